Background: an optimization exercise with open tools, aiming at small area. Do not read the settings as production practice.
In this exercise RTL edits were held to simulation tests only and were not proved equivalent to the original.
Runs are listed by start time; runs that overlapped did not see each other's results, and the first one shown may already differ from the original design.
Not every run is shown, and edits may drop behaviour that the tests do not exercise.
Power and IR drop assume default switching activity. The flow treats the clock pin as an ideal source, which a real chip does not have.

## flow/design.v

```verilog
module cic_filter #(
    parameter INPUT_WIDTH  = 5,            
    parameter R            = 16,            
    parameter N            = 15,           
    parameter M            = 1,            
    parameter INTERNAL_WIDTH = INPUT_WIDTH + N * $clog2(R*M) 
)(
    input  wire                          clk,
    input  wire                          rst_n,
    input  wire                          in_valid,
    input  wire signed [INPUT_WIDTH-1:0] in_data,
    output reg                           out_valid,
    output reg  signed [INTERNAL_WIDTH-1:0] out_data
);
    reg signed [INTERNAL_WIDTH-1:0] integrator [0:N-1];
    reg signed [INTERNAL_WIDTH-1:0] comb [0:N-1];
    reg signed [INTERNAL_WIDTH-1:0] comb_delay [0:N-1];
    reg [$clog2(R)-1:0] decim_counter;
    reg signed [INTERNAL_WIDTH-1:0] decimated_sample;
    reg decimated_valid;
    wire signed [INTERNAL_WIDTH-1:0] in_data_ext;
    assign in_data_ext = {{(INTERNAL_WIDTH-INPUT_WIDTH){in_data[INPUT_WIDTH-1]}}, in_data};
    integer i;
    always @(posedge clk or negedge rst_n) begin
        if (!rst_n) begin
            for (i = 0; i < N; i = i + 1) begin
                integrator[i] <= 0;
            end
            decim_counter <= 0;
            decimated_sample <= 0;
            decimated_valid <= 0;
        end else if (in_valid) begin
            integrator[0] <= integrator[0] + in_data_ext;
            for (i = 1; i < N; i = i + 1) begin
                integrator[i] <= integrator[i] + integrator[i-1];
            end
            if (decim_counter == R - 1) begin
                decim_counter <= 0;
                decimated_sample <= integrator[N-1];
                decimated_valid <= 1;
            end else begin
                decim_counter <= decim_counter + 1;
                decimated_valid <= 0;
            end
        end else begin
            decimated_valid <= 0;
        end
    end
    always @(posedge clk or negedge rst_n) begin
        if (!rst_n) begin
            for (i = 0; i < N; i = i + 1) begin
                comb[i] <= 0;
                comb_delay[i] <= 0;
            end
            out_valid <= 0;
            out_data <= 0;
        end else if (decimated_valid) begin
            comb[0] <= decimated_sample - comb_delay[0];
            comb_delay[0] <= decimated_sample;
            for (i = 1; i < N; i = i + 1) begin
                comb[i] <= comb[i-1] - comb_delay[i];
                comb_delay[i] <= comb[i-1];
            end
            out_data <= comb[N-1];
            out_valid <= 1;
        end else begin
            out_valid <= 0;
        end
    end
endmodule
```

## flow/run.sh

```bash
#!/bin/bash
# synth_recipe.tcl (not shown) runs the flow's synth.tcl, then flattens the netlist and writes it again
# the make line also repeats each setting of config.mk as NAME=value (left out here)
make -C /OpenROAD-flow-scripts/flow DESIGN_CONFIG=/design/flow/config.mk WORK_HOME=/design/flow/orfs CLKGATE_MAP_FILE= SYNTH_SCRIPT=/design/flow/synth_recipe.tcl finish
```

## flow/config.mk

```make
export PLATFORM = sky130hd
export DESIGN_NAME = cic_filter
export DESIGN_NICKNAME = cic_filter
export VERILOG_FILES = /design/flow/design.v
export SDC_FILE = /design/flow/constraint.sdc
export NUM_CORES = 4
export LEC_CHECK = 0
export CAP_MARGIN = 20
export CORE_MARGIN = 2
export CORE_UTILIZATION = 45
export SLEW_MARGIN = 20
```

## flow/constraint.sdc

```tcl
create_clock -name core_clock -period 15.0 [get_ports {clk}]
set_input_delay 3.0000 -clock core_clock [delete_from_list [all_inputs] [get_ports {clk}]]
set_output_delay 3.0000 -clock core_clock [all_outputs]
set_load 0.01 [all_outputs]
```

==> flow_metrics.env, run 1 <==
export IMPL_area_delta_synth_final_pct=8.378
export IMPL_ys_top_cells_by_area="dfrtp_1 35%, ha_1 11%, mux2_2 8.6%"
export IMPL_ys_flop_type="dfrtp_1"
export IMPL_ios=74
export IMPL_die_y_um=702.4
export IMPL_cts_buffers=368
export IMPL_routabilityCongestion=0.8685
export IMPL_utilization=0.4895
export IMPL_critical_path_max_fanout=5
export IMPL_postCtsHoldBufs=0
export IMPL_fin_crit_sh=0.4702
export IMPL_worst_endpoint_arrival_ns=7.90
export IMPL_r2r_start="comb[0][0]"
export IMPL_core_um2=485900
export IMPL_worstPathRequired_ns=15.84
export IMPL_tightestPinTransition_ns=1.106
export IMPL_hold_path_startpoint="integrator[14][64]"
export IMPL_synth_nets=26356
export IMPL_synth_distinct_cells=103
export IMPL_firstDrtPassIters=6
export IMPL_ys_seq_area_frac=0.3490
export IMPL_cts_root_buf="clkbuf_16"
export IMPL_crit_top_cell="a31oi_1"
export IMPL_slew_violations=0
export IMPL_post_cts_buffers=0
export IMPL_dr_total_vias=171641
export IMPL_drc=0
export IMPL_holdCritPathClass="reg2reg"
export IMPL_rr_endpoint="comb[1][58]"
export IMPL_start_util=0.4517
export IMPL_synth_edf_count=0
export IMPL_post_place_cells=29930
export IMPL_hold_violations=0
export IMPL_ys_warn_count=4
export IMPL_cts_resized=0
export IMPL_fin_crit_ns=7.053
export IMPL_drv_cap=0
export IMPL_critPathLaunchType="input port"
export IMPL_crit_type="in2reg"
export IMPL_drt_wirelength_per_cell_um=17.51
export IMPL_crit_chain="clkdlybuf4s50_1 -> ha_1 -> fa_1 -> a21oi_1 -> o21bai_1 -> a211oi_2 -> o21ai_2 -> a31oi_1 -> o31ai_2 -> a31oi_1 -> o41a_1 -> nor2_1 -> o311ai_2 -> o31a_1 -> xnor2_1 -> mux2_2"
export IMPL_crit_slowest_cell="clkdlybuf4s50_1"
export IMPL_grt_max_degree=258
export IMPL_yosysTopAreaCell="dfrtp_1"
export IMPL_die_w_um=702.4
export IMPL_grt_pass1_wl_mm=882.9
export IMPL_ant_nets=0
export IMPL_rsz0062_at_grt="false"
export IMPL_path_buf_inv=1
export IMPL_grt_ovfl_total=0
export IMPL_insertion_delay_ns=0.97
export IMPL_hpwl_mm=401.6
export IMPL_die_area_um2=493300
export IMPL_cts_sinks=3061
export IMPL_cts_max_level=5
export IMPL_synth_area_um2=219500
export IMPL_numPortBuffers=73
export IMPL_netlist_area_leader_share=0.3490
export IMPL_nets=25810
export IMPL_setup_violations=0
export IMPL_max_freq_mhz=141.8
export IMPL_avgSynthCellArea_um2=8.996
export IMPL_critPathCaptureType="flip-flop"
export IMPL_grt_pass1_vias=166616
export IMPL_status="timing/DRC/antenna clean"
export IMPL_vias_per_cell=5.608
export IMPL_cts_clk_slew_worst_paths_ns=0.06
export IMPL_drt_initial_drc_count=10778
export IMPL_wl_mm=535.9
export IMPL_drive_gt1_frac=0.1064
export IMPL_grt_antenna_before_repair=4
export IMPL_num_rows=256
export IMPL_cpLargestDelayFamily="compound AO/OA/AOI/OAI gates"
export IMPL_reg2reg_depth=16
export IMPL_setup_worst_path_end="integrator[0][56]"
export IMPL_synthArstFlopShare=1.000
export IMPL_cp_startpoint="in_data[0]"
export IMPL_tns_ns=0
export IMPL_stdcell_count=30605
export IMPL_clk_path_buf_depth=4
export IMPL_critPathMaxStageDelay_ns=0.61
export IMPL_ys_ff_latch=3061
export IMPL_r2r_setup_slack_ns=9.72
export IMPL_path_depth=16
export IMPL_fillers=46071
export IMPL_syn_inst=24397
export IMPL_maxSlewHeadroom=0.2439
export IMPL_cts_tree="done"
export IMPL_finClkSkew_ns=0.04487
export IMPL_grt_use_total=0.2121
==> worst register-to-register path: stages (launching register included) <==
cell and delay, ns:
dfrtp_1 0.35, inv_1 0.05, ha_1 0.21, fa_1 0.39, nand2b_1 0.16, a21boi_0 0.24, o21ai_0 0.23, a211oi_1 0.45
o211ai_1 0.19, a21oi_1 0.39, a21boi_0 0.35, a2111oi_0 1.03, o2111a_1 0.38, a41oi_1 0.23, nor3_1 0.26, mux2i_1 0.21
nand2_1 0.06
==> through the flow <==
step / instance area [um2] / hold slack, ns / setup slack [ns]
after floorplan: 219500 / 0.3519 / 8.714
after global placement: 225100 / 0.4748 / 6.894
after detailed placement: 225100 / 0.4712 / 7.021
after CTS: 237800 / 0.4835 / 8.051
after global routing: 237900 / 0.5010 / 7.765
final: 237900 / 0.4810 / 7.947
==> layout make-up <==
class,count,area (um2),area share
multi-input cells,18806,133400,0.5607
repair buffers,165,1679,0.007059
diodes,4,10.01,0.00004208
flip-flops and latches,3061,76600,0.3220
well taps,6450,8070,0.03393
inverters,1449,5449,0.02291
clock buffers,515,10700,0.04500
clock inverters,155,1973,0.008295
==> cells by family (layout without fill, tap and decap cells) <==
family                     Yosys count  count (layout)  synth area share
adders and majority gates         1951            1951            0.1123
and+or+nand+nor                   5792            5792            0.1223
xor gates and xnor gates          1781            1781           0.07107
other                                0               4                 0
DFF                               3061            3061            0.3490
AOI/OAI and AO/OA                 7570            7570            0.2144
buffers and inverters             2530            2284           0.04329
muxes                             1712            1712           0.08767
==> routing by layer <==
layer / track usage / vias up / wire [um]
met4: 0.04959 / 2 / 12790
met1: 0.2885 / 82189 / 251700
met3: 0.01961 / 718 / 16380
li1: - / 86235 / -
met5: 0 / - / 13
met2: 0.3644 / 2497 / 255000
==> layout by cell type, fill, tap and decap left out, types with 47 or more instances in the layout <==
cell             count
nand2_1           2521
or2_2               49
a21boi_0            72
a221oi_1            62
o31ai_1            141
clkbuf_16          378
a211oi_1           122
nand4_1            433
mux2_2            1682
nor4_1              47
o21a_1             185
inv_1             1446
o21ai_0           2047
a31oi_1            232
clkbuf_1            64
o211ai_1            83
a31o_2              48
o21bai_1           356
and4_1              50
nor2_1            1062
clkinv_2            69
xor2_1             669
buf_4               72
nand2b_1           252
and3_1             203
clkbuf_8            73
a21oi_1           2233
xnor2_1           1112
a41oi_1             52
nor3_1             250
a21o_1            1398
clkdlybuf4s50_1     70
nor2b_1            265
dfrtp_1           3060
and2_1             104
or3_1               65
ha_1              1921
nand3_1            363
==> Yosys cell counts (40+ instances only) <==
master,count
o31a_1,40
o31ai_1,141
o211ai_1,83
nor2_1,1062
nand2b_1,252
xor2_1,669
a21oi_1,2233
or2_2,49
xnor2_1,1112
mux2_2,1682
ha_1,1921
o21bai_1,356
a221oi_1,62
or3_1,65
nor3_1,250
a41oi_1,52
a21boi_0,72
dfrtp_1,3061
nand4_1,433
inv_1,1448
and4_1,50
o21ai_0,2047
nand2_1,2521
a211oi_1,122
a31o_2,48
nand3_1,363
a221o_1,40
nor2b_1,265
a21o_1,1398
o21a_1,185
a31oi_1,232
clkbuf_1,1039
and2_1,104
and3_1,203
nor4_1,47
==> how the worst min path moves through the flow <==
stage                     slack [ns]  cells after the start            endpoint
after floorplan                 0.35                      0           out_valid
after CTS                       0.48                      1    comb_delay[9][0]
after detailed placement        0.47                      1  integrator[14][64]
final                           0.48                      1  integrator[14][64]
after global routing            0.50                      1    comb_delay[9][0]
after global placement          0.47                      1  integrator[14][64]
==> state kept, by name, summed over array words and instances, names as in the netlist <==
register,count
decim_counter,4
out_data,65
comb_delay,975
decimated_sample,65
integrator,975
decimated_valid,1
out_valid,1
comb,975
Power of run 1 is left out: the tool's default activity adds up to more than one toggle a clock period on the data nets, which glitch-free logic cannot reach.
==> inputs of run 2 (changes only) <==
==> flow/design.v (replaced) <==
module cic_filter #(
    parameter INPUT_WIDTH  = 5,
    parameter R            = 16,
    parameter N            = 15,
    parameter M            = 1,
    parameter INTERNAL_WIDTH = INPUT_WIDTH + N * $clog2(R*M)
)(
    input  wire                          clk,
    input  wire                          rst_n,
    input  wire                          in_valid,
    input  wire signed [INPUT_WIDTH-1:0] in_data,
    output reg                           out_valid,
    output wire signed [INTERNAL_WIDTH-1:0] out_data
);
    localparam W  = INTERNAL_WIDTH;    
    localparam NS = 3;                 
    localparam L  = N;                 
    localparam S0 = 22, S1 = 22, S2 = W - S0 - S1;
    function integer LO(input integer s);
        LO = (s == 0) ? 0 : (s == 1) ? S0 : S0 + S1;
    endfunction
    function integer SW(input integer s);
        SW = (s == 0) ? S0 : (s == 1) ? S1 : S2;
    endfunction
    genvar s, k;
    reg [NS-1:1] gd;          
    wire [NS-1:0] g = {gd, in_valid};
    reg [NS-1:1] gsign;       
    reg [3:0]    cnt;         
    wire ev0 = in_valid & (cnt == R-1);    
    reg [NS-1:1] ev;          
    always @(posedge clk or negedge rst_n) begin
        if (!rst_n) begin
            gd <= 0;
            gsign <= 0;
            ev <= 0;
            cnt <= 0;
        end else begin
            gd <= g[NS-2:0];
            gsign <= {gsign[NS-2:1], in_valid & in_data[INPUT_WIDTH-1]};
            ev <= {ev[NS-2:1], ev0};
            if (in_valid) cnt <= cnt + 1'b1;
        end
    end
    reg  [N*W-1:0]  integ;
    reg  [N*NS-1:0] icarry;    
    generate
        for (s = 0; s < NS; s = s + 1) begin : iseg
            for (k = 0; k < N; k = k + 1) begin : istage
                wire [SW(s)-1:0] addend;
                wire             cin;
                if (k == 0) begin : first
                    if (s == 0)
                        assign addend = {{(SW(0)-INPUT_WIDTH){in_data[INPUT_WIDTH-1]}}, in_data} & {SW(0){in_valid}};
                    else
                        assign addend = {SW(s){gsign[s]}};
                end else begin : rest
                    assign addend = integ[(k-1)*W+LO(s) +: SW(s)] & {SW(s){g[s]}};
                end
                if (s == 0) begin : c0
                    assign cin = 1'b0;
                end else begin : cn
                    assign cin = icarry[k*NS+s];
                end
                wire [SW(s):0] sum = {1'b0, integ[k*W+LO(s) +: SW(s)]} + {1'b0, addend} + cin;
                always @(posedge clk or negedge rst_n) begin
                    if (!rst_n) begin
                        integ[k*W+LO(s) +: SW(s)] <= 0;
                    end else begin
                        integ[k*W+LO(s) +: SW(s)] <= sum[SW(s)-1:0];
                    end
                end
                if (s < NS-1) begin : cout
                    always @(posedge clk or negedge rst_n) begin
                        if (!rst_n) icarry[k*NS+s+1] <= 1'b0;
                        else        icarry[k*NS+s+1] <= sum[SW(s)];
                    end
                end
            end
        end
    endgenerate
    reg [W-1:0] dlat;
    generate
        for (s = 0; s < NS; s = s + 1) begin : dseg
            wire le;
            if (s == 0) begin : l0
                assign le = ev0;
            end else begin : ln
                assign le = ev[s];
            end
            always @(posedge clk) begin
                if (le) dlat[LO(s) +: SW(s)] <= integ[(N-1)*W+LO(s) +: SW(s)];
            end
        end
    endgenerate
    reg [3:0] ph;         
    reg       dpend;      
    reg       busy;       
    reg       pdone;      
    reg [3:0] ocnt;       
    wire step0  = (ph == 0) & dpend;
    wire proc0  = (ph == 0) ? dpend : busy;
    wire last0  = (ph == L-1) & busy;
    wire pmask0 = ~pdone;
    always @(posedge clk or negedge rst_n) begin
        if (!rst_n) begin
            ph <= 0;
            dpend <= 0;
            busy <= 0;
            pdone <= 0;
            ocnt <= 0;
        end else begin
            ph <= (ph == L-1) ? 4'd0 : ph + 1'b1;
            if (ev0) dpend <= 1'b1;
            else if (ph == 0) dpend <= 1'b0;
            if (ph == 0) busy <= dpend;
            else if (ph == L-1) busy <= 1'b0;
            if (last0) pdone <= 1'b1;
            if (step0 && ocnt != L) ocnt <= ocnt + 1'b1;
        end
    end
    reg [NS-1:1] step_d, proc_d, last_d, pmask_d;
    always @(posedge clk or negedge rst_n) begin
        if (!rst_n) begin
            step_d <= 0; proc_d <= 0; last_d <= 0; pmask_d <= {(NS-1){1'b1}};
        end else begin
            step_d  <= {step_d[NS-2:1],  step0};
            proc_d  <= {proc_d[NS-2:1],  proc0};
            last_d  <= {last_d[NS-2:1],  last0};
            pmask_d <= {pmask_d[NS-2:1], pmask0};
        end
    end
    reg  [L*W-1:0] rp;    
    reg  [L*W-1:0] rq;    
    reg  [W-1:0] acc;           
    reg  [NS-1:1] ccarry;       
    wire [W-1:0] p_in, q_in;
    generate
        for (s = 0; s < NS; s = s + 1) begin : cseg
            wire st, pr, la, pm, cin;
            if (s == 0) begin : c0
                assign st = step0; assign pr = proc0; assign la = last0; assign pm = pmask0;
                assign cin = 1'b1;
            end else begin : cn
                assign st = step_d[s]; assign pr = proc_d[s]; assign la = last_d[s]; assign pm = pmask_d[s];
                assign cin = ccarry[s];
            end
            wire [SW(s)-1:0] src  = st ? dlat[LO(s) +: SW(s)] : acc[LO(s) +: SW(s)];
            wire [SW(s)-1:0] pnot = ~rp[LO(s) +: SW(s)] | {SW(s){pm}};
            wire [SW(s):0]   dif  = {1'b0, src} + {1'b0, pnot} + cin;
            assign p_in[LO(s) +: SW(s)] = pr ? src : rp[LO(s) +: SW(s)];
            assign q_in[LO(s) +: SW(s)] = la ? dif[SW(s)-1:0] :
                                          pr ? rq[W+LO(s) +: SW(s)] : rq[LO(s) +: SW(s)];
            always @(posedge clk) begin
                acc[LO(s) +: SW(s)] <= dif[SW(s)-1:0];
            end
            if (s < NS-1) begin : cout
                always @(posedge clk) ccarry[s+1] <= dif[SW(s)];
            end
        end
    endgenerate
    always @(posedge clk) begin
        rp <= {p_in, rp[L*W-1:W]};
        rq <= {q_in, rq[L*W-1:W]};
    end
    reg [S0-1:0] o0a, o0b;
    reg [S1-1:0] o1a;
    reg [NS-2:0] vpipe;    
    reg [NS-2:0] rpipe;    
    always @(posedge clk) begin
        o0a <= rq[S0-1:0];
        o0b <= o0a;
        o1a <= rq[S0 +: S1];
    end
    always @(posedge clk or negedge rst_n) begin
        if (!rst_n) begin
            vpipe <= 0; rpipe <= 0; out_valid <= 1'b0;
        end else begin
            vpipe <= {vpipe[NS-3:0], step0};
            rpipe <= {rpipe[NS-3:0], step0 & (ocnt == L)};
            out_valid <= vpipe[NS-3];
        end
    end
    wire real_r = rpipe[NS-2];
    assign out_data = {rq[S0+S1 +: S2], o1a, o0b} & {W{real_r}};
endmodule
==> run 2 against run 1 <==
Still clean on timing, DRC and antenna. Non-clock buffer count down 65. Count of clock-buffer cells in the layout down 21. Utilization up 2.1 points. Critical path type unchanged.
==> flow_metrics.env, run 2 <==
export IMPL_status="timing/DRC/antenna clean"
export IMPL_hold_violations=0
export IMPL_fin_crit_sh=0.4389
export IMPL_clk_path_buf_depth=4
export IMPL_holdCritPathClass="reg2reg"
export IMPL_slew_violations=0
export IMPL_vias_per_cell=4.919
export IMPL_rsz0062_at_grt="false"
export IMPL_synthTopCellsByCount="2,083 x dfxtp_1, 1,034 x dfrtp_1, 995 x and2_1"
export IMPL_routabilityCongestion=0.8422
export IMPL_crit_type="in2reg"
export IMPL_ys_top_cells_by_area="dfxtp_1 34%, dfrtp_1 21%, ha_1 10%"
export IMPL_final_common_cell="dfxtp_1"
export IMPL_start_util=0.4534
export IMPL_ys_warn_count=1
export IMPL_core_um2=271200
export IMPL_cts_clk_slew_worst_paths_ns=0.06
export IMPL_cts_root_buf="clkbuf_16"
export IMPL_max_freq_mhz=151.9
export IMPL_synthArstFlopShare=0.3254
export IMPL_drt_initial_drc_count=2640
export IMPL_grt_antenna_before_repair=1
export IMPL_area_delta_synth_final_pct=12.60
export IMPL_critPathCaptureType="flip-flop"
export IMPL_grt_pass1_wl_mm=343.4
export IMPL_grt_use_total=0.1435
export IMPL_maxSlewHeadroom=0.3482
export IMPL_postCtsHoldBufs=0
export IMPL_hpwl_mm=137.0
export IMPL_yosysTopAreaCell="dfxtp_1"
export IMPL_cts_sinks=3184
export IMPL_die_y_um=526.8
export IMPL_critical_path_max_fanout=129
export IMPL_die_area_um2=277500
export IMPL_num_rows=191
export IMPL_grt_ovfl_total=0
export IMPL_tightestPinTransition_ns=0.9777
export IMPL_synth_edf_count=65
export IMPL_synth_most_common_cell="dfxtp_1"
export IMPL_nets=11965
export IMPL_fillers=23105
export IMPL_grt_pass1_vias=75135
export IMPL_cts_resized=0
export IMPL_ant_nets=0
export IMPL_synth_distinct_cells=91
export IMPL_wl_mm=200.3
export IMPL_fin_crit_ns=6.583
export IMPL_die_w_um=526.8
export IMPL_ios=74
export IMPL_grt_max_degree=274
export IMPL_finClkSkew_ns=0.06625
export IMPL_cts_max_level=5
export IMPL_synth_nets=11698
export IMPL_firstDrtPassIters=5
export IMPL_worstPathRequired_ns=15.73
export IMPL_worst_endpoint_arrival_ns=7.31
export IMPL_netlist_area_leader_share=0.3391
export IMPL_cts_tree="done"
export IMPL_numPortBuffers=73
export IMPL_drv_cap=0
export IMPL_setup_violations=0
export IMPL_tns_ns=0
export IMPL_syn_inst=10618
export IMPL_seq_area_um2=69590
export IMPL_final_cell_mix="2,083 x dfxtp_1, 1,028 x dfrtp_1, 995 x and2_1, 992 x ha_1, 653 x a21oi_1"
export IMPL_ys_seq_area_frac=0.5657
export IMPL_multiInputGateArea_um2=51730
export IMPL_cts_buffers=324
export IMPL_ys_ff_latch=3184
export IMPL_critPathLaunchType="input port"
export IMPL_dr_total_vias=72349
export IMPL_drive_gt1_frac=0.06278
export IMPL_insertion_delay_ns=0.88
export IMPL_r2r_setup_slack_ns=9.89
export IMPL_post_cts_buffers=0
export IMPL_reg_top3="integ (975), rp (975), rq (975)"
export IMPL_ys_flop_type="dfxtp_1"
export IMPL_drc=0
export IMPL_drt_wirelength_per_cell_um=13.62
export IMPL_synth_area_um2=123000
export IMPL_avgSynthCellArea_um2=11.58
[run 2: cell count changes after synthesis, sizes merged, moves of 929 or more]
cell | previous run | this run
dfrtp | 3061 | 1034
a21oi | 2238 | 655
nand2 | 2521 | 471
inv | 1448 | 283
o21ai | 2087 | 352
dfxtp | 0 | 2083
a21o | 1398 | 332
ha | 1921 | 992
mux2 | 1682 | 105
[run 2: critical path, stage by stage]
cell,delay [ns]
buf_6,0.51
buf_4,0.64
and2_1,0.23
ha_1,0.26
a21o_1,0.19
a21oi_1,0.21
o21bai_1,0.12
a2111oi_0,0.59
o31ai_1,0.25
a21boi_1,0.27
o21ai_0,0.16
a2111oi_0,0.47
or3_1,0.21
o21ai_0,0.10
[run 2: final timing paths]
| kind | start | to | depth (start not counted) |
|---|---|---|---|
| max | in_valid | icarry[40] | 14 |
| min | rp[778] | rp[713] | 0 |
| max reg2reg | gd[1] | integ[822] | 16 |
| min reg2reg | rp[778] | rp[713] | 0 |
| max in group asynchronous | rst_n | proc_d[1] | 4 |
| min in group asynchronous | rst_n | integ[63] | 1 |
[run 2: area by class of cell]
class                   instances  share of cell area
flip-flops and latches       3184              0.5025
well taps                    3570             0.03225
multi-input cells            6990              0.3735
inverters                     285            0.007761
clock inverters                82            0.007083
diodes                          2          0.00003614
clock buffers                 494             0.06930
repair buffers                100            0.007526
[run 2: per-layer routing]
layer	track usage	routed length [um]	vias to the layer above
li1	-	-	37348
met3	0.02408	6405	364
met5	0	0	-
met2	0.2489	94370	747
met4	0.04166	4850	0
met1	0.1830	94670	33890
[run 2: cell families after synthesis]
family / share of synthesized area
compound gates: 0.1111
xor+xnor: 0.06274
fa+ha+maj: 0.1139
buf+inv: 0.01368
flops: 0.5657
mux: 0.01385
simple gates: 0.1189
[run 2: per-stage QoR]
| step | cell area (um2) | util | instances | setup slack (ns) | hold slack (ns) |
|---|---|---|---|---|---|
| 2_1_floorplan | 123000 | - | 10618 | 8.659 | 0.3096 |
| 3_3_place_gp | 127800 | 0.4713 | 14127 | 7.542 | 0.3095 |
| 3_5_place_dp | 127800 | 0.4713 | 14127 | 7.514 | 0.3121 |
| 4_1_cts | 138400 | 0.5103 | 14703 | 8.407 | 0.2728 |
| 5_1_grt | 138500 | 0.5106 | 14706 | 7.803 | 0.2845 |
| 6_report | 138500 | 0.5106 | 14707 | 8.417 | 0.2686 |
Power of run 2 is not shown: the default activity estimate is doubtful for this run.
==> inputs of run 3 (changes only) <==
--- a/flow/design.v
+++ b/flow/design.v
@@ -62,7 +62,8 @@
                 end else begin : cn
                     assign cin = icarry[k*NS+s];
                 end
-                wire [SW(s):0] sum = {1'b0, integ[k*W+LO(s) +: SW(s)]} + {1'b0, addend} + cin;
+                wire [SW(s):0] sum;
+                cic_rca #(.WIDTH(SW(s))) add (.a(integ[k*W+LO(s) +: SW(s)]), .b(addend), .ci(cin), .s(sum));
                 always @(posedge clk or negedge rst_n) begin
                     if (!rst_n) begin
                         integ[k*W+LO(s) +: SW(s)] <= 0;
@@ -147,7 +148,8 @@
             end
             wire [SW(s)-1:0] src  = st ? dlat[LO(s) +: SW(s)] : acc[LO(s) +: SW(s)];
             wire [SW(s)-1:0] pnot = ~rp[LO(s) +: SW(s)] | {SW(s){pm}};
-            wire [SW(s):0]   dif  = {1'b0, src} + {1'b0, pnot} + cin;
+            wire [SW(s):0]   dif;
+            cic_rca #(.WIDTH(SW(s))) sub (.a(src), .b(pnot), .ci(cin), .s(dif));
             assign p_in[LO(s) +: SW(s)] = pr ? src : rp[LO(s) +: SW(s)];
             assign q_in[LO(s) +: SW(s)] = la ? dif[SW(s)-1:0] :
                                           pr ? rq[W+LO(s) +: SW(s)] : rq[LO(s) +: SW(s)];
@@ -184,3 +186,22 @@
     wire real_r = rpipe[NS-2];
     assign out_data = {rq[S0+S1 +: S2], o1a, o0b} & {W{real_r}};
 endmodule
+module cic_rca #(
+    parameter WIDTH = 8
+)(
+    input  wire [WIDTH-1:0] a,
+    input  wire [WIDTH-1:0] b,
+    input  wire             ci,
+    output wire [WIDTH:0]   s
+);
+    wire [WIDTH:0] c;
+    assign c[0] = ci;
+    genvar i;
+    generate
+        for (i = 0; i < WIDTH; i = i + 1) begin : fa
+            assign s[i]   = a[i] ^ b[i] ^ c[i];
+            assign c[i+1] = (a[i] & b[i]) | (a[i] & c[i]) | (b[i] & c[i]);
+        end
+    endgenerate
+    assign s[WIDTH] = c[WIDTH];
+endmodule
==> run 3 against run 2 <==
Still clean on timing, DRC and antenna. Die area decreased by 17%. Clock skew increased by 0.011 ns. Sequential share of layout area increased by 9.4 points. Worst hold slack about the same. Count of clock-buffer cells in the layout decreased by 21. Utilization increased by 0.83 points. Synthesized area decreased by 17%. Non-clock buffer count increased by 4. Fmax decreased by 50%. Critical path type is now reg2reg. Largest cell class unchanged.
==> flow_metrics.env, run 3 <==
export IMPL_status="timing/DRC/antenna clean"
export IMPL_synthArstFlopShare=0.3254
export IMPL_fin_crit_ns=13.16
export IMPL_setup_ws_ns=1.840
export IMPL_ys_seq_area_frac=0.6830
export IMPL_crit_slowest_cell="dfrtp_2"
export IMPL_ir_drop_mv=0.1006
export IMPL_crit_top_cell="fa_1"
export IMPL_p_clk_frac=0.299
export IMPL_netlist_area_leader_share=0.4093
export IMPL_hpwl_mm=83.41
export IMPL_slew_violations=0
export IMPL_critical_path_max_fanout=70
export IMPL_cts_sinks=3184
export IMPL_hold_violations=0
export IMPL_cts_root_buf="clkbuf_16"
export IMPL_routabilityCongestion=0.7438
export IMPL_yosysTopAreaCell="dfxtp_1"
export IMPL_drc=0
export IMPL_ant_nets=0
export IMPL_fin_crit_sh=0.8773
export IMPL_drt_initial_drc_count=2027
export IMPL_synth_area_um2=101900
export IMPL_worst_endpoint_arrival_ns=13.94
export IMPL_num_rows=174
export IMPL_power_leakage_uw=0.05027
export IMPL_drt_wirelength_per_cell_um=13.52
export IMPL_grt_antenna_before_repair=8
export IMPL_ys_ff_latch=3184
export IMPL_final_cell_mix="2,083 x dfxtp_1, 1,028 x dfrtp_1, 1,008 x fa_1, 915 x and2_1, 367 x inv_1"
export IMPL_post_cts_buffers=0
export IMPL_avgSynthCellArea_um2=16.14
export IMPL_vias_per_cell=4.329
export IMPL_holdCritPathClass="reg2reg"
export IMPL_maxSlewHeadroom=0.2905
export IMPL_die_y_um=479.8
export IMPL_cts_resized=0
export IMPL_setup_violations=0
export IMPL_die_w_um=479.8
export IMPL_pre_cts_ws_ns=1.580
export IMPL_cts_tree="done"
export IMPL_clk_path_buf_depth=4
export IMPL_tightestPinTransition_ns=1.061
export IMPL_critPathLaunchType="flip-flop"
export IMPL_swShare=0.2794
export IMPL_tns_ns=0
export IMPL_ys_flop_type="dfxtp_1"
export IMPL_area_delta_synth_final_pct=14.54
export IMPL_worstPathRequired_ns=15.78
export IMPL_drv_cap=0
export IMPL_insertion_delay_ns=0.91
export IMPL_synthTopCellsByCount="2,083 x dfxtp_1, 1,034 x dfrtp_1, 1,008 x fa_1"
export IMPL_synth_nets=7344
export IMPL_postCtsHoldBufs=0
export IMPL_final_common_cell="dfxtp_1"
export IMPL_grt_pass1_wl_mm=235.0
export IMPL_ys_top_cells_by_area="dfxtp_1 41%, dfrtp_1 25%, fa_1 20%"
export IMPL_crit_type="reg2reg"
export IMPL_die_area_um2=230200
export IMPL_p_int_uw=18960
export IMPL_nets=7598
export IMPL_p_per_area_nw_per_um2=225.5
export IMPL_max_freq_mhz=75.99
export IMPL_ios=74
export IMPL_grt_pass1_vias=45925
export IMPL_grt_use_total=0.1246
export IMPL_synth_edf_count=65
export IMPL_critPathCaptureType="flip-flop"
export IMPL_cts_max_level=5
export IMPL_synth_most_common_cell="dfxtp_1"
export IMPL_start_util=0.4530
export IMPL_combPwrFrac=0.204
export IMPL_syn_inst=6310
export IMPL_firstDrtPassIters=5
export IMPL_core_um2=224900
export IMPL_p_sw_uw=7350
export IMPL_finClkSkew_ns=0.07763
export IMPL_grt_max_degree=310
export IMPL_rsz0062_at_grt="false"
export IMPL_critPathMaxStageDelay_ns=0.66
export IMPL_fillers=18277
export IMPL_wl_mm=132.3
export IMPL_reg_top3="integ (975), rp (975), rq (975)"
export IMPL_dr_total_vias=42376
export IMPL_drive_gt1_frac=0.08052
export IMPL_power_frac_seq=0.497
export IMPL_numPortBuffers=73
export IMPL_grt_ovfl_total=0
export IMPL_cts_buffers=324
export IMPL_ys_warn_count=1
export IMPL_synth_distinct_cells=43
export IMPL_cts_clk_slew_worst_paths_ns=0.06
## run 3: per-layer routing
layer  share of wire  track usage  vias to the layer above
met5        0.000053            0                        -
li1                -            -                    20009
met3           0.041      0.02653                      288
met4           0.027      0.04291                        2
met1            0.50       0.1917                    21532
met2            0.43       0.1747                      545
## run 3: kinds of logic after synthesis
| family | Yosys count | synth area share |
|---|---|---|
| flip-flops | 3184 | 0.6830 |
| buffers and inverters | 546 | 0.02057 |
| AND/OR/NAND/NOR | 1198 | 0.06957 |
| adder cells (fa/ha/maj) | 1026 | 0.2003 |
| multiplexers | 78 | 0.007799 |
| AO/OA/AOI/OAI | 242 | 0.01566 |
| XOR/XNOR | 36 | 0.003095 |
## run 3: power groups by stage
stage | logic [uW] | registers (uW) | clock network (uW)
4_1_cts | 5630 | 13200 | 8140
5_1_grt | 6660 | 13600 | 8510
6_report | 5360 | 13100 | 7870
3_5_place_dp | 5570 | 13300 | 0
3_3_place_gp | 5110 | 13200 | 0
2_1_floorplan | 4330 | 12800 | 0
## run 3: worst max-delay path: cells and delay by family (launching register included)
kind | cells | cell delay [ns]
fa+ha+maj | 21 | 9.80
simple gates | 4 | 1.42
flops | 1 | 0.66
buf+inv | 3 | 0.93
compound gates | 2 | 0.25
## run 3: cell type report
cell class              count  area (um2)  area share
clock buffers             473        9642     0.08263
inverters                 370        1389     0.01190
flip-flops and latches   3184       69590      0.5964
well taps                2992        3744     0.03208
clock inverters            82        1007    0.008632
multi-input cells        2580       30200      0.2588
repair buffers            104        1105    0.009468
diodes                      4       10.01  0.00008578
## run 3: final timing paths
check | cells after the start | start | end | slack, ns
max in group asynchronous | 4 | rst_n | integ[19] | 10.58
min in group asynchronous | 1 | rst_n | integ[847] | 2.11
worst min-delay path | 0 | rp[393] | rp[328] | 0.27
worst min register to register | 0 | rp[393] | rp[328] | 0.27
worst max-delay path | 30 | ph[1] | rq[931] | 1.84
worst max register to register | 30 | ph[1] | rq[931] | 1.84
## run 3: through the flow
step | area (um2) | util | hold WS (ns) | total power [uW] | cells
finish | 116700 | 0.5189 | 0.2685 | 26310 | 9789
global route | 116700 | 0.5188 | 0.2860 | 28730 | 9786
CTS | 116600 | 0.5183 | 0.2808 | 26970 | 9781
detailed placement | 105900 | 0.4710 | 0.3121 | 18920 | 9226
global placement | 105900 | 0.4710 | 0.3096 | 18330 | 9226
floorplan | 101900 | - | 0.3096 | 17160 | 6310
==> inputs of run 4 (changes only) <==
--- a/flow/config.mk
+++ b/flow/config.mk
@@ -7,5 +7,7 @@
 export LEC_CHECK = 0
 export CAP_MARGIN = 20
 export CORE_MARGIN = 2
-export CORE_UTILIZATION = 45
+export CORE_UTILIZATION = 60
+export CTS_BUF_LIST = sky130_fd_sc_hd__clkbuf_8
+export CTS_CLUSTER_SIZE = 32
 export SLEW_MARGIN = 20
==> run 4 against run 3 <==
Non-clock buffer count grew 1. Combinational power up 1%. Power shrank 3.4%. Largest power group unchanged. Synthesized cell count stayed put. Still clean on timing, DRC and antenna.
==> flow_metrics.env, run 4 <==
export IMPL_cts_clk_slew_worst_paths_ns=0.06
export IMPL_final_cell_mix="2,083 x dfxtp_1, 1,029 x dfrtp_1, 1,008 x fa_1, 915 x and2_1, 627 x clkbuf_8"
export IMPL_ios=74
export IMPL_drc=0
export IMPL_maxSlewHeadroom=0.2931
export IMPL_cpLargestDelayFamily="adder cells"
export IMPL_slew_violations=0
export IMPL_avgSynthCellArea_um2=16.14
export IMPL_grt_use_total=0.1646
export IMPL_cts_resized=0
export IMPL_setup_violations=0
export IMPL_die_y_um=416.1
export IMPL_synthArstFlopShare=0.3254
export IMPL_power_leakage_uw=0.05061
export IMPL_cts_root_buf="clkbuf_8"
export IMPL_synth_top_family_by_area="adder cells"
export IMPL_path_buf_inv=3
export IMPL_insertion_delay_ns=1.06
export IMPL_synth_xor_area_share=0.003095
export IMPL_crit_type="reg2reg"
export IMPL_syn_inst=6310
export IMPL_ant_nets=0
export IMPL_grt_antenna_before_repair=5
export IMPL_synth_compound_area_share=0.01566
export IMPL_hpwl_mm=80.28
export IMPL_synth_distinct_cells=43
export IMPL_drt_initial_drc_count=2057
export IMPL_postCtsHoldBufs=0
export IMPL_tns_ns=0
export IMPL_ys_seq_area_frac=0.6830
export IMPL_synth_area_um2=101900
export IMPL_drt_wirelength_per_cell_um=14.04
export IMPL_synthTopCellsByCount="2,083 x dfxtp_1, 1,034 x dfrtp_1, 1,008 x fa_1"
export IMPL_yosys_area_share_adder=0.2003
export IMPL_crit_slowest_cell="dfrtp_1"
export IMPL_grt_pass1_vias=46119
export IMPL_critical_path_max_fanout=24
export IMPL_finClkSkew_ns=0.08666
export IMPL_muxShareOfSynthArea=0.007799
export IMPL_ys_flop_type="dfxtp_1"
export IMPL_crit_top_cell="fa_1"
export IMPL_area_delta_synth_final_pct=12.68
export IMPL_utilization=0.6788
export IMPL_worstPathRequired_ns=15.94
export IMPL_status="timing/DRC/antenna clean"
export IMPL_synth_most_common_cell="dfxtp_1"
export IMPL_critPathCaptureType="flip-flop"
export IMPL_fillers=11738
export IMPL_wl_mm=130.7
export IMPL_vias_per_cell=4.605
export IMPL_num_rows=151
export IMPL_ys_top_cells_by_area="dfxtp_1 41%, dfrtp_1 25%, fa_1 20%"
export IMPL_cts_buffers=481
export IMPL_stdcell_count=9308
export IMPL_critPathMaxStageDelay_ns=0.53
export IMPL_numPortBuffers=73
export IMPL_start_util=0.6025
export IMPL_rsz0062_at_grt="false"
export IMPL_yosys_area_share_simple=0.06957
export IMPL_grt_pass1_wl_mm=231.4
export IMPL_tightestPinTransition_ns=1.060
export IMPL_synth_edf_count=65
export IMPL_fin_crit_sh=0.8066
export IMPL_holdCritPathClass="reg2reg"
export IMPL_cts_tree="done"
export IMPL_firstDrtPassIters=5
export IMPL_yosysTopAreaCell="dfxtp_1"
export IMPL_final_common_cell="dfxtp_1"
export IMPL_ir_drop_mv=0.1309
export IMPL_p_per_area_nw_per_um2=221.4
export IMPL_routabilityCongestion=0.7323
export IMPL_die_w_um=416.1
export IMPL_fin_crit_ns=12.10
export IMPL_grt_ovfl_total=0
export IMPL_drv_cap=0
export IMPL_die_area_um2=173100
export IMPL_critPathLaunchType="flip-flop"
export IMPL_drive_gt1_frac=0.1068
export IMPL_reg_top3="integ (975), rp (975), rq (975)"
export IMPL_core_um2=169100
export IMPL_max_freq_mhz=82.65
export IMPL_hold_violations=0
export IMPL_nets=7756
export IMPL_post_cts_buffers=0
export IMPL_ys_warn_count=1
export IMPL_clk_path_buf_depth=4
export IMPL_worst_endpoint_arrival_ns=13.04
export IMPL_netlist_area_leader_share=0.4093
export IMPL_grt_max_degree=186
export IMPL_cts_max_level=5
export IMPL_ys_ff_latch=3184
export IMPL_dr_total_vias=42859
export IMPL_cts_sinks=3184
export IMPL_post_place_cells=8455
export IMPL_synth_nets=7344
-- run 4: layer usage --
metal / track usage / vias to the layer above / part of all wire / wire length (um)
met4: 0.06453 / 0 / 0.029 / 3759
met1: 0.2654 / 21560 / 0.52 / 67390
li1: - / 20372 / - / -
met5: 0 / - / 0 / 0
met2: 0.2182 / 595 / 0.42 / 54520
met3: 0.03568 / 332 / 0.039 / 5068
-- run 4: cells by family (layout without fill, tap and decap cells) --
kind of cell | after synthesis | after routing
xor gates and xnor gates | 36 | 36
adders and majority gates | 1026 | 1026
DFF | 3184 | 3184
other | 0 | 4
muxes | 78 | 78
buffers and inverters | 546 | 1322
AOI/OAI and AO/OA | 242 | 242
and+or+nand+nor | 1198 | 1198
-- run 4: area by class of cell --
cell class | instances | area, um2 | area share
well taps | 2218 | 2775 | 0.02418
clock buffers | 626 | 8616 | 0.07506
multi-input cells | 2580 | 30200 | 0.2631
inverters | 370 | 1389 | 0.01210
repair buffers | 105 | 1075 | 0.009364
diodes | 4 | 10.01 | 0.00008720
flip-flops and latches | 3184 | 69590 | 0.6063
clock inverters | 221 | 1130 | 0.009843
-- run 4: where the power goes --
part | total, uW | switching [uW] | internal, uW
logic | 5440 | 2840 | 2600
registers | 13100 | 1480 | 11600
clock network | 6900 | 3070 | 3830
total | 25400 | 7380 | 18000
-- run 4: per-stage QoR --
stage	power, uW	worst slack (ns)	instance area [um2]	hold slack, ns
final	25410	2.900	114800	0.2472
after global routing	27770	2.449	114800	0.2477
after CTS	26020	2.844	114700	0.2305
after detailed placement	18970	1.969	105000	0.3121
after global placement	18420	2.072	105000	0.3095
after floorplan	17160	2.386	101900	0.3096
-- run 4: path summary, 6_finish.rpt --
check	startpoint	to	slack (ns)	cells past startpoint
hold reg to reg	rp[791]	rp[726]	0.25	0
max in group asynchronous	rst_n	proc_d[2]	10.18	4
setup reg to reg	ph[0]	rq[931]	2.90	31
min in group asynchronous	rst_n	integ[5]	2.02	1
setup / recovery	ph[0]	rq[931]	2.90	31
hold / removal	rp[791]	rp[726]	0.25	0
-- run 4: worst register-to-register path: cells and delay by family, from the launching register on --
kind,cells,cell delay [ns]
flops,1,0.53
simple gates,4,0.81
buf+inv,3,0.42
compound gates,2,0.19
fa+ha+maj,22,10.02
==> inputs of run 5 (changes only) <==
--- a/flow/design.v
+++ b/flow/design.v
@@ -23,23 +23,28 @@
         SW = (s == 0) ? S0 : (s == 1) ? S1 : S2;
     endfunction
     genvar s, k;
-    reg [NS-1:1] gd;          
-    wire [NS-1:0] g = {gd, in_valid};
-    reg [NS-1:1] gsign;       
-    reg [3:0]    cnt;         
-    wire ev0 = in_valid & (cnt == R-1);    
-    reg [NS-1:1] ev;          
-    always @(posedge clk or negedge rst_n) begin
-        if (!rst_n) begin
-            gd <= 0;
+    reg  [INPUT_WIDTH-1:0] xr;       
+    reg  [NS-1:0] g;                 
+    reg  [NS-1:0] gn;                
+    reg  [NS-1:1] gsign;             
+    reg  [3:0]    cnt;               
+    wire ev0 = g[0] & (cnt == R-1);  
+    reg  [NS-1:1] ev;                
+    always @(posedge clk or negedge rst_n) begin
+        if (!rst_n) begin
+            xr <= 0;
+            g <= 0;
+            gn <= {NS{1'b1}};
             gsign <= 0;
             ev <= 0;
             cnt <= 0;
         end else begin
-            gd <= g[NS-2:0];
-            gsign <= {gsign[NS-2:1], in_valid & in_data[INPUT_WIDTH-1]};
+            xr <= in_valid ? in_data : {INPUT_WIDTH{1'b0}};
+            g <= {g[NS-2:0], in_valid};
+            gn <= {gn[NS-2:0], ~in_valid};
+            gsign <= {gsign[NS-2:1], xr[INPUT_WIDTH-1]};
             ev <= {ev[NS-2:1], ev0};
-            if (in_valid) cnt <= cnt + 1'b1;
+            if (g[0]) cnt <= cnt + 1'b1;
         end
     end
     reg  [N*W-1:0]  integ;
@@ -51,14 +56,14 @@
                 wire             cin;
                 if (k == 0) begin : first
                     if (s == 0)
-                        assign addend = {{(SW(0)-INPUT_WIDTH){in_data[INPUT_WIDTH-1]}}, in_data} & {SW(0){in_valid}};
+                        assign addend = {{(SW(0)-INPUT_WIDTH){xr[INPUT_WIDTH-1]}}, xr};
                     else
                         assign addend = {SW(s){gsign[s]}};
                 end else begin : rest
-                    assign addend = integ[(k-1)*W+LO(s) +: SW(s)] & {SW(s){g[s]}};
+                    assign addend = ~(integ[(k-1)*W+LO(s) +: SW(s)] | {SW(s){gn[s]}});
                 end
                 if (s == 0) begin : c0
-                    assign cin = 1'b0;
+                    assign cin = (k == 0) ? 1'b0 : g[0];
                 end else begin : cn
                     assign cin = icarry[k*NS+s];
                 end
@@ -135,7 +140,9 @@
     reg  [L*W-1:0] rq;    
     reg  [W-1:0] acc;           
     reg  [NS-1:1] ccarry;       
-    wire [W-1:0] p_in, q_in;
+    wire [W-1:0] p_in;          
+    wire [W-1:0] q_in;          
+    wire [W-1:0] q_new;         
     generate
         for (s = 0; s < NS; s = s + 1) begin : cseg
             wire st, pr, la, pm, cin;
@@ -151,8 +158,14 @@
             wire [SW(s):0]   dif;
             cic_rca #(.WIDTH(SW(s))) sub (.a(src), .b(pnot), .ci(cin), .s(dif));
             assign p_in[LO(s) +: SW(s)] = pr ? src : rp[LO(s) +: SW(s)];
-            assign q_in[LO(s) +: SW(s)] = la ? dif[SW(s)-1:0] :
-                                          pr ? rq[W+LO(s) +: SW(s)] : rq[LO(s) +: SW(s)];
+            wire [SW(s)-1:0] qshift = proc0 ? rq[W+LO(s) +: SW(s)] : rq[LO(s) +: SW(s)];
+            if (s == 0) begin : q0
+                assign q_in[LO(s) +: SW(s)]  = la ? dif[SW(s)-1:0] : qshift;
+                assign q_new[LO(s) +: SW(s)] = {SW(s){1'b0}};
+            end else begin : qn
+                assign q_in[LO(s) +: SW(s)]  = qshift;
+                assign q_new[LO(s) +: SW(s)] = la ? dif[SW(s)-1:0] : rq[(L-s)*W+LO(s) +: SW(s)];
+            end
             always @(posedge clk) begin
                 acc[LO(s) +: SW(s)] <= dif[SW(s)-1:0];
             end
@@ -163,28 +176,32 @@
     endgenerate
     always @(posedge clk) begin
         rp <= {p_in, rp[L*W-1:W]};
-        rq <= {q_in, rq[L*W-1:W]};
-    end
-    reg [S0-1:0] o0a, o0b;
-    reg [S1-1:0] o1a;
-    reg [NS-2:0] vpipe;    
-    reg [NS-2:0] rpipe;    
-    always @(posedge clk) begin
-        o0a <= rq[S0-1:0];
-        o0b <= o0a;
-        o1a <= rq[S0 +: S1];
-    end
-    always @(posedge clk or negedge rst_n) begin
-        if (!rst_n) begin
-            vpipe <= 0; rpipe <= 0; out_valid <= 1'b0;
-        end else begin
-            vpipe <= {vpipe[NS-3:0], step0};
-            rpipe <= {rpipe[NS-3:0], step0 & (ocnt == L)};
-            out_valid <= vpipe[NS-3];
-        end
-    end
-    wire real_r = rpipe[NS-2];
-    assign out_data = {rq[S0+S1 +: S2], o1a, o0b} & {W{real_r}};
+    end
+    generate
+        for (k = 0; k < L; k = k + 1) begin : qpos
+            for (s = 0; s < NS; s = s + 1) begin : qseg
+                always @(posedge clk) begin
+                    if (k == L-1)
+                        rq[k*W+LO(s) +: SW(s)] <= q_in[LO(s) +: SW(s)];
+                    else if (s > 0 && k == L-1-s)
+                        rq[k*W+LO(s) +: SW(s)] <= q_new[LO(s) +: SW(s)];
+                    else
+                        rq[k*W+LO(s) +: SW(s)] <= rq[(k+1)*W+LO(s) +: SW(s)];
+                end
+            end
+        end
+    endgenerate
+    wire step0_next = (ph == L-1) & (dpend | ev0);
+    reg  real_r;     
+    always @(posedge clk or negedge rst_n) begin
+        if (!rst_n) begin
+            out_valid <= 1'b0; real_r <= 1'b0;
+        end else begin
+            out_valid <= step0_next;
+            real_r <= step0_next & (ocnt == L);
+        end
+    end
+    assign out_data = rq[W-1:0] & {W{real_r}};
 endmodule
 module cic_rca #(
     parameter WIDTH = 8
==> flow/flow/run.sh (new file) <==
#!/bin/bash
# The standard layout, with clock tree synthesis set to larger sink clusters
# and no dummy loads. Each tool's output is in the ORFS logs under orfs/logs.
export CTS_ARGS="-sink_clustering_enable -repair_clock_nets -dont_use_dummy_load -buf_list sky130_fd_sc_hd__clkbuf_16 -sink_clustering_size 30 -sink_clustering_max_diameter 100"
bash standard.sh > standard.log 2>&1
==> flow/standard.sh (new file) <==
#!/bin/bash
# synth_recipe.tcl (not shown) runs the flow's synth.tcl, then flattens the netlist and writes it again
# the make line also repeats each setting of config.mk as NAME=value (left out here)
make -C /OpenROAD-flow-scripts/flow DESIGN_CONFIG=/design/flow/config.mk WORK_HOME=/design/flow/orfs CLKGATE_MAP_FILE= SYNTH_SCRIPT=/design/flow/synth_recipe.tcl "${@:-finish}"
--- a/flow/config.mk
+++ b/flow/config.mk
@@ -8,6 +8,5 @@
 export CAP_MARGIN = 20
 export CORE_MARGIN = 2
 export CORE_UTILIZATION = 60
-export CTS_BUF_LIST = sky130_fd_sc_hd__clkbuf_8
-export CTS_CLUSTER_SIZE = 32
+export CTS_BUF_LIST = sky130_fd_sc_hd__clkbuf_16
 export SLEW_MARGIN = 20
removed: flow/run.sh
==> run 5 against run 4 <==
Combinational power is essentially flat. Critical path depth is 3 lower. Cell count down 9.0%. Via count shrank 7.4%. Synthesized area down 2.9%. Fmax fell by 0.72%. Global-route usage shrank 0.72 points. Non-clock buffer count up 6. Sequential power hardly changed. Count of clock-buffer cells in the layout down 512. Sequential share of layout area grew 4.6 points. Sequential cell count fell by 59. Critical path type unchanged.
==> flow_metrics.env, run 5 <==
export IMPL_status="timing/DRC/antenna clean"
export IMPL_crit_slowest_cell="dfrtp_1"
export IMPL_die_y_um=410.0
export IMPL_critical_path_max_fanout=48
export IMPL_grt_pass1_vias=41673
export IMPL_maxSlewHeadroom=0.2717
export IMPL_slew_violations=0
export IMPL_cts_sinks=3125
export IMPL_holdCritPathClass="reg2reg"
export IMPL_cts_resized=0
export IMPL_ys_seq_area_frac=0.6921
export IMPL_crit_type="reg2reg"
export IMPL_ys_warn_count=1
export IMPL_drc=0
export IMPL_firstDrtPassIters=5
export IMPL_worst_endpoint_arrival_ns=12.79
export IMPL_fin_crit_ns=12.19
export IMPL_nets=7326
export IMPL_postCtsHoldBufs=0
export IMPL_fillers=11675
export IMPL_synth_most_common_cell="dfxtp_1"
export IMPL_synthArstFlopShare=0.3338
export IMPL_drt_initial_drc_count=2218
export IMPL_start_util=0.6061
export IMPL_area_delta_synth_final_pct=6.077
export IMPL_critPathLaunchType="flip-flop"
export IMPL_grt_ovfl_total=0
export IMPL_grt_antenna_before_repair=3
export IMPL_p_total_uw=22180
export IMPL_cts_root_buf="clkbuf_16"
export IMPL_die_w_um=410.0
export IMPL_numPortBuffers=73
export IMPL_worstPathRequired_ns=15.61
export IMPL_hold_violations=0
export IMPL_routabilityCongestion=0.7738
export IMPL_die_area_um2=168100
export IMPL_synth_distinct_cells=46
export IMPL_wl_mm=121.5
export IMPL_ys_ff_latch=3125
export IMPL_synthTopCellsByCount="2,017 x dfxtp_1, 1,038 x dfrtp_1, 1,022 x fa_1"
export IMPL_ant_nets=0
export IMPL_clk_path_buf_depth=3
export IMPL_ir_drop_mv=0.1326
export IMPL_final_common_cell="dfxtp_1"
export IMPL_cts_tree="done"
export IMPL_synth_edf_count=65
export IMPL_yosysTopAreaCell="dfxtp_1"
export IMPL_tns_ns=0
export IMPL_final_cell_mix="2,017 x dfxtp_1, 1,038 x dfrtp_1, 1,022 x fa_1, 920 x nor2_1, 367 x inv_1"
export IMPL_grt_use_total=0.1574
export IMPL_fin_crit_sh=0.8125
export IMPL_stdcell_count=8466
export IMPL_vias_per_cell=4.686
export IMPL_rsz0062_at_grt="false"
export IMPL_setup_ws_ns=2.813
export IMPL_drv_cap=0
export IMPL_critPathMaxStageDelay_ns=0.54
export IMPL_post_cts_buffers=0
export IMPL_synth_nets=7279
export IMPL_pre_cts_ws_ns=2.784
export IMPL_power_leakage_uw=0.04511
export IMPL_dr_total_vias=39670
export IMPL_post_place_cells=8349
export IMPL_finClkSkew_ns=0.09618
export IMPL_netlist_area_leader_share=0.4083
export IMPL_drive_gt1_frac=0.04547
export IMPL_cts_buffers=114
export IMPL_hpwl_mm=80.87
export IMPL_synth_area_um2=98890
export IMPL_grt_max_degree=240
export IMPL_num_rows=148
export IMPL_core_um2=163100
export IMPL_ys_top_cells_by_area="dfxtp_1 41%, dfrtp_1 26%, fa_1 21%"
export IMPL_cts_clk_slew_worst_paths_ns=0.11
export IMPL_insertion_delay_ns=0.78
export IMPL_crit_top_cell="fa_1"
export IMPL_avgSynthCellArea_um2=15.83
export IMPL_ios=74
export IMPL_ys_flop_type="dfxtp_1"
export IMPL_critPathCaptureType="flip-flop"
export IMPL_max_freq_mhz=82.06
export IMPL_setup_violations=0
export IMPL_reg_top3="integ (975), rp (975), rq (975)"
export IMPL_cts_max_level=3
export IMPL_tightestPinTransition_ns=1.092
export IMPL_drt_wirelength_per_cell_um=14.35
export IMPL_syn_inst=6245
export IMPL_grt_pass1_wl_mm=214.3
export IMPL_p_per_area_nw_per_um2=211.4
==> run 5: metrics by stage <==
stage                     hold slack, ns  instance area (um2)  utilization
after floorplan                   0.3096                98890            -
after global placement            0.3095               102000       0.6251
after detailed placement          0.3121               102000       0.6251
after CTS                         0.2721               104800       0.6426
after global routing              0.2813               104900       0.6430
final                             0.2711               104900       0.6430
==> run 5: cells by family after synthesis <==
| family | count (synthesis) | share of synthesized area |
|---|---|---|
| buffers and inverters | 549 | 0.02113 |
| flip-flops | 3125 | 0.6921 |
| AND/OR/NAND/NOR | 1190 | 0.05167 |
| AO/OA/AOI/OAI | 222 | 0.01383 |
| multiplexers | 98 | 0.01065 |
| XOR/XNOR | 35 | 0.003239 |
| adder cells (fa/ha/maj) | 1026 | 0.2074 |
==> run 5: routing by layer <==
| layer | GRT usage | wire length (um) | vias to the layer above |
|---|---|---|---|
| met5 | 0 | 0 | - |
| met4 | 0.03385 | 2147 | 0 |
| met3 | 0.01992 | 3743 | 135 |
| met2 | 0.2190 | 51130 | 327 |
| met1 | 0.2667 | 64450 | 20104 |
| li1 | - | - | 19104 |
==> run 5: worst max-delay path: cells and delay by family (launching register included) <==
family / cells / cell delay, ns
adders and majority gates: 22 / 9.98
DFF: 1 / 0.54
buffers and inverters: 2 / 0.58
AOI/OAI and AO/OA: 1 / 0.32
and+or+nand+nor: 3 / 0.66
==> run 5: worst paths after layout <==
| check | from | end | slack, ns | cells past startpoint |
|---|---|---|---|---|
| max in group asynchronous | rst_n | integ[692] | 9.65 | 4 |
| min in group asynchronous | rst_n | xr[3] | 2.21 | 1 |
| min reg2reg | rq[327] | rq[262] | 0.27 | 0 |
| max reg2reg | ph[1] | rq[931] | 2.81 | 28 |
| min | rq[327] | rq[262] | 0.27 | 0 |
| max | ph[1] | rq[931] | 2.81 | 28 |
==> run 5: final cells by class <==
class | instances | area, um2 | share of cell area
sequential | 3125 | 68450 | 0.6525
multi-input combinational | 2571 | 28370 | 0.2704
clock buffer | 114 | 2853 | 0.02720
tap | 2175 | 2721 | 0.02594
inverter | 369 | 1385 | 0.01320
timing repair buffer | 111 | 1119 | 0.01066
antenna | 1 | 2.502 | 0.00002386
==> run 5: power by group <==
group          switching, uW  internal (uW)
logic                   2960           2510
registers               1550          11500
clock network           2260           1370
total                   6770          15400
==> inputs of run 6 (changes only) <==
==> flow/flow/run.sh (replaced) <==
#!/bin/bash
# The standard layout, with clock tree synthesis set to larger sink clusters
# and no dummy loads. Each tool's output is in the ORFS logs under orfs/logs.
export CTS_ARGS="-sink_clustering_enable -repair_clock_nets -dont_use_dummy_load -buf_list sky130_fd_sc_hd__clkbuf_8 -sink_clustering_size 16 -sink_clustering_max_diameter 80"
bash standard.sh > standard.log 2>&1
--- a/flow/config.mk
+++ b/flow/config.mk
@@ -8,5 +8,5 @@
 export CAP_MARGIN = 20
 export CORE_MARGIN = 2
 export CORE_UTILIZATION = 60
-export CTS_BUF_LIST = sky130_fd_sc_hd__clkbuf_16
+export CTS_BUF_LIST = sky130_fd_sc_hd__clkbuf_8
 export SLEW_MARGIN = 20
==> run 6 against run 5 <==
Still clean. Count of clock-buffer cells in the layout grew 100. Fmax hardly changed. Synthesized area did not move. Sequential share of layout area decreased by 0.057 points. Wire length rose by 1.7%. Combinational power about the same. Register-to-register slack barely moved. Power is 0.11% lower. First-iteration DRC count fell by 6.2%. Critical endpoint unchanged.
==> flow_metrics.env, run 6 <==
export IMPL_status="timing/DRC/antenna clean"
export IMPL_cts_sinks=3125
export IMPL_ant_nets=0
export IMPL_hold_violations=0
export IMPL_p_total_uw=22150
export IMPL_ys_warn_count=1
export IMPL_cts_tree="done"
export IMPL_path_buf_inv=2
export IMPL_fin_crit_sh=0.8126
export IMPL_synth_distinct_cells=46
export IMPL_maxSlewHeadroom=0.1854
export IMPL_synth_nets=7279
export IMPL_reg2reg_depth=28
export IMPL_tns_ns=0
export IMPL_cts_clk_slew_worst_paths_ns=0.09
export IMPL_crit_type="reg2reg"
export IMPL_start_util=0.6061
export IMPL_area_delta_synth_final_pct=6.170
export IMPL_die_w_um=410.0
export IMPL_synth_edf_count=65
export IMPL_drt_wirelength_per_cell_um=14.42
export IMPL_ir_drop_mv=0.1119
export IMPL_drv_cap=0
export IMPL_hpwl_mm=80.87
export IMPL_worstPathRequired_ns=15.85
export IMPL_critPathLaunchType="flip-flop"
export IMPL_hold_path_startpoint="rp[546]"
export IMPL_r2r_setup_slack_ns=2.81
export IMPL_final_cell_mix="2,017 x dfxtp_1, 1,038 x dfrtp_1, 1,022 x fa_1, 920 x nor2_1, 367 x inv_1"
export IMPL_cts_root_buf="clkbuf_8"
export IMPL_critPathMaxStageDelay_ns=0.52
export IMPL_p_clk_frac=0.162
export IMPL_ys_ff_latch=3125
export IMPL_rr_endpoint="rq[931]"
export IMPL_drive_gt1_frac=0.06041
export IMPL_ys_flop_type="dfxtp_1"
export IMPL_drc=0
export IMPL_num_rows=148
export IMPL_rsz0062_at_grt="false"
export IMPL_power_frac_seq=0.591
export IMPL_cpLargestDelayFamily="adder cells"
export IMPL_netlist_area_leader_share=0.4083
export IMPL_drt_initial_drc_count=2080
export IMPL_worst_endpoint_arrival_ns=13.04
export IMPL_holdPathEnd="rp[481]"
export IMPL_critPathCaptureType="flip-flop"
export IMPL_firstDrtPassIters=5
export IMPL_grt_ovfl_total=0
export IMPL_final_common_cell="dfxtp_1"
export IMPL_p_sw_uw=6828
export IMPL_synth_top_family_by_area="adder cells"
export IMPL_numPortBuffers=73
export IMPL_grt_max_degree=240
export IMPL_postCtsHoldBufs=0
export IMPL_min_delay_path_depth=0
export IMPL_ys_top_cells_by_area="dfxtp_1 41%, dfrtp_1 26%, fa_1 21%"
export IMPL_avgSynthCellArea_um2=15.83
export IMPL_vias_per_cell=4.694
export IMPL_synth_compound_area_share=0.01383
export IMPL_fillers=11728
export IMPL_tightestPinTransition_ns=1.222
export IMPL_nets=7426
export IMPL_yosys_area_share_simple=0.05167
export IMPL_max_freq_mhz=82.04
export IMPL_slew_violations=0
export IMPL_critical_path_max_fanout=48
export IMPL_synth_most_common_cell="dfxtp_1"
export IMPL_crit_slowest_cell="dfrtp_1"
export IMPL_power_leakage_uw=0.04525
export IMPL_holdCritPathClass="reg2reg"
export IMPL_grt_pass1_wl_mm=217.1
export IMPL_combPwrFrac=0.247
export IMPL_p_per_area_nw_per_um2=211.0
export IMPL_grt_antenna_before_repair=4
export IMPL_core_um2=163100
export IMPL_post_cts_buffers=0
export IMPL_grt_pass1_vias=42595
export IMPL_insertion_delay_ns=0.96
export IMPL_yosys_area_share_adder=0.2074
export IMPL_grt_use_total=0.1610
export IMPL_yosysTopAreaCell="dfxtp_1"
export IMPL_synth_xor_area_share=0.003239
export IMPL_synthArstFlopShare=0.3338
export IMPL_synthTopCellsByCount="2,017 x dfxtp_1, 1,038 x dfrtp_1, 1,022 x fa_1"
export IMPL_clk_path_buf_depth=3
export IMPL_die_y_um=410.0
export IMPL_reg_top3="integ (975), rp (975), rq (975)"
export IMPL_r2r_start="ph[0]"
export IMPL_setup_violations=0
export IMPL_routabilityCongestion=0.7738
export IMPL_crit_top_cell="fa_1"
export IMPL_cts_buffers=214
export IMPL_finClkSkew_ns=0.07058
export IMPL_wl_mm=123.5
export IMPL_dr_total_vias=40208
export IMPL_swShare=0.3082
export IMPL_cts_resized=0
export IMPL_ios=74
export IMPL_die_area_um2=168100
export IMPL_synth_area_um2=98890
export IMPL_cts_max_level=4
export IMPL_syn_inst=6245
export IMPL_fin_crit_ns=12.19
export IMPL_ys_seq_area_frac=0.6921
export IMPL_muxShareOfSynthArea=0.01065
export IMPL_p_int_uw=15330
run 6: how the worst max path moves through the flow:
stage | start | endpoint | cells past startpoint
finish | ph[0] | rq[931] | 28
detailed placement | ph[0] | rq[931] | 28
global route | ph[0] | rq[931] | 28
CTS | ph[0] | rq[931] | 28
floorplan | ph[0] | rq[931] | 30
global placement | ph[0] | rq[931] | 28
run 6: cells by family after synthesis:
kind of cell,after synthesis
flops,3125
mux,98
xor+xnor,35
compound gates,222
fa+ha+maj,1026
simple gates,1190
buf+inv,549
run 6: worst reg2reg max path: cells and delay by family, from the launching register on:
kind	cells	cell delay [ns]
and+or+nand+nor	3	0.68
adders and majority gates	22	10.01
AOI/OAI and AO/OA	1	0.32
DFF	1	0.52
buffers and inverters	2	0.57
run 6: final cells by class:
cell class	instances	area, um2	share of cell area
sequential	3125	68450	0.6520
antenna	1	2.502	0.00002383
inverter	369	1385	0.01319
timing repair buffer	111	1119	0.01065
clock buffer	214	2945	0.02805
tap	2175	2721	0.02592
multi-input combinational	2571	28370	0.2702
run 6: stage by stage:
step	cells	worst slack (ns)	hold slack, ns	instance area [um2]	utilization
3_5_place_dp	8349	2.784	0.3121	102000	0.6251
5_1_grt	8566	2.312	0.2753	105000	0.6435
4_1_cts	8563	2.752	0.2805	104900	0.6432
3_3_place_gp	8348	2.794	0.3095	102000	0.6251
2_1_floorplan	6245	3.323	0.3096	98890	-
6_report	8566	2.811	0.2826	105000	0.6435
run 6: power by group through the flow:
stage	sequential, uW	combinational (uW)	clock (uW)
3_5_place_dp	13400	5680	0
3_3_place_gp	13300	5190	0
2_1_floorplan	12900	4330	0
6_report	13100	5470	3600
5_1_grt	13600	6740	4100
4_1_cts	13200	5710	3780
run 6: routing by layer:
| metal | vias up | share of wire | global-route usage |
|---|---|---|---|
| li1 | 19273 | - | - |
| met1 | 20287 | 0.53 | 0.2665 |
| met2 | 446 | 0.42 | 0.2192 |
| met3 | 202 | 0.037 | 0.02931 |
| met4 | 0 | 0.021 | 0.04520 |
| met5 | - | 0 | 0 |
==> inputs of run 7 (changes only) <==
==> flow/flow/run.sh (replaced) <==
#!/bin/bash
# The standard layout (standard.sh), with two changes:
#  - clock tree synthesis uses larger sink clusters and adds no dummy loads;
#  - the port buffers are the smallest buffer cell.
# Each tool's full output is in the ORFS logs under orfs/logs; make's own
# output is in standard.log.
export CTS_ARGS="-sink_clustering_enable -repair_clock_nets -dont_use_dummy_load -buf_list sky130_fd_sc_hd__clkbuf_16 -sink_clustering_size 30 -sink_clustering_max_diameter 100"
export BUFFER_PORTS_ARGS="-buffer_cell sky130_fd_sc_hd__buf_1"
bash standard.sh > standard.log 2>&1
--- a/flow/config.mk
+++ b/flow/config.mk
@@ -8,5 +8,5 @@
 export CAP_MARGIN = 20
 export CORE_MARGIN = 2
 export CORE_UTILIZATION = 60
-export CTS_BUF_LIST = sky130_fd_sc_hd__clkbuf_8
+export CTS_BUF_LIST = sky130_fd_sc_hd__clkbuf_16
 export SLEW_MARGIN = 20
==> run 7 against run 6 <==
Synthesized area did not move. Clock power barely moved. Synthesized cell count did not move. Setup slack improved by 0.067 ns. Still clean. Final area fell by 0.52%. Power barely moved. Register-to-register slack improved by 0.07 ns. Global-route usage fell by 0.23 points. Sequential cell count did not move.
==> flow_metrics.env, run 7 <==
export IMPL_area_delta_synth_final_pct=5.614
export IMPL_post_place_cells=8349
export IMPL_ys_seq_area_frac=0.6921
export IMPL_ys_flop_type="dfxtp_1"
export IMPL_cts_max_level=3
export IMPL_synthTopCellsByCount="2,017 x dfxtp_1, 1,038 x dfrtp_1, 1,022 x fa_1"
export IMPL_ir_drop_mv=0.1475
export IMPL_insertion_delay_ns=0.79
export IMPL_synth_area_um2=98890
export IMPL_crit_slowest_cell="dfrtp_1"
export IMPL_avgSynthCellArea_um2=15.83
export IMPL_p_sw_uw=6766
export IMPL_final_area_um2=104400
export IMPL_fillers=11827
export IMPL_cts_root_buf="clkbuf_16"
export IMPL_critPathLaunchType="flip-flop"
export IMPL_die_y_um=410.0
export IMPL_core_um2=163100
export IMPL_p_clk_frac=0.164
export IMPL_die_area_um2=168100
export IMPL_netlist_area_leader_share=0.4083
export IMPL_numPortBuffers=73
export IMPL_crit_top_cell="fa_1"
export IMPL_reg_top3="integ (975), rp (975), rq (975)"
export IMPL_drv_cap=0
export IMPL_synth_edf_count=65
export IMPL_synth_distinct_cells=46
export IMPL_final_common_cell="dfxtp_1"
export IMPL_nets=7325
export IMPL_ios=74
export IMPL_grt_pass1_wl_mm=216.1
export IMPL_fin_crit_sh=0.8082
export IMPL_postCtsHoldBufs=0
export IMPL_syn_inst=6245
export IMPL_critPathCaptureType="flip-flop"
export IMPL_swShare=0.3051
export IMPL_ys_top_cells_by_area="dfxtp_1 41%, dfrtp_1 26%, fa_1 21%"
export IMPL_power_leakage_uw=0.04494
export IMPL_slew_violations=0
export IMPL_num_rows=148
export IMPL_firstDrtPassIters=7
export IMPL_maxSlewHeadroom=0.2651
export IMPL_cts_buffers=114
export IMPL_multiInputGateArea_um2=28370
export IMPL_ys_ff_latch=3125
export IMPL_holdCritPathClass="reg2reg"
export IMPL_yosysTopAreaCell="dfxtp_1"
export IMPL_status="timing/DRC/antenna clean"
export IMPL_worst_endpoint_arrival_ns=12.76
export IMPL_critPathMaxStageDelay_ns=0.53
export IMPL_power_frac_seq=0.590
export IMPL_hold_ws_ns=0.2789
export IMPL_synth_nets=7279
export IMPL_crit_type="reg2reg"
export IMPL_drc=0
export IMPL_max_freq_mhz=82.49
export IMPL_cts_tree="done"
export IMPL_cts_sinks=3125
export IMPL_grt_use_total=0.1587
export IMPL_fin_crit_ns=12.12
export IMPL_die_w_um=410.0
export IMPL_tns_ns=0
export IMPL_grt_pass1_vias=41999
export IMPL_synthArstFlopShare=0.3338
export IMPL_dr_total_vias=39733
export IMPL_post_cts_buffers=0
export IMPL_hpwl_mm=80.87
export IMPL_cts_clk_slew_worst_paths_ns=0.11
export IMPL_seq_area_um2=68450
export IMPL_p_per_area_nw_per_um2=212.3
export IMPL_tightestPinTransition_ns=1.102
export IMPL_ys_warn_count=1
export IMPL_final_cell_mix="2,017 x dfxtp_1, 1,038 x dfrtp_1, 1,022 x fa_1, 920 x nor2_1, 367 x inv_1"
export IMPL_synth_most_common_cell="dfxtp_1"
export IMPL_routabilityCongestion=0.7694
export IMPL_combPwrFrac=0.246
export IMPL_drt_wirelength_per_cell_um=14.41
export IMPL_hold_violations=0
export IMPL_worstPathRequired_ns=15.64
export IMPL_clk_path_buf_depth=3
export IMPL_p_int_uw=15410
export IMPL_grt_ovfl_total=0
export IMPL_drt_initial_drc_count=2386
export IMPL_finClkSkew_ns=0.06586
export IMPL_stdcell_count=8466
export IMPL_critical_path_max_fanout=48
export IMPL_drive_gt1_frac=0.04532
export IMPL_cts_resized=0
export IMPL_vias_per_cell=4.693
export IMPL_ant_nets=0
export IMPL_rsz0062_at_grt="false"
export IMPL_post_dp_cell_area_um2=101600
export IMPL_setup_violations=0
export IMPL_wl_mm=122.0
export IMPL_start_util=0.6061
export IMPL_grt_antenna_before_repair=1
export IMPL_grt_max_degree=222
run 7: cell counts after synthesis:
Identical to the previous run, type by type.
run 7: path summary, 6_finish.rpt:
path,start,to,slack (ns),depth (start not counted)
max,ph[0],rq[931],2.88,28
min,rp[664],rp[599],0.28,0
max reg2reg,ph[0],rq[931],2.88,28
min reg2reg,rp[664],rp[599],0.28,0
max in group asynchronous,rst_n,integ[903],9.98,4
min in group asynchronous,rst_n,xr[3],2.30,1
run 7: logic make-up (layout without fill, tap and decap cells):
family / Yosys count / after routing / synth area share
AOI/OAI and AO/OA: 222 / 222 / 0.01383
xor gates and xnor gates: 35 / 35 / 0.003239
adders and majority gates: 1026 / 1026 / 0.2074
buffers and inverters: 549 / 593 / 0.02113
DFF: 3125 / 3125 / 0.6921
muxes: 98 / 98 / 0.01065
other: 0 / 2 / 0
and+or+nand+nor: 1190 / 1190 / 0.05167
run 7: layout make-up:
type,count,area share
timing repair buffer,110,0.006302
antenna,2,0.00004792
tap,2175,0.02606
multi-input combinational,2571,0.2716
sequential,3125,0.6554
clock buffer,114,0.02731
inverter,369,0.01326
run 7: layer usage:
metal | global-route usage | vias up | share of wire | wire, um
li1 | - | 19108 | - | -
met1 | 0.2684 | 20129 | 0.53 | 65070
met2 | 0.2211 | 340 | 0.42 | 50930
met3 | 0.02146 | 156 | 0.028 | 3416
met4 | 0.03290 | 0 | 0.021 | 2564
met5 | 0 | - | 0 | 0
run 7: stage by stage:
step                      total power [uW]  setup slack, ns    util
after global routing                 24470            2.371  0.6401
final                                22180            2.878  0.6402
after global placement               18460            2.893  0.6224
after floorplan                      17230            3.323       -
after CTS                            22710            2.804  0.6400
after detailed placement             19060            2.835  0.6225
run 7: power by group through the flow:
stage               registers, uW  clock network [uW]  logic [uW]
floorplan                   12900                   0        4330
CTS                         13200                3790        5710
detailed placement          13400                   0        5680
global route                13600                4090        6790
finish                      13100                3630        5460
global placement            13300                   0        5180
run 7: critical path: cells and delay by family, from the launching register on:
| kind | cells | cell delay, ns |
|---|---|---|
| buffers and inverters | 2 | 0.55 |
| AOI/OAI and AO/OA | 1 | 0.32 |
| and+or+nand+nor | 3 | 0.67 |
| adders and majority gates | 22 | 9.92 |
| DFF | 1 | 0.53 |
==> inputs of run 8 (changes only) <==
--- a/flow/design.v
+++ b/flow/design.v
@@ -102,38 +102,35 @@
     reg [3:0] ph;         
     reg       dpend;      
     reg       busy;       
-    reg       pdone;      
-    reg [3:0] ocnt;       
+    reg       started;    
     wire step0  = (ph == 0) & dpend;
     wire proc0  = (ph == 0) ? dpend : busy;
     wire last0  = (ph == L-1) & busy;
-    wire pmask0 = ~pdone;
+    wire pre0   = ~started;
     always @(posedge clk or negedge rst_n) begin
         if (!rst_n) begin
             ph <= 0;
             dpend <= 0;
             busy <= 0;
-            pdone <= 0;
-            ocnt <= 0;
+            started <= 0;
         end else begin
             ph <= (ph == L-1) ? 4'd0 : ph + 1'b1;
             if (ev0) dpend <= 1'b1;
             else if (ph == 0) dpend <= 1'b0;
             if (ph == 0) busy <= dpend;
             else if (ph == L-1) busy <= 1'b0;
-            if (last0) pdone <= 1'b1;
-            if (step0 && ocnt != L) ocnt <= ocnt + 1'b1;
-        end
-    end
-    reg [NS-1:1] step_d, proc_d, last_d, pmask_d;
+            if (step0) started <= 1'b1;
+        end
+    end
+    reg [NS-1:1] step_d, proc_d, last_d, pre_d;
     always @(posedge clk or negedge rst_n) begin
         if (!rst_n) begin
-            step_d <= 0; proc_d <= 0; last_d <= 0; pmask_d <= {(NS-1){1'b1}};
+            step_d <= 0; proc_d <= 0; last_d <= 0; pre_d <= {(NS-1){1'b1}};
         end else begin
             step_d  <= {step_d[NS-2:1],  step0};
             proc_d  <= {proc_d[NS-2:1],  proc0};
             last_d  <= {last_d[NS-2:1],  last0};
-            pmask_d <= {pmask_d[NS-2:1], pmask0};
+            pre_d   <= {pre_d[NS-2:1],   pre0};
         end
     end
     reg  [L*W-1:0] rp;    
@@ -145,20 +142,21 @@
     wire [W-1:0] q_new;         
     generate
         for (s = 0; s < NS; s = s + 1) begin : cseg
-            wire st, pr, la, pm, cin;
+            wire st, pr, la, pz, cin;
             if (s == 0) begin : c0
-                assign st = step0; assign pr = proc0; assign la = last0; assign pm = pmask0;
+                assign st = step0; assign pr = proc0; assign la = last0; assign pz = pre0;
                 assign cin = 1'b1;
             end else begin : cn
-                assign st = step_d[s]; assign pr = proc_d[s]; assign la = last_d[s]; assign pm = pmask_d[s];
+                assign st = step_d[s]; assign pr = proc_d[s]; assign la = last_d[s]; assign pz = pre_d[s];
                 assign cin = ccarry[s];
             end
             wire [SW(s)-1:0] src  = st ? dlat[LO(s) +: SW(s)] : acc[LO(s) +: SW(s)];
-            wire [SW(s)-1:0] pnot = ~rp[LO(s) +: SW(s)] | {SW(s){pm}};
+            wire [SW(s)-1:0] pnot = ~rp[LO(s) +: SW(s)];
             wire [SW(s):0]   dif;
             cic_rca #(.WIDTH(SW(s))) sub (.a(src), .b(pnot), .ci(cin), .s(dif));
-            assign p_in[LO(s) +: SW(s)] = pr ? src : rp[LO(s) +: SW(s)];
-            wire [SW(s)-1:0] qshift = proc0 ? rq[W+LO(s) +: SW(s)] : rq[LO(s) +: SW(s)];
+            assign p_in[LO(s) +: SW(s)] = pr ? src : pz ? {SW(s){1'b0}} : rp[LO(s) +: SW(s)];
+            wire [SW(s)-1:0] qshift = proc0 ? rq[W+LO(s) +: SW(s)] :
+                                      pre0  ? {SW(s){1'b0}} : rq[LO(s) +: SW(s)];
             if (s == 0) begin : q0
                 assign q_in[LO(s) +: SW(s)]  = la ? dif[SW(s)-1:0] : qshift;
                 assign q_new[LO(s) +: SW(s)] = {SW(s){1'b0}};
@@ -192,16 +190,11 @@
         end
     endgenerate
     wire step0_next = (ph == L-1) & (dpend | ev0);
-    reg  real_r;     
-    always @(posedge clk or negedge rst_n) begin
-        if (!rst_n) begin
-            out_valid <= 1'b0; real_r <= 1'b0;
-        end else begin
-            out_valid <= step0_next;
-            real_r <= step0_next & (ocnt == L);
-        end
-    end
-    assign out_data = rq[W-1:0] & {W{real_r}};
+    always @(posedge clk or negedge rst_n) begin
+        if (!rst_n) out_valid <= 1'b0;
+        else        out_valid <= step0_next;
+    end
+    assign out_data = rq[W-1:0];
 endmodule
 module cic_rca #(
     parameter WIDTH = 8
==> run 8 against run 7 <==
Cell count fell by 1.2%. Synthesized cell count fell by 0.83%. Clock skew fell by 0.013 ns. Register-to-register slack improved by 0.71 ns. Global-route usage rose by 0.14 points. Power fell by 0.25%. Setup slack improved by 0.71 ns.
==> flow_metrics.env, run 8 <==
export IMPL_status="timing/DRC/antenna clean"
export IMPL_maxSlewHeadroom=0.2888
export IMPL_cts_tree="done"
export IMPL_cts_root_buf="clkbuf_16"
export IMPL_core_um2=162400
export IMPL_yosysTopAreaCell="dfxtp_1"
export IMPL_drc=0
export IMPL_synth_distinct_cells=37
export IMPL_p_sw_uw=6842
export IMPL_synthArstFlopShare=0.3327
export IMPL_finClkSkew_ns=0.05299
export IMPL_dr_total_vias=38846
export IMPL_worst_endpoint_arrival_ns=12.07
export IMPL_crit_slowest_cell="dfstp_4"
export IMPL_cts_buffers=113
export IMPL_p_int_uw=15280
export IMPL_power_frac_seq=0.587
export IMPL_synth_most_common_cell="dfxtp_1"
export IMPL_grt_max_degree=186
export IMPL_drive_gt1_frac=0.03893
export IMPL_p_clk_frac=0.164
export IMPL_start_util=0.6035
export IMPL_die_w_um=408.2
export IMPL_setup_ws_ns=3.590
export IMPL_max_freq_mhz=87.64
export IMPL_ys_ff_latch=3120
export IMPL_netlist_area_leader_share=0.4120
export IMPL_combPwrFrac=0.249
export IMPL_crit_top_cell="fa_1"
export IMPL_synth_nets=7226
export IMPL_insertion_delay_ns=0.75
export IMPL_grt_pass1_vias=41226
export IMPL_grt_use_total=0.1601
export IMPL_tightestPinTransition_ns=1.067
export IMPL_vias_per_cell=4.643
export IMPL_postCtsHoldBufs=0
export IMPL_path_buf_inv=5
export IMPL_pre_cts_ws_ns=3.480
export IMPL_final_common_cell="dfxtp_1"
export IMPL_swShare=0.3093
export IMPL_drt_wirelength_per_cell_um=14.56
export IMPL_final_cell_mix="2,017 x dfxtp_1, 1,031 x dfrtp_1, 1,021 x fa_1, 880 x nor2_1, 374 x inv_1"
export IMPL_critical_path_max_fanout=99
export IMPL_crit_type="reg2reg"
export IMPL_grt_antenna_before_repair=0
export IMPL_ys_seq_area_frac=0.6970
export IMPL_fin_crit_sh=0.7606
export IMPL_drt_initial_drc_count=2092
export IMPL_cts_sinks=3120
export IMPL_clk_path_buf_depth=3
export IMPL_ys_warn_count=1
export IMPL_area_delta_synth_final_pct=5.230
export IMPL_fin_crit_ns=11.41
export IMPL_synth_area_um2=98010
export IMPL_wl_mm=121.8
export IMPL_r2r_setup_slack_ns=3.59
export IMPL_tns_ns=0
export IMPL_num_rows=148
export IMPL_ir_drop_mv=0.1240
export IMPL_critPathMaxStageDelay_ns=0.98
export IMPL_ant_nets=0
export IMPL_holdCritPathClass="reg2reg"
export IMPL_numPortBuffers=73
export IMPL_slew_violations=0
export IMPL_ys_top_cells_by_area="dfxtp_1 41%, dfrtp_1 26%, fa_1 21%"
export IMPL_routabilityCongestion=0.7139
export IMPL_fillers=11890
export IMPL_grt_ovfl_total=0
export IMPL_p_per_area_nw_per_um2=214.5
export IMPL_reg_top3="integ (975), rp (975), rq (975)"
export IMPL_worstPathRequired_ns=15.66
export IMPL_ys_flop_type="dfxtp_1"
export IMPL_cts_resized=0
export IMPL_rsz0062_at_grt="false"
export IMPL_critPathCaptureType="flip-flop"
export IMPL_die_area_um2=166600
export IMPL_syn_inst=6193
export IMPL_drv_cap=0
export IMPL_synth_edf_count=65
export IMPL_firstDrtPassIters=5
export IMPL_n_antenna_cell=0
export IMPL_synthTopCellsByCount="2,017 x dfxtp_1, 1,033 x dfrtp_1, 1,021 x fa_1"
export IMPL_avgSynthCellArea_um2=15.83
export IMPL_hpwl_mm=80.52
export IMPL_cts_max_level=3
export IMPL_hold_violations=0
export IMPL_cts_clk_slew_worst_paths_ns=0.11
export IMPL_post_cts_buffers=0
export IMPL_critPathLaunchType="flip-flop"
export IMPL_power_leakage_uw=0.04459
export IMPL_setup_violations=0
export IMPL_cpLargestDelayFamily="adder cells"
export IMPL_grt_pass1_wl_mm=215.9
export IMPL_die_y_um=408.2
export IMPL_ios=74
export IMPL_nets=7226
-- run 8: changes by cell type in the layout (fill, tap and decap cells not counted), sizes merged, moves of 6 or more --
cell	before	now
nand2	11	140
and2	112	5
nand3	24	84
mux2	58	11
nor2b	41	0
nor2	920	883
a31oi	27	2
a211oi	22	0
mux2i	40	62
o221ai	21	0
inv	368	374
-- run 8: kinds of logic (layout without fill, tap and decap cells) --
family | count (synthesis) | after routing | synth area share
xor gates and xnor gates | 36 | 36 | 0.003217
DFF | 3120 | 3120 | 0.6970
muxes | 73 | 73 | 0.007596
and+or+nand+nor | 1190 | 1190 | 0.04895
AOI/OAI and AO/OA | 153 | 153 | 0.008604
adders and majority gates | 1025 | 1025 | 0.2091
buffers and inverters | 596 | 594 | 0.02557
-- run 8: final timing paths --
path / endpoint / startpoint / cells past startpoint
worst max-delay path: integ[476] / gn[0] / 28
worst min-delay path: rp[223] / rp[288] / 0
worst max register to register: integ[476] / gn[0] / 28
worst min register to register: rp[223] / rp[288] / 0
max in group asynchronous: integ[764] / rst_n / 4
min in group asynchronous: xr[2] / rst_n / 1
-- run 8: layer usage --
layer,global-route usage,share of wire,vias up
li1,-,-,18666
met1,0.2697,0.53,19836
met2,0.2253,0.43,221
met3,0.01888,0.026,123
met4,0.03531,0.018,0
met5,0,0,-
-- run 8: per-stage QoR --
| stage | utilization | instance area (um2) | total power [uW] | cells | hold slack, ns |
|---|---|---|---|---|---|
| final | 0.6351 | 103100 | 22120 | 8366 | 0.2841 |
| after global placement | 0.6173 | 100300 | 18460 | 8251 | 0.3095 |
| after CTS | 0.6349 | 103100 | 22660 | 8365 | 0.2963 |
| after detailed placement | 0.6175 | 100300 | 19030 | 8252 | 0.3121 |
| after global routing | 0.6351 | 103100 | 24400 | 8366 | 0.3003 |
| after floorplan | - | 98010 | 17090 | 6193 | 0.3096 |
-- run 8: final cells by class --
class                   instances  area, um2  share of cell area
flip-flops and latches       3120      68330              0.6625
multi-input cells            2477      27210              0.2638
clock buffers                 113       2828             0.02742
well taps                    2175       2721             0.02639
inverters                     375       1409             0.01366
repair buffers                106      640.6            0.006211
-- run 8: power by group through the flow --
| stage | Sequential, uW | Combinational, uW | Clock (uW) |
|---|---|---|---|
| 3_3_place_gp | 13200 | 5260 | 0 |
| 3_5_place_dp | 13300 | 5740 | 0 |
| 5_1_grt | 13500 | 6840 | 4080 |
| 6_report | 13000 | 5510 | 3620 |
| 4_1_cts | 13100 | 5770 | 3780 |
| 2_1_floorplan | 12800 | 4290 | 0 |
==> inputs of run 9 (changes only) <==
--- a/flow/config.mk
+++ b/flow/config.mk
@@ -7,6 +7,7 @@
 export LEC_CHECK = 0
 export CAP_MARGIN = 20
 export CORE_MARGIN = 2
-export CORE_UTILIZATION = 60
+export CORE_UTILIZATION = 70
 export CTS_BUF_LIST = sky130_fd_sc_hd__clkbuf_16
+export PLACE_DENSITY = 0.72
 export SLEW_MARGIN = 20
==> run 9 against run 8 <==
Final area is 0.42% lower. Synthesized cell count unchanged. Still clean on timing, DRC and antenna. Sequential cell count stayed put.
==> flow_metrics.env, run 9 <==
export IMPL_holdPathEnd="rp[861]"
export IMPL_critPathCaptureType="flip-flop"
export IMPL_p_int_uw=15330
export IMPL_ios=74
export IMPL_syn_inst=6193
export IMPL_dr_total_vias=39213
export IMPL_cpLargestDelayFamily="adder cells"
export IMPL_nets=7223
export IMPL_finClkSkew_ns=0.06461
export IMPL_maxSlewHeadroom=0.2951
export IMPL_stdcell_count=8067
export IMPL_power_leakage_uw=0.04456
export IMPL_post_dp_cell_area_um2=99860
export IMPL_ant_nets=0
export IMPL_max_freq_mhz=88.16
export IMPL_netlist_area_leader_share=0.4120
export IMPL_synth_area_um2=98010
export IMPL_setup_violations=0
export IMPL_die_y_um=378.2
export IMPL_routabilityCongestion=0.7377
export IMPL_p_clk_frac=0.162
export IMPL_ys_ff_latch=3120
export IMPL_cts_clk_slew_worst_paths_ns=0.11
export IMPL_reg_top3="integ (975), rp (975), rq (975)"
export IMPL_num_rows=137
export IMPL_cts_resized=0
export IMPL_status="timing/DRC/antenna clean"
export IMPL_critPathLaunchType="flip-flop"
export IMPL_critical_path_max_fanout=119
export IMPL_grt_ovfl_total=0
export IMPL_seq_area_um2=68330
export IMPL_synth_nets=7226
export IMPL_grt_antenna_before_repair=0
export IMPL_hold_ws_ns=0.2783
export IMPL_synthArstFlopShare=0.3327
export IMPL_crit_slowest_cell="dfstp_4"
export IMPL_core_um2=139200
export IMPL_slew_violations=0
export IMPL_drive_gt1_frac=0.03846
export IMPL_grt_max_degree=189
export IMPL_cts_sinks=3120
export IMPL_cts_tree="done"
export IMPL_synth_edf_count=65
export IMPL_drv_cap=0
export IMPL_ir_drop_mv=0.1215
export IMPL_worst_endpoint_arrival_ns=12.01
export IMPL_fin_crit_sh=0.7562
export IMPL_ys_flop_type="dfxtp_1"
export IMPL_r2r_setup_slack_ns=3.66
export IMPL_yosysTopAreaCell="dfxtp_1"
export IMPL_die_area_um2=143000
export IMPL_die_w_um=378.2
export IMPL_vias_per_cell=4.861
export IMPL_insertion_delay_ns=0.77
export IMPL_avgSynthCellArea_um2=15.83
export IMPL_reg2reg_depth=26
export IMPL_numPortBuffers=73
export IMPL_combPwrFrac=0.253
export IMPL_post_place_cells=7951
export IMPL_wl_mm=123.6
export IMPL_crit_top_cell="fa_1"
export IMPL_tightestPinTransition_ns=1.057
export IMPL_synth_most_common_cell="dfxtp_1"
export IMPL_grt_pass1_vias=42006
export IMPL_drt_wirelength_per_cell_um=15.32
export IMPL_postCtsHoldBufs=0
export IMPL_tns_ns=0
export IMPL_firstDrtPassIters=5
export IMPL_cts_root_buf="clkbuf_16"
export IMPL_area_delta_synth_final_pct=4.784
export IMPL_ys_warn_count=1
export IMPL_fin_crit_ns=11.34
export IMPL_worstPathRequired_ns=15.67
export IMPL_swShare=0.3114
export IMPL_rsz0062_at_grt="false"
export IMPL_holdCritPathClass="reg2reg"
export IMPL_power_frac_seq=0.586
export IMPL_final_area_um2=102700
export IMPL_hpwl_mm=83.33
export IMPL_fillers=8502
export IMPL_grt_use_total=0.1907
export IMPL_cts_buffers=113
export IMPL_drc=0
export IMPL_p_sw_uw=6934
export IMPL_critPathMaxStageDelay_ns=1.31
export IMPL_final_common_cell="dfxtp_1"
export IMPL_p_per_area_nw_per_um2=216.8
export IMPL_synth_distinct_cells=37
export IMPL_synthTopCellsByCount="2,017 x dfxtp_1, 1,033 x dfrtp_1, 1,021 x fa_1"
export IMPL_hold_violations=0
export IMPL_crit_type="reg2reg"
export IMPL_rr_endpoint="integ[151]"
export IMPL_hold_path_startpoint="rp[926]"
export IMPL_final_cell_mix="2,017 x dfxtp_1, 1,031 x dfrtp_1, 1,021 x fa_1, 880 x nor2_1, 374 x inv_1"
export IMPL_drt_initial_drc_count=2243
export IMPL_path_buf_inv=4
export IMPL_r2r_start="gn[0]"
export IMPL_min_delay_path_depth=0
export IMPL_cts_max_level=3
export IMPL_ys_seq_area_frac=0.6970
export IMPL_post_cts_buffers=0
export IMPL_grt_pass1_wl_mm=217.1
export IMPL_multiInputGateArea_um2=27210
export IMPL_start_util=0.7041
export IMPL_clk_path_buf_depth=3
export IMPL_ys_top_cells_by_area="dfxtp_1 41%, dfrtp_1 26%, fa_1 21%"
## run 9: changes by cell type in the layout (fill, tap and decap cells not counted), sizes merged
cell | before | now
buf | 105 | 102
diode | 0 | 3
## run 9: cell families (layout without fill, tap and decap cells)
logic type | count (synthesis) | after routing | share of synthesized area
DFF | 3120 | 3120 | 0.6970
and+or+nand+nor | 1190 | 1190 | 0.04895
adders and majority gates | 1025 | 1025 | 0.2091
buffers and inverters | 596 | 591 | 0.02557
AOI/OAI and AO/OA | 153 | 153 | 0.008604
muxes | 73 | 73 | 0.007596
xor gates and xnor gates | 36 | 36 | 0.003217
other | 0 | 3 | 0
## run 9: metrics by stage
| step | util | total power (uW) | setup slack, ns |
|---|---|---|---|
| finish | 0.7378 | 22270 | 3.657 |
| global placement | 0.7174 | 18370 | 3.681 |
| global route | 0.7378 | 24430 | 3.044 |
| floorplan | - | 17090 | 4.438 |
| CTS | 0.7377 | 22740 | 3.483 |
| detailed placement | 0.7174 | 19150 | 3.523 |
## run 9: routing by layer
metal | track usage | vias up | wire length (um)
met5 | 0 | - | 0
met4 | 0.04074 | 0 | 2188
met3 | 0.02185 | 122 | 3207
met2 | 0.2784 | 271 | 55300
met1 | 0.3167 | 20137 | 62900
li1 | - | 18683 | -
## run 9: cell type report
type / count / area share
timing repair buffer: 103 / 0.005544
clock buffer: 113 / 0.02753
sequential: 3120 / 0.6653
multi-input combinational: 2477 / 0.2650
antenna: 3 / 0.00007310
tap: 1876 / 0.02286
inverter: 375 / 0.01372
## run 9: power groups by stage
stage / registers (uW) / clock network [uW] / logic, uW
after floorplan: 12800 / 0 / 4290
after global placement: 13200 / 0 / 5190
after detailed placement: 13300 / 0 / 5830
after CTS: 13100 / 3720 / 5870
after global routing: 13500 / 4000 / 6920
final: 13000 / 3600 / 5630
## run 9: how the worst max path moves through the flow
stage          startpoint          to  slack [ns]  depth (start not counted)
2_1_floorplan       gn[1]  integ[173]        4.44                         30
6_report            gn[0]  integ[151]        3.66                         26
3_5_place_dp        gn[0]  integ[151]        3.52                         26
5_1_grt             gn[1]  integ[628]        3.04                         28
3_3_place_gp        gn[0]  integ[151]        3.68                         26
4_1_cts             gn[1]  integ[628]        3.48                         28
## run 9: worst register-to-register path: stages, from the launching register on
cell and delay (ns):
dfstp_4 1.31, buf_4 0.80, or2_2 0.32, fa_1 0.16
inv_1 0.05, fa_1 0.42, fa_1 0.43, fa_1 0.42
fa_1 0.42, fa_1 0.43, fa_1 0.42, fa_1 0.43
fa_1 0.44, fa_1 0.44, fa_1 0.43, fa_1 0.43
fa_1 0.42, fa_1 0.43, fa_1 0.45, fa_1 0.43
fa_1 0.43, fa_1 0.42, fa_1 0.42, fa_1 0.39
inv_1 0.08, fa_1 0.41, inv_1 0.06
==> inputs of run 10 (changes only) <==
==> flow/flow/run.sh (replaced) <==
#!/bin/bash
# The standard layout (standard.sh), with two changes:
#  - clock tree synthesis uses larger sink clusters and adds no dummy loads;
#  - the port buffers are the smallest buffer cell.
# Each tool's full output is in the ORFS logs under orfs/logs; make's own
# output is in standard.log.
export CTS_ARGS="-sink_clustering_enable -repair_clock_nets -dont_use_dummy_load -buf_list sky130_fd_sc_hd__clkbuf_16 -sink_clustering_size 30 -sink_clustering_max_diameter 80"
export BUFFER_PORTS_ARGS="-buffer_cell sky130_fd_sc_hd__buf_1"
bash standard.sh > standard.log 2>&1
--- a/flow/config.mk
+++ b/flow/config.mk
@@ -7,7 +7,7 @@
 export LEC_CHECK = 0
 export CAP_MARGIN = 20
 export CORE_MARGIN = 2
-export CORE_UTILIZATION = 70
+export CORE_UTILIZATION = 75
 export CTS_BUF_LIST = sky130_fd_sc_hd__clkbuf_16
-export PLACE_DENSITY = 0.72
+export PLACE_DENSITY = 0.8
 export SLEW_MARGIN = 20
==> run 10 against run 9 <==
Sequential cell count stayed put. Count of clock-buffer cells in the layout is 7 higher. Combinational power is 4.1% higher. Register-to-register slack worse by 0.29 ns.
==> flow_metrics.env, run 10 <==
export IMPL_cts_buffers=120
export IMPL_reg_top3="integ (975), rp (975), rq (975)"
export IMPL_synth_xor_area_share=0.003217
export IMPL_crit_type="reg2reg"
export IMPL_setup_violations=0
export IMPL_drt_initial_drc_count=2459
export IMPL_max_freq_mhz=85.98
export IMPL_die_y_um=365.5
export IMPL_rsz0062_at_grt="false"
export IMPL_wl_mm=140.5
export IMPL_post_place_cells=7818
export IMPL_insertion_delay_ns=0.81
export IMPL_cts_root_buf="clkbuf_16"
export IMPL_cts_tree="done"
export IMPL_synthTopCellsByCount="2,017 x dfxtp_1, 1,033 x dfrtp_1, 1,021 x fa_1"
export IMPL_hpwl_mm=90.02
export IMPL_start_util=0.7559
export IMPL_vias_per_cell=5.101
export IMPL_r2r_start="gn[1]"
export IMPL_worstPathRequired_ns=15.67
export IMPL_synth_nets=7226
export IMPL_clk_path_buf_depth=3
export IMPL_synth_area_um2=98010
export IMPL_yosysTopAreaCell="dfxtp_1"
export IMPL_critPathCaptureType="flip-flop"
export IMPL_drt_wirelength_per_cell_um=17.70
export IMPL_fin_crit_sh=0.7753
export IMPL_synth_edf_count=65
export IMPL_tightestPinTransition_ns=1.090
export IMPL_ys_warn_count=1
export IMPL_core_um2=129600
export IMPL_final_cell_mix="2,017 x dfxtp_1, 1,031 x dfrtp_1, 1,021 x fa_1, 882 x nor2_1, 374 x inv_1"
export IMPL_synth_compound_area_share=0.008605
export IMPL_critPathMaxStageDelay_ns=1.12
export IMPL_critical_path_max_fanout=85
export IMPL_grt_max_degree=200
export IMPL_grt_pass1_wl_mm=239.0
export IMPL_die_area_um2=133600
export IMPL_cts_max_level=3
export IMPL_critPathLaunchType="flip-flop"
export IMPL_crit_top_cell="fa_1"
export IMPL_num_rows=132
export IMPL_r2r_setup_slack_ns=3.37
export IMPL_p_per_area_nw_per_um2=221.1
export IMPL_crit_slowest_cell="dfstp_4"
export IMPL_fin_crit_ns=11.63
export IMPL_hold_path_startpoint="rp[334]"
export IMPL_tns_ns=0
export IMPL_yosys_area_share_adder=0.2091
export IMPL_grt_ovfl_total=0
export IMPL_drv_cap=0
export IMPL_ant_nets=0
export IMPL_n_antenna_cell=0
export IMPL_drc=0
export IMPL_synth_top_family_by_area="adder cells"
export IMPL_slew_violations=0
export IMPL_syn_inst=6193
export IMPL_yosys_area_share_simple=0.04895
export IMPL_cts_clk_slew_worst_paths_ns=0.11
export IMPL_ys_top_cells_by_area="dfxtp_1 41%, dfrtp_1 26%, fa_1 21%"
export IMPL_maxSlewHeadroom=0.2731
export IMPL_power_leakage_uw=0.04468
export IMPL_grt_antenna_before_repair=3
export IMPL_avgSynthCellArea_um2=15.83
export IMPL_postCtsHoldBufs=0
export IMPL_routabilityCongestion=0.7397
export IMPL_ir_drop_mv=0.1388
export IMPL_firstDrtPassIters=5
export IMPL_grt_use_total=0.2303
export IMPL_stdcell_count=7940
export IMPL_holdCritPathClass="reg2reg"
export IMPL_drive_gt1_frac=0.03969
export IMPL_path_buf_inv=5
export IMPL_muxShareOfSynthArea=0.007596
export IMPL_die_w_um=365.5
export IMPL_grt_pass1_vias=45200
export IMPL_synth_most_common_cell="dfxtp_1"
export IMPL_ys_ff_latch=3120
export IMPL_synthArstFlopShare=0.3327
export IMPL_finClkSkew_ns=0.1140
export IMPL_synth_distinct_cells=37
export IMPL_ios=74
export IMPL_cts_sinks=3120
export IMPL_cpLargestDelayFamily="adder cells"
export IMPL_numPortBuffers=73
export IMPL_dr_total_vias=40505
export IMPL_hold_violations=0
export IMPL_ys_seq_area_frac=0.6970
export IMPL_nets=7233
export IMPL_final_common_cell="dfxtp_1"
export IMPL_worst_endpoint_arrival_ns=12.30
export IMPL_status="timing/DRC/antenna clean"
export IMPL_cts_resized=0
export IMPL_netlist_area_leader_share=0.4120
export IMPL_cp_startpoint="gn[1]"
export IMPL_ys_flop_type="dfxtp_1"
export IMPL_post_cts_buffers=0
export IMPL_area_delta_synth_final_pct=4.843
[run 10: power breakdown]
group / internal [uW] / leakage (uW) / total [uW] / switching [uW]
combinational: 2620 / 0.0139 / 5860 / 3250
sequential: 11400 / 0.0293 / 13100 / 1680
clock: 1430 / 0.00148 / 3730 / 2290
total: 15500 / 0.0447 / 22700 / 7220
[run 10: kinds of logic after synthesis]
| family | Yosys count |
|---|---|
| buf+inv | 596 |
| xor+xnor | 36 |
| compound gates | 153 |
| mux | 73 |
| simple gates | 1190 |
| fa+ha+maj | 1025 |
| flops | 3120 |
[run 10: path summary, 6_finish.rpt]
kind / cells after the start / to
worst max-delay path: 28 / integ[953]
worst min-delay path: 0 / rp[269]
worst max register to register: 28 / integ[953]
worst min register to register: 0 / rp[269]
max in group asynchronous: 4 / integ[464]
min in group asynchronous: 1 / started
[run 10: metrics by stage]
stage | hold slack, ns | utilization | worst slack (ns) | total power [uW] | area [um2]
floorplan | 0.3096 | - | 4.438 | 17090 | 98010
detailed placement | 0.3121 | 0.7689 | 3.427 | 19300 | 99680
global route | 0.2703 | 0.7926 | 2.805 | 24720 | 102800
finish | 0.2630 | 0.7926 | 3.370 | 22720 | 102800
CTS | 0.2576 | 0.7920 | 3.223 | 23120 | 102700
global placement | 0.3095 | 0.7688 | 3.674 | 18280 | 99680
[run 10: cell type report]
cell class                 instances  area [um2]
clock buffer                     120        3003
sequential                      3120       68330
fill                            6812       26900
tap                             1742        2180
timing repair buffer             106       626.9
multi-input combinational       2477       27210
inverter                         375        1409
[run 10: worst reg2reg max path: cells and delay by family, from the launching register on]
family / cells / cell delay, ns
simple gates: 1 / 0.19
buf+inv: 5 / 1.00
flops: 1 / 1.12
fa+ha+maj: 22 / 9.28
[run 10: layer usage]
metal,wire (um),part of all wire,track usage
met1,63980,0.46,0.3491
met2,69590,0.50,0.3693
met5,9,0.000064,0
met4,3192,0.023,0.05132
met3,3770,0.027,0.02981
==> inputs of run 11 (changes only) <==
==> flow/flow/run.sh (replaced) <==
#!/bin/bash
# The standard layout (standard.sh), with two changes:
#  - clock tree synthesis uses larger sink clusters and adds no dummy loads;
#  - the port buffers are the smallest buffer cell.
# Each tool's full output is in the ORFS logs under orfs/logs; make's own
# output is in standard.log.
export CTS_ARGS="-sink_clustering_enable -repair_clock_nets -dont_use_dummy_load -buf_list sky130_fd_sc_hd__clkbuf_8 -sink_clustering_size 20 -sink_clustering_max_diameter 60"
export BUFFER_PORTS_ARGS="-buffer_cell sky130_fd_sc_hd__buf_1"
bash standard.sh > standard.log 2>&1
--- a/flow/config.mk
+++ b/flow/config.mk
@@ -7,7 +7,7 @@
 export LEC_CHECK = 0
 export CAP_MARGIN = 20
 export CORE_MARGIN = 2
-export CORE_UTILIZATION = 75
-export CTS_BUF_LIST = sky130_fd_sc_hd__clkbuf_16
-export PLACE_DENSITY = 0.8
+export CORE_UTILIZATION = 70
+export CTS_BUF_LIST = sky130_fd_sc_hd__clkbuf_8
+export PLACE_DENSITY = 0.72
 export SLEW_MARGIN = 20
==> run 11 against run 10 <==
Utilization is 5.7 points lower. Global-route usage is 3.9 points lower. First-iteration DRC count is 17% lower. Sequential power hardly changed. Via count is 2.2% lower. Setup slack better by 0.24 ns. Critical endpoint is now integ[151].
==> flow_metrics.env, run 11 <==
export IMPL_power_leakage_uw=0.04451
export IMPL_synthArstFlopShare=0.3327
export IMPL_setup_violations=0
export IMPL_ir_drop_mv=0.1025
export IMPL_crit_type="reg2reg"
export IMPL_tns_ns=0
export IMPL_insertion_delay_ns=0.90
export IMPL_grt_use_total=0.1916
export IMPL_grt_antenna_before_repair=1
export IMPL_cts_clk_slew_worst_paths_ns=0.11
export IMPL_r2r_start="gn[0]"
export IMPL_min_delay_path_depth=0
export IMPL_status="timing/DRC/antenna clean"
export IMPL_synthTopCellsByCount="2,017 x dfxtp_1, 1,033 x dfrtp_1, 1,021 x fa_1"
export IMPL_dr_total_vias=39607
export IMPL_numPortBuffers=73
export IMPL_start_util=0.7041
export IMPL_firstDrtPassIters=5
export IMPL_final_area_um2=102400
export IMPL_pre_cts_ws_ns=3.523
export IMPL_worstPathRequired_ns=15.83
export IMPL_worst_endpoint_arrival_ns=12.21
export IMPL_avgSynthCellArea_um2=15.83
export IMPL_drive_gt1_frac=0.04982
export IMPL_wl_mm=123.4
export IMPL_reg_top3="integ (975), rp (975), rq (975)"
export IMPL_grt_pass1_wl_mm=217.0
export IMPL_ys_ff_latch=3120
export IMPL_area_delta_synth_final_pct=4.521
export IMPL_max_freq_mhz=87.83
export IMPL_ant_nets=0
export IMPL_reg2reg_depth=26
export IMPL_nets=7297
export IMPL_ys_seq_area_frac=0.6970
export IMPL_grt_ovfl_total=0
export IMPL_tightestPinTransition_ns=1.068
export IMPL_routabilityCongestion=0.7377
export IMPL_finClkSkew_ns=0.07871
export IMPL_holdPathEnd="rq[701]"
export IMPL_rr_endpoint="integ[151]"
export IMPL_die_y_um=378.2
export IMPL_hold_path_startpoint="rq[766]"
export IMPL_postCtsHoldBufs=0
export IMPL_drv_cap=0
export IMPL_synth_distinct_cells=37
export IMPL_ys_flop_type="dfxtp_1"
export IMPL_r2r_setup_slack_ns=3.61
export IMPL_critPathLaunchType="flip-flop"
export IMPL_drt_wirelength_per_cell_um=15.16
export IMPL_synth_nets=7226
export IMPL_cts_root_buf="clkbuf_8"
export IMPL_final_common_cell="dfxtp_1"
export IMPL_cts_sinks=3120
export IMPL_ys_warn_count=1
export IMPL_final_cell_mix="2,017 x dfxtp_1, 1,031 x dfrtp_1, 1,021 x fa_1, 880 x nor2_1, 374 x inv_1"
export IMPL_synth_edf_count=65
export IMPL_p_per_area_nw_per_um2=215.0
export IMPL_hold_violations=0
export IMPL_fin_crit_ns=11.39
export IMPL_drt_initial_drc_count=2052
export IMPL_critPathCaptureType="flip-flop"
export IMPL_cts_max_level=4
export IMPL_vias_per_cell=4.866
export IMPL_critical_path_max_fanout=119
export IMPL_holdCritPathClass="reg2reg"
export IMPL_clk_path_buf_depth=3
export IMPL_maxSlewHeadroom=0.2877
export IMPL_cts_resized=0
export IMPL_yosysTopAreaCell="dfxtp_1"
export IMPL_rsz0062_at_grt="false"
export IMPL_fin_crit_sh=0.7590
export IMPL_ys_top_cells_by_area="dfxtp_1 41%, dfrtp_1 26%, fa_1 21%"
export IMPL_hpwl_mm=83.33
export IMPL_die_w_um=378.2
export IMPL_num_rows=137
export IMPL_slew_violations=0
export IMPL_ios=74
export IMPL_die_area_um2=143000
export IMPL_cts_buffers=187
export IMPL_drc=0
export IMPL_syn_inst=6193
export IMPL_netlist_area_leader_share=0.4120
export IMPL_synth_most_common_cell="dfxtp_1"
export IMPL_post_dp_cell_area_um2=99860
export IMPL_grt_pass1_vias=42392
export IMPL_cts_tree="done"
export IMPL_grt_max_degree=189
export IMPL_core_um2=139200
export IMPL_setup_ws_ns=3.614
export IMPL_synth_area_um2=98010
export IMPL_post_cts_buffers=0
==> run 11: how the worst max path moves through the flow <==
stage / from / endpoint / cells after the start
after floorplan: gn[1] / integ[173] / 30
after global routing: gn[0] / integ[151] / 26
final: gn[0] / integ[151] / 26
after global placement: gn[0] / integ[151] / 26
after CTS: gn[0] / integ[151] / 26
after detailed placement: gn[0] / integ[151] / 26
==> run 11: logic make-up (layout without fill, tap and decap cells) <==
group                      Yosys count  in the layout  synth area share
DFF                               3120           3120            0.6970
and+or+nand+nor                   1190           1190           0.04895
adders and majority gates         1025           1025            0.2091
buffers and inverters              596            665           0.02557
AOI/OAI and AO/OA                  153            153          0.008604
muxes                               73             73          0.007596
xor gates and xnor gates            36             36          0.003217
other                                0              2                 0
==> run 11: per-stage QoR <==
stage | util | instances | hold WS [ns] | total power (uW)
2_1_floorplan | - | 6193 | 0.3096 | 17090
4_1_cts | 0.7359 | 8138 | 0.2737 | 22520
3_5_place_dp | 0.7174 | 7951 | 0.3121 | 19150
6_report | 0.7360 | 8140 | 0.2779 | 22030
5_1_grt | 0.7360 | 8139 | 0.2788 | 24230
3_3_place_gp | 0.7174 | 7951 | 0.3096 | 18370
==> run 11: critical path, stage by stage, from the launching register on <==
cell	delay (ns)
dfstp_4	1.32
buf_4	0.74
or2_2	0.24
fa_1	0.16
inv_1	0.05
fa_1	0.42
fa_1	0.43
fa_1	0.42
fa_1	0.42
fa_1	0.43
fa_1	0.42
fa_1	0.43
fa_1	0.43
fa_1	0.45
fa_1	0.43
fa_1	0.43
fa_1	0.42
fa_1	0.43
fa_1	0.45
fa_1	0.43
fa_1	0.43
fa_1	0.42
fa_1	0.42
fa_1	0.39
inv_1	0.08
fa_1	0.41
inv_1	0.06
==> run 11: cell type report <==
class	instances	area, um2
antenna	2	5.005
clock buffer	187	2574
fill	8583	36750
inverter	375	1409
multi-input combinational	2477	27210
sequential	3120	68330
tap	1876	2347
timing repair buffer	103	569.3
==> run 11: power breakdown <==
part / switching [uW] / internal (uW) / leakage (uW)
Combinational: 3070 / 2540 / 0.0139
Clock: 2250 / 1120 / 0.00134
Sequential: 1600 / 11400 / 0.0293
==> run 11: layer usage <==
layer	track usage	vias to the layer above	wire (um)
met3	0.03025	170	3724
met4	0.04931	0	2549
met5	0	-	0
li1	-	18793	-
met1	0.3139	20282	62370
met2	0.2741	362	54780
==> inputs of run 12 (changes only) <==
--- a/flow/config.mk
+++ b/flow/config.mk
@@ -9,5 +9,7 @@
 export CORE_MARGIN = 2
 export CORE_UTILIZATION = 70
 export CTS_BUF_LIST = sky130_fd_sc_hd__clkbuf_8
+export GPL_ROUTABILITY_DRIVEN = 0
+export GPL_TIMING_DRIVEN = 0
 export PLACE_DENSITY = 0.72
 export SLEW_MARGIN = 20
==> run 12 against run 11 <==
Count of clock-buffer cells in the layout is 1 higher. Sequential cell count stayed put. Register-to-register slack worse by 0.40 ns. Critical path depth is 4 higher. Highest routed layer unchanged. Via count is 3.3% higher. Setup slack worse by 0.40 ns. Final area is 1.6% higher. Critical endpoint is now integ[238].
==> flow_metrics.env, run 12 <==
export IMPL_cts_tree="done"
export IMPL_wl_mm=139.9
export IMPL_cts_resized=0
export IMPL_num_rows=137
export IMPL_vias_per_cell=4.888
export IMPL_worst_endpoint_arrival_ns=12.61
export IMPL_nets=7527
export IMPL_postCtsHoldBufs=0
export IMPL_critPathCaptureType="flip-flop"
export IMPL_crit_slowest_cell="clkbuf_1"
export IMPL_critPathMaxStageDelay_ns=0.78
export IMPL_die_y_um=378.2
export IMPL_clk_path_buf_depth=3
export IMPL_cts_sinks=3120
export IMPL_start_util=0.7041
export IMPL_p_total_uw=22260
export IMPL_die_area_um2=143000
export IMPL_post_cts_buffers=0
export IMPL_crit_type="reg2reg"
export IMPL_ys_top_cells_by_area="dfxtp_1 41%, dfrtp_1 26%, fa_1 21%"
export IMPL_r2r_setup_slack_ns=3.21
export IMPL_syn_inst=6193
export IMPL_worstPathRequired_ns=15.82
export IMPL_synth_most_common_cell="dfxtp_1"
export IMPL_dr_total_vias=40913
export IMPL_netlist_area_leader_share=0.4120
export IMPL_max_freq_mhz=84.84
export IMPL_ant_nets=0
export IMPL_ir_drop_mv=0.1274
export IMPL_utilization=0.7476
export IMPL_min_delay_path_depth=0
export IMPL_swShare=0.3176
export IMPL_final_common_cell="dfxtp_1"
export IMPL_p_clk_frac=0.152
export IMPL_drc=0
export IMPL_reg_top3="integ (975), rp (975), rq (975)"
export IMPL_cts_max_level=4
export IMPL_ys_ff_latch=3120
export IMPL_synth_distinct_cells=37
export IMPL_status="timing/DRC/antenna clean"
export IMPL_critPathLaunchType="flip-flop"
export IMPL_seq_area_um2=68320
export IMPL_fillers=8596
export IMPL_final_cell_mix="2,017 x dfxtp_1, 1,029 x dfrtp_1, 1,021 x fa_1, 882 x nor2_1, 374 x inv_1"
export IMPL_cts_buffers=188
export IMPL_firstDrtPassIters=6
export IMPL_tns_ns=0
export IMPL_hold_violations=0
export IMPL_combPwrFrac=0.262
export IMPL_setup_violations=0
export IMPL_p_per_area_nw_per_um2=213.9
export IMPL_rsz0062_at_grt="false"
export IMPL_tightestPinTransition_ns=0.9799
export IMPL_cts_root_buf="clkbuf_8"
export IMPL_drv_cap=0
export IMPL_slew_violations=0
export IMPL_die_w_um=378.2
export IMPL_synth_edf_count=65
export IMPL_grt_use_total=0.2156
export IMPL_cts_clk_slew_worst_paths_ns=0.11
export IMPL_critical_path_max_fanout=10
export IMPL_reg2reg_depth=30
export IMPL_synthTopCellsByCount="2,017 x dfxtp_1, 1,033 x dfrtp_1, 1,021 x fa_1"
export IMPL_power_frac_seq=0.585
export IMPL_drive_gt1_frac=0.06208
export IMPL_finClkSkew_ns=0.08185
export IMPL_grt_pass1_vias=45456
export IMPL_ys_flop_type="dfxtp_1"
export IMPL_core_um2=139200
export IMPL_drt_wirelength_per_cell_um=16.71
export IMPL_power_leakage_uw=0.04532
export IMPL_synthArstFlopShare=0.3327
export IMPL_avgSynthCellArea_um2=15.83
export IMPL_grt_max_degree=35
export IMPL_p_int_uw=15190
export IMPL_yosysTopAreaCell="dfxtp_1"
export IMPL_synth_nets=7226
export IMPL_ys_warn_count=1
export IMPL_multiInputGateArea_um2=27200
export IMPL_fin_crit_sh=0.7858
export IMPL_fin_crit_ns=11.79
export IMPL_p_sw_uw=7068
export IMPL_synth_area_um2=98010
export IMPL_drt_initial_drc_count=1456
export IMPL_crit_top_cell="fa_1"
export IMPL_grt_pass1_wl_mm=237.6
export IMPL_insertion_delay_ns=0.95
export IMPL_maxSlewHeadroom=0.3467
export IMPL_ios=74
export IMPL_area_delta_synth_final_pct=6.179
export IMPL_grt_antenna_before_repair=4
export IMPL_grt_ovfl_total=0
export IMPL_holdCritPathClass="reg2reg"
export IMPL_hpwl_mm=105.7
export IMPL_ys_seq_area_frac=0.6970
export IMPL_numPortBuffers=73
[run 12: changes by cell type in the layout (fill, tap and decap cells not counted), sizes merged]
cell and delta:
clkbuf +129, inv +1, buf +101, clkinv -1
[run 12: kinds of logic (layout without fill, tap and decap cells)]
family                     after synthesis  count (layout)  synth area share
DFF                                   3120            3120            0.6970
buffers and inverters                  596             895           0.02557
xor gates and xnor gates                36              36          0.003217
and+or+nand+nor                       1190            1190           0.04895
muxes                                   73              73          0.007596
other                                    0               2                 0
AOI/OAI and AO/OA                      153             153          0.008604
adders and majority gates             1025            1025            0.2091
[run 12: power groups by stage]
stage | clock, uW | sequential, uW | combinational, uW
4_1_cts | 3520 | 13100 | 6060
3_5_place_dp | 0 | 13300 | 6020
5_1_grt | 3810 | 13500 | 7060
2_1_floorplan | 0 | 12800 | 4290
3_3_place_gp | 0 | 13200 | 5290
6_report | 3390 | 13000 | 5840
[run 12: final cells by class]
type                    count  share of cell area
flip-flops and latches   3120              0.6565
multi-input cells        2477              0.2614
well taps                1876             0.02256
inverters                 375             0.01353
diodes                      2          0.00004809
clock buffers             188             0.02486
repair buffers            111             0.01060
plain buffers             221             0.01056
[run 12: routing by layer]
| layer | vias up | track usage | share of wire |
|---|---|---|---|
| met5 | - | 0 | 0 |
| met4 | 0 | 0.05585 | 0.023 |
| met3 | 207 | 0.03434 | 0.032 |
| met2 | 405 | 0.3300 | 0.47 |
| met1 | 21044 | 0.3317 | 0.48 |
| li1 | 19257 | - | - |
[run 12: metrics by stage]
step | cells | hold WS, ns | instance area (um2) | setup slack [ns]
2_1_floorplan | 6193 | 0.3096 | 98010 | 4.438
3_3_place_gp | 8142 | 0.3095 | 100600 | -42.98
3_5_place_dp | 8180 | 0.3121 | 101500 | 3.132
4_1_cts | 8368 | 0.2730 | 104100 | 3.070
5_1_grt | 8369 | 0.2878 | 104100 | 2.621
6_report | 8370 | 0.2675 | 104100 | 3.213
[run 12: path summary, 6_finish.rpt]
| path | end | start |
|---|---|---|
| min in group asynchronous | integ[123] | rst_n |
| worst max-delay path | integ[238] | gn[1] |
| worst min register to register | rp[839] | rp[904] |
| worst min-delay path | rp[839] | rp[904] |
| max in group asynchronous | integ[921] | rst_n |
| worst max register to register | integ[238] | gn[1] |
[run 12: worst max-delay path: cells and delay by family (launching register included)]
kind                     cells  cell delay, ns
buffers and inverters        7            1.82
adder cells (fa/ha/maj)     22            9.10
flip-flops                   1            0.61
AND/OR/NAND/NOR              1            0.15
==> inputs of run 13 (changes only) <==
--- a/flow/design.v
+++ b/flow/design.v
@@ -47,7 +47,9 @@
             if (g[0]) cnt <= cnt + 1'b1;
         end
     end
-    reg  [N*W-1:0]  integ;
+    localparam [N*W-1:0] IMASK = 975'h60000280000800003000014000040000180000a0000200000c00005000010000060000280000800003000014000040000180000a0000200000c00005000010000060000280000800003000014000040000180000a0000200000c00005000010000060000280000800003000014000040000180000600000;
+    reg  [N*W-1:0]  istore;
+    wire [N*W-1:0]  integ = istore ^ IMASK;
     reg  [N*NS-1:0] icarry;    
     generate
         for (s = 0; s < NS; s = s + 1) begin : iseg
@@ -71,9 +73,9 @@
                 cic_rca #(.WIDTH(SW(s))) add (.a(integ[k*W+LO(s) +: SW(s)]), .b(addend), .ci(cin), .s(sum));
                 always @(posedge clk or negedge rst_n) begin
                     if (!rst_n) begin
-                        integ[k*W+LO(s) +: SW(s)] <= 0;
+                        istore[k*W+LO(s) +: SW(s)] <= IMASK[k*W+LO(s) +: SW(s)];
                     end else begin
-                        integ[k*W+LO(s) +: SW(s)] <= sum[SW(s)-1:0];
+                        istore[k*W+LO(s) +: SW(s)] <= sum[SW(s)-1:0] ^ IMASK[k*W+LO(s) +: SW(s)];
                     end
                 end
                 if (s < NS-1) begin : cout
@@ -150,7 +152,7 @@
                 assign st = step_d[s]; assign pr = proc_d[s]; assign la = last_d[s]; assign pz = pre_d[s];
                 assign cin = ccarry[s];
             end
-            wire [SW(s)-1:0] src  = st ? dlat[LO(s) +: SW(s)] : acc[LO(s) +: SW(s)];
+            wire [SW(s)-1:0] src  = st ? dlat[LO(s) +: SW(s)] : ~acc[LO(s) +: SW(s)];
             wire [SW(s)-1:0] pnot = ~rp[LO(s) +: SW(s)];
             wire [SW(s):0]   dif;
             cic_rca #(.WIDTH(SW(s))) sub (.a(src), .b(pnot), .ci(cin), .s(dif));
@@ -165,7 +167,7 @@
                 assign q_new[LO(s) +: SW(s)] = la ? dif[SW(s)-1:0] : rq[(L-s)*W+LO(s) +: SW(s)];
             end
             always @(posedge clk) begin
-                acc[LO(s) +: SW(s)] <= dif[SW(s)-1:0];
+                acc[LO(s) +: SW(s)] <= ~dif[SW(s)-1:0];
             end
             if (s < NS-1) begin : cout
                 always @(posedge clk) ccarry[s+1] <= dif[SW(s)];
--- a/flow/config.mk
+++ b/flow/config.mk
@@ -9,7 +9,5 @@
 export CORE_MARGIN = 2
 export CORE_UTILIZATION = 70
 export CTS_BUF_LIST = sky130_fd_sc_hd__clkbuf_8
-export GPL_ROUTABILITY_DRIVEN = 0
-export GPL_TIMING_DRIVEN = 0
 export PLACE_DENSITY = 0.72
 export SLEW_MARGIN = 20
==> run 13 against run 12 <==
Critical path type unchanged. Combinational power decreased by 8.0%. Non-clock buffer count down 227. Fmax grew 3.1%. Via count is 3.5% lower. Critical path depth fell by 2. Sequential cell count unchanged. Global-route usage fell by 2.3 points.
==> flow_metrics.env, run 13 <==
export IMPL_firstDrtPassIters=5
export IMPL_synth_area_um2=97420
export IMPL_ys_ff_latch=3120
export IMPL_die_area_um2=142200
export IMPL_synthTopCellsByCount="2,017 x dfxtp_1, 1,021 x fa_1, 959 x dfrtp_1"
export IMPL_cts_buffers=189
export IMPL_critical_path_max_fanout=156
export IMPL_crit_slowest_cell="dfstp_4"
export IMPL_start_util=0.7068
export IMPL_crit_top_cell="fa_1"
export IMPL_vias_per_cell=4.979
export IMPL_routabilityCongestion=0.7619
export IMPL_cts_tree="done"
export IMPL_setup_violations=0
export IMPL_critPathCaptureType="flip-flop"
export IMPL_final_cell_mix="2,017 x dfxtp_1, 1,021 x fa_1, 958 x dfrtp_1, 905 x nor2_1, 198 x inv_1"
export IMPL_reg_top3="istore (975), rp (975), rq (975)"
export IMPL_numPortBuffers=73
export IMPL_synth_distinct_cells=36
export IMPL_cts_clk_slew_worst_paths_ns=0.11
export IMPL_ant_nets=0
export IMPL_ir_drop_mv=0.1142
export IMPL_dr_total_vias=39496
export IMPL_cts_root_buf="clkbuf_8"
export IMPL_drt_initial_drc_count=2361
export IMPL_syn_inst=6072
export IMPL_wl_mm=123.9
export IMPL_slew_violations=0
export IMPL_maxSlewHeadroom=0.3171
export IMPL_grt_ovfl_total=0
export IMPL_cts_max_level=4
export IMPL_drive_gt1_frac=0.05117
export IMPL_tightestPinTransition_ns=1.024
export IMPL_critPathMaxStageDelay_ns=0.90
export IMPL_power_leakage_uw=0.04340
export IMPL_crit_type="reg2reg"
export IMPL_critPathLaunchType="flip-flop"
export IMPL_drc=0
export IMPL_ys_top_cells_by_area="dfxtp_1 41%, dfrtp_1 25%, fa_1 21%"
export IMPL_grt_pass1_wl_mm=218.0
export IMPL_cts_resized=0
export IMPL_fillers=8520
export IMPL_insertion_delay_ns=0.94
export IMPL_worstPathRequired_ns=15.80
export IMPL_hold_violations=0
export IMPL_drt_wirelength_per_cell_um=15.62
export IMPL_post_place_cells=7739
export IMPL_stdcell_count=7933
export IMPL_grt_use_total=0.1929
export IMPL_ys_seq_area_frac=0.7021
export IMPL_fin_crit_ns=11.43
export IMPL_p_per_area_nw_per_um2=214.4
export IMPL_setup_ws_ns=3.567
export IMPL_netlist_area_leader_share=0.4145
export IMPL_tns_ns=0
export IMPL_ios=74
export IMPL_synth_nets=7105
export IMPL_grt_antenna_before_repair=4
export IMPL_rsz0062_at_grt="false"
export IMPL_grt_pass1_vias=42311
export IMPL_core_um2=137800
export IMPL_ys_warn_count=1
export IMPL_die_w_um=377.1
export IMPL_pre_cts_ws_ns=3.498
export IMPL_yosysTopAreaCell="dfxtp_1"
export IMPL_synth_edf_count=65
export IMPL_cts_sinks=3120
export IMPL_clk_path_buf_depth=3
export IMPL_avgSynthCellArea_um2=16.04
export IMPL_fin_crit_sh=0.7622
export IMPL_max_freq_mhz=87.46
export IMPL_postCtsHoldBufs=0
export IMPL_status="timing/DRC/antenna clean"
export IMPL_ys_flop_type="dfxtp_1"
export IMPL_area_delta_synth_final_pct=4.535
export IMPL_synth_most_common_cell="dfxtp_1"
export IMPL_grt_max_degree=262
export IMPL_worst_endpoint_arrival_ns=12.24
export IMPL_final_common_cell="dfxtp_1"
export IMPL_hpwl_mm=82.80
export IMPL_num_rows=136
export IMPL_nets=7172
export IMPL_drv_cap=0
export IMPL_synthArstFlopShare=0.3327
export IMPL_finClkSkew_ns=0.07310
export IMPL_die_y_um=377.1
export IMPL_post_cts_buffers=0
export IMPL_holdCritPathClass="reg2reg"
==> run 13: changes by cell type in the layout (fill, tap and decap cells not counted), sizes merged, moves of 24 or more <==
cell    change
inv       -177
clkbuf    -127
buf        -99
dfrtp      -74
dfstp      +74
nand2b     +68
or2        -67
a21oi      +58
mux2i      -41
nor2       +24
==> run 13: layer usage <==
metal  track usage  part of all wire  vias up
met3       0.02995             0.032      186
met4       0.05192             0.023        0
met5             0                 0        -
met1        0.3188              0.50    20321
met2        0.2726              0.44      390
li1              -                 -    18599
==> run 13: stage by stage <==
| stage | area (um2) | util | total power, uW | hold slack, ns |
|---|---|---|---|---|
| after floorplan | 97420 | - | 16890 | 0.3096 |
| after global placement | 99150 | 0.7193 | 18120 | 0.3096 |
| after detailed placement | 99150 | 0.7193 | 18910 | 0.3121 |
| after CTS | 101700 | 0.7382 | 22310 | 0.2827 |
| after global routing | 101800 | 0.7389 | 23950 | 0.2868 |
| final | 101800 | 0.7389 | 21830 | 0.2737 |
==> run 13: layout make-up <==
class	instances	area, um2	area share
Clock buffer	189	2601	0.02554
Tap cell	1794	2245	0.02204
Sequential cell	3120	68420	0.6718
Antenna cell	2	5.005	0.00004914
Multi-Input combinational cell	2524	27170	0.2668
Timing Repair Buffer	105	653.1	0.006413
Inverter	199	748.2	0.007347
==> run 13: cell families (layout without fill, tap and decap cells) <==
group | after synthesis | count (layout) | synth area share
flip-flops | 3120 | 3120 | 0.7021
AO/OA/AOI/OAI | 216 | 216 | 0.01191
other | 0 | 2 | 0
adder cells (fa/ha/maj) | 1025 | 1025 | 0.2103
buffers and inverters | 428 | 493 | 0.01919
multiplexers | 25 | 25 | 0.002620
XOR/XNOR | 36 | 36 | 0.003237
AND/OR/NAND/NOR | 1222 | 1222 | 0.05059
==> run 13: power by group <==
| group | leakage [uW] | switching, uW | internal [uW] | total, uW |
|---|---|---|---|---|
| logic | 0.0129 | 2920 | 2450 | 5370 |
| registers | 0.0292 | 1620 | 11500 | 13100 |
| clock network | 0.00136 | 2260 | 1130 | 3390 |
| total | 0.0434 | 6800 | 15000 | 21800 |
==> run 13: worst paths after layout <==
path	start	slack (ns)	cells after the start	to
worst min register to register	rp[138]	0.27	0	rp[73]
max in group asynchronous	rst_n	9.86	4	started
min in group asynchronous	rst_n	2.11	1	istore[124]
worst max register to register	gn[1]	3.57	28	istore[238]
worst max-delay path	gn[1]	3.57	28	istore[238]
worst min-delay path	rp[138]	0.27	0	rp[73]
==> run 13: critical path: cells and delay by family, from the launching register on <==
kind,cells,cell delay (ns)
adder cells (fa/ha/maj),22,9.03
buffers and inverters,5,1.07
flip-flops,1,0.90
AND/OR/NAND/NOR,1,0.15
==> inputs of run 14 (changes only) <==
==> flow/flow/run.sh (replaced) <==
#!/bin/bash
# The standard layout (standard.sh), with two changes:
#  - clock tree synthesis uses larger sink clusters and adds no dummy loads;
#  - the port buffers are the smallest buffer cell.
# Each tool's full output is in the ORFS logs under orfs/logs; make's own
# output is in standard.log.
export CTS_ARGS="-sink_clustering_enable -repair_clock_nets -dont_use_dummy_load -buf_list sky130_fd_sc_hd__clkbuf_8 -sink_clustering_size 18 -sink_clustering_max_diameter 45"
export BUFFER_PORTS_ARGS="-buffer_cell sky130_fd_sc_hd__buf_1"
bash standard.sh > standard.log 2>&1
==> run 14 against run 13 <==
Still clean. Clock power is 7.1% higher. Synthesized cell count stayed put. Wire length hardly changed. Register-to-register slack worse by 0.02 ns. Worst hold slack worse by 0.036 ns. Combinational power hardly changed. First-iteration DRC count is 3.1% lower. Critical path type unchanged. Largest power group unchanged.
==> flow_metrics.env, run 14 <==
export IMPL_status="timing/DRC/antenna clean"
export IMPL_syn_inst=6072
export IMPL_topRoutingLayerUsed="met4"
export IMPL_pre_cts_ws_ns=3.498
export IMPL_drt_initial_drc_count=2287
export IMPL_synthArstFlopShare=0.3327
export IMPL_tns_ns=0
export IMPL_crit_type="reg2reg"
export IMPL_fin_crit_sh=0.7633
export IMPL_crit_top_cell="fa_1"
export IMPL_netlist_area_leader_share=0.4145
export IMPL_die_y_um=377.1
export IMPL_clk_path_buf_depth=3
export IMPL_p_clk_frac=0.165
export IMPL_critPathCaptureType="flip-flop"
export IMPL_postCtsHoldBufs=0
export IMPL_max_freq_mhz=87.34
export IMPL_synth_nets=7105
export IMPL_cts_tree="done"
export IMPL_dr_total_vias=39682
export IMPL_ys_seq_area_frac=0.7021
export IMPL_fillers=8441
export IMPL_critical_path_max_fanout=157
export IMPL_grt_use_total=0.1933
export IMPL_synthTopCellsByCount="2,017 x dfxtp_1, 1,021 x fa_1, 959 x dfrtp_1"
export IMPL_ys_flop_type="dfxtp_1"
export IMPL_synth_area_um2=97420
export IMPL_drive_gt1_frac=0.05670
export IMPL_wl_met2_mm=54.90
export IMPL_combPwrFrac=0.243
export IMPL_cts_resized=0
export IMPL_vias_per_cell=4.979
export IMPL_firstDrtPassIters=4
export IMPL_hold_violations=0
export IMPL_die_w_um=377.1
export IMPL_start_util=0.7068
export IMPL_p_int_uw=15240
export IMPL_tightestPinTransition_ns=1.038
export IMPL_cp_startpoint="gn[1]"
export IMPL_hpwl_mm=82.80
export IMPL_reg2reg_depth=28
export IMPL_r2r_start="gn[1]"
export IMPL_worstPathRequired_ns=15.75
export IMPL_grt_ovfl_total=0
export IMPL_post_dp_cell_area_um2=99150
export IMPL_met1_length_mm=62.11
export IMPL_avgSynthCellArea_um2=16.04
export IMPL_rr_endpoint="istore[173]"
export IMPL_slew_violations=0
export IMPL_swShare=0.3095
export IMPL_worst_endpoint_arrival_ns=12.20
export IMPL_grt_antenna_before_repair=4
export IMPL_die_area_um2=142200
export IMPL_critPathMaxStageDelay_ns=0.90
export IMPL_setup_worst_path_end="istore[173]"
export IMPL_power_leakage_uw=0.04365
export IMPL_crit_slowest_cell="dfstp_4"
export IMPL_insertion_delay_ns=0.93
export IMPL_synth_most_common_cell="dfxtp_1"
export IMPL_power_frac_seq=0.592
export IMPL_num_rows=136
export IMPL_maxSlewHeadroom=0.3080
export IMPL_ios=74
export IMPL_final_common_cell="dfxtp_1"
export IMPL_p_sw_uw=6835
export IMPL_post_cts_buffers=0
export IMPL_r2r_setup_slack_ns=3.55
export IMPL_final_cell_mix="2,017 x dfxtp_1, 1,021 x fa_1, 958 x dfrtp_1, 905 x nor2_1, 225 x clkbuf_8"
export IMPL_ir_drop_mv=0.1119
export IMPL_cts_buffers=225
export IMPL_ant_nets=0
export IMPL_drv_cap=0
export IMPL_yosysTopAreaCell="dfxtp_1"
export IMPL_hold_ws_ns=0.2376
export IMPL_dr_wl_met3_mm=4.046
export IMPL_fin_crit_ns=11.45
export IMPL_synth_edf_count=65
export IMPL_core_um2=137800
export IMPL_ys_ff_latch=3120
export IMPL_final_area_um2=102300
export IMPL_cts_max_level=4
export IMPL_numPortBuffers=73
export IMPL_routabilityCongestion=0.7619
export IMPL_grt_max_degree=262
export IMPL_ys_warn_count=1
export IMPL_cts_sinks=3120
export IMPL_setup_violations=0
export IMPL_setup_ws_ns=3.551
export IMPL_ys_top_cells_by_area="dfxtp_1 41%, dfrtp_1 25%, fa_1 21%"
export IMPL_cts_root_buf="clkbuf_8"
export IMPL_p_per_area_nw_per_um2=215.7
export IMPL_synth_distinct_cells=36
export IMPL_finClkSkew_ns=0.1318
export IMPL_rsz0062_at_grt="false"
export IMPL_nets=7208
export IMPL_wl_mm=124.0
export IMPL_reg_top3="istore (975), rp (975), rq (975)"
export IMPL_cts_clk_slew_worst_paths_ns=0.10
export IMPL_grt_pass1_vias=42708
export IMPL_drc=0
export IMPL_holdCritPathClass="reg2reg"
export IMPL_grt_pass1_wl_mm=218.7
export IMPL_critPathLaunchType="flip-flop"
export IMPL_area_delta_synth_final_pct=5.046
export IMPL_drt_wirelength_per_cell_um=15.56
## run 14: cell types whose count changed in the layout (fill, tap and decap cells not counted)
cell and change:
clkbuf_8 +36, diode_2 +1
## run 14: cell families after synthesis
logic type      Yosys count  synth area share
flops                  3120            0.7021
simple gates           1222           0.05059
fa+ha+maj              1025            0.2103
buf+inv                 428           0.01919
compound gates          216           0.01191
xor+xnor                 36          0.003237
mux                      25          0.002620
## run 14: power groups by stage
stage | Combinational [uW] | Clock (uW) | Sequential [uW]
finish | 5370 | 3630 | 13100
global route | 6570 | 4090 | 13600
CTS | 5600 | 3790 | 13200
detailed placement | 5550 | 0 | 13400
global placement | 4890 | 0 | 13200
floorplan | 4040 | 0 | 12900
## run 14: critical path, delay by kind of cell (launching register included)
family | cells | cell delay (ns)
buffers and inverters | 5 | 1.09
adders and majority gates | 22 | 9.09
and+or+nand+nor | 1 | 0.14
DFF | 1 | 0.90
## run 14: area by class of cell
class	count	area [um2]	share of cell area
diodes	3	7.507	0.00007336
well taps	1794	2245	0.02193
multi-input cells	2524	27170	0.2655
inverters	199	748.2	0.007311
clock buffers	225	3097	0.03026
repair buffers	105	653.1	0.006382
flip-flops and latches	3120	68420	0.6685
## run 14: how the worst min path moves through the flow
stage,start,endpoint,slack [ns],cells past startpoint
floorplan,rp[65],rp[0],0.31,0
global placement,rp[270],rp[205],0.31,0
detailed placement,rp[322],rp[257],0.31,0
CTS,rp[286],rp[221],0.23,0
global route,rp[805],rp[740],0.23,0
finish,rp[538],rp[473],0.24,0
## run 14: per-stage QoR
| step | std cells | total power, uW | util |
|---|---|---|---|
| after floorplan | 6072 | 16890 | - |
| after global placement | 7739 | 18120 | 0.7193 |
| after detailed placement | 7739 | 18910 | 0.7193 |
| after CTS | 7964 | 22570 | 0.7418 |
| after global routing | 7968 | 24220 | 0.7424 |
| final | 7970 | 22080 | 0.7425 |
## run 14: routing by layer
metal | track usage | vias to the layer above
li1 | - | 18684
met1 | 0.3165 | 20380
met2 | 0.2737 | 400
met3 | 0.03287 | 218
met4 | 0.05298 | 0
met5 | 0 | -
==> inputs of run 15 (changes only) <==
==> flow/flow/run.sh (replaced) <==
#!/bin/bash
# The standard layout (standard.sh), with two changes:
#  - clock tree synthesis uses larger sink clusters and adds no dummy loads;
#  - the port buffers are the smallest buffer cell.
# Each tool's full output is in the ORFS logs under orfs/logs; make's own
# output is in standard.log.
export CTS_ARGS="-sink_clustering_enable -repair_clock_nets -dont_use_dummy_load -buf_list sky130_fd_sc_hd__clkbuf_8 -sink_clustering_size 16 -sink_clustering_max_diameter 50"
export BUFFER_PORTS_ARGS="-buffer_cell sky130_fd_sc_hd__buf_1"
bash standard.sh > standard.log 2>&1
==> run 15 against run 14 <==
Fmax is 1.5% lower. First-iteration DRC count fell by 4.5%. Clock skew down 0.044 ns. Wire length increased by 0.41%. Clock power increased by 1%. Synthesized cell count unchanged. Critical endpoint is now istore[498]. Highest routed layer unchanged.
==> flow_metrics.env, run 15 <==
export IMPL_status="timing/DRC/antenna clean"
export IMPL_die_y_um=377.1
export IMPL_vias_per_cell=4.978
export IMPL_numPortBuffers=73
export IMPL_postCtsHoldBufs=0
export IMPL_slew_violations=0
export IMPL_grt_use_total=0.1942
export IMPL_drc=0
export IMPL_critPathLaunchType="flip-flop"
export IMPL_worstPathRequired_ns=15.76
export IMPL_grt_pass1_vias=42815
export IMPL_syn_inst=6072
export IMPL_synthTopCellsByCount="2,017 x dfxtp_1, 1,021 x fa_1, 959 x dfrtp_1"
export IMPL_dr_total_vias=39702
export IMPL_fillers=8423
export IMPL_final_cell_mix="2,017 x dfxtp_1, 1,021 x fa_1, 958 x dfrtp_1, 905 x nor2_1, 229 x clkbuf_8"
export IMPL_yosysTopAreaCell="dfxtp_1"
export IMPL_ir_drop_mv=0.1110
export IMPL_worst_endpoint_arrival_ns=12.38
export IMPL_cts_max_level=4
export IMPL_cts_root_buf="clkbuf_8"
export IMPL_synth_nets=7105
export IMPL_cts_clk_slew_worst_paths_ns=0.09
export IMPL_drive_gt1_frac=0.05731
export IMPL_setup_ws_ns=3.381
export IMPL_critical_path_max_fanout=200
export IMPL_nets=7212
export IMPL_grt_antenna_before_repair=3
export IMPL_pre_cts_ws_ns=3.498
export IMPL_insertion_delay_ns=0.95
export IMPL_stdcell_count=7975
export IMPL_finClkSkew_ns=0.08725
export IMPL_crit_top_cell="fa_1"
export IMPL_firstDrtPassIters=5
export IMPL_die_area_um2=142200
export IMPL_hpwl_mm=82.80
export IMPL_rsz0062_at_grt="false"
export IMPL_synthArstFlopShare=0.3327
export IMPL_cts_sinks=3120
export IMPL_cts_buffers=229
export IMPL_fin_crit_ns=11.62
export IMPL_drt_initial_drc_count=2183
export IMPL_grt_max_degree=262
export IMPL_ant_nets=0
export IMPL_maxSlewHeadroom=0.3115
export IMPL_avgSynthCellArea_um2=16.04
export IMPL_wl_mm=124.5
export IMPL_synth_distinct_cells=36
export IMPL_ys_warn_count=1
export IMPL_crit_type="reg2reg"
export IMPL_cts_tree="done"
export IMPL_fin_crit_sh=0.7746
export IMPL_die_w_um=377.1
export IMPL_crit_slowest_cell="dfstp_4"
export IMPL_area_delta_synth_final_pct=5.105
export IMPL_tightestPinTransition_ns=1.033
export IMPL_tns_ns=0
export IMPL_hold_violations=0
export IMPL_ys_flop_type="dfxtp_1"
export IMPL_grt_ovfl_total=0
export IMPL_post_place_cells=7739
export IMPL_multiInputGateArea_um2=27170
export IMPL_drv_cap=0
export IMPL_reg_top3="istore (975), rp (975), rq (975)"
export IMPL_synth_most_common_cell="dfxtp_1"
export IMPL_p_per_area_nw_per_um2=216.0
export IMPL_ios=74
export IMPL_critPathCaptureType="flip-flop"
export IMPL_netlist_area_leader_share=0.4145
export IMPL_clk_path_buf_depth=3
export IMPL_core_um2=137800
export IMPL_power_leakage_uw=0.04368
export IMPL_start_util=0.7068
export IMPL_synth_area_um2=97420
export IMPL_routabilityCongestion=0.7619
export IMPL_cts_resized=0
export IMPL_seq_area_um2=68420
export IMPL_synth_edf_count=65
export IMPL_max_freq_mhz=86.07
export IMPL_ys_seq_area_frac=0.7021
export IMPL_critPathMaxStageDelay_ns=0.89
export IMPL_grt_pass1_wl_mm=219.6
export IMPL_holdCritPathClass="reg2reg"
export IMPL_num_rows=136
export IMPL_ys_top_cells_by_area="dfxtp_1 41%, dfrtp_1 25%, fa_1 21%"
export IMPL_ys_ff_latch=3120
export IMPL_post_cts_buffers=0
export IMPL_drt_wirelength_per_cell_um=15.61
export IMPL_setup_violations=0
export IMPL_final_common_cell="dfxtp_1"
-- run 15: path summary, 6_finish.rpt --
kind                         start     endpoint  slack [ns]  depth (start not counted)
setup / recovery             gn[1]  istore[498]        3.38                         28
hold / removal             rp[478]      rp[413]        0.25                          0
setup reg to reg             gn[1]  istore[498]        3.38                         28
hold reg to reg            rp[478]      rp[413]        0.25                          0
max in group asynchronous    rst_n  istore[856]        9.83                          4
min in group asynchronous    rst_n   istore[58]        2.14                          1
-- run 15: cell families (layout without fill, tap and decap cells) --
logic type / count (synthesis) / count (layout) / synth area share
xor gates and xnor gates: 36 / 36 / 0.003237
other: 0 / 4 / 0
muxes: 25 / 25 / 0.002620
AOI/OAI and AO/OA: 216 / 216 / 0.01191
adders and majority gates: 1025 / 1025 / 0.2103
and+or+nand+nor: 1222 / 1222 / 0.05059
buffers and inverters: 428 / 533 / 0.01919
DFF: 3120 / 3120 / 0.7021
-- run 15: worst max-delay path, delay by kind of cell, from the launching register on --
kind	cells	cell delay [ns]
adders and majority gates	22	9.11
buffers and inverters	5	0.99
DFF	1	0.89
and+or+nand+nor	1	0.16
-- run 15: per-stage QoR --
stage,utilization,hold WS (ns),power (uW),cell area (um2)
floorplan,-,0.3096,16890,97420
global placement,0.7193,0.3096,18120,99150
detailed placement,0.7193,0.3121,18910,99150
CTS,0.7422,0.2396,22600,102300
global route,0.7428,0.2482,24250,102400
finish,0.7429,0.2545,22110,102400
-- run 15: where the power goes --
part           internal, uW  switching [uW]
clock network          1360            2310
logic                  2450            2920
registers             11500            1620
-- run 15: area by class of cell --
class / count / area share
multi-input cells: 2524 / 0.2654
diodes: 4 / 0.00009775
flip-flops and latches: 3120 / 0.6682
well taps: 1794 / 0.02192
repair buffers: 105 / 0.006378
clock buffers: 229 / 0.03078
inverters: 199 / 0.007307
-- run 15: per-layer routing --
layer,track usage,share of wire
met4,0.05411,0.022
met5,0,0
met1,0.3175,0.50
met2,0.2748,0.44
met3,0.03355,0.034

-- re-timing with driven ports --
In the flow no input, the clock included, has a driving cell. The finished layouts below were timed again as built, in two steps. Step 1: set_driving_cell puts a clkbuf_16 on clk and a buf_2 on each other input, an assumption about the parent block. Step 2 adds t to the input delays and takes it off the output delays; t is the mean of the earliest and latest rising clock arrival at the registers after step 1. Input paths then give back, and output paths get back, about the clock's delay inside the block. Slacks: no drivers / after step 1 / after step 2; pairs: no drivers / after step 1.
run | shift t [ns] | setup slack, ns | clock arrival spread, ns
run 1 | 1.062 | 7.947 / 8.041 / 6.978 | 0.054 / 0.053
run 2 | 0.938 | 8.417 / 8.456 / 7.518 | 0.070 / 0.069
run 3 | 0.962 | 1.840 / 1.840 / 1.840 | 0.091 / 0.092
run 4 | 1.086 | 2.900 / 2.900 / 1.926 | 0.096 / 0.096
run 5 | 0.802 | 2.813 / 2.813 / 2.813 | 0.116 / 0.116
run 6 | 0.983 | 2.811 / 2.811 / 2.811 | 0.094 / 0.095
run 7 | 0.803 | 2.878 / 2.878 / 2.878 | 0.125 / 0.124
run 8 | 0.801 | 3.590 / 3.590 / 3.590 | 0.057 / 0.058
run 9 | 0.800 | 3.657 / 3.657 / 3.657 | 0.076 / 0.076
run 10 | 0.821 | 3.370 / 3.370 / 3.370 | 0.141 / 0.141
run 11 | 0.946 | 3.614 / 3.614 / 3.614 | 0.109 / 0.109
run 12 | 0.958 | 3.213 / 3.213 / 3.213 | 0.134 / 0.133
run 13 | 0.953 | 3.567 / 3.567 / 3.567 | 0.112 / 0.112
run 14 | 0.928 | 3.551 / 3.551 / 3.551 | 0.150 / 0.149
run 15 | 0.956 | 3.381 / 3.381 / 3.381 | 0.125 / 0.126
After both steps setup and hold are still met in every run listed. The setup slack of run 4, which loses most, moves by 0.000 ns with the drivers and by -0.974 ns with both steps.
